From an optimization exercise on the open Yosys and OpenROAD flow, aimed at small area, a short achievable clock period and few clock cycles per item; shortcuts taken in it are not production practice.
At most, simulation tests tie the RTL to the original design; equivalence was not proved.
Runs are listed by start time; runs that overlapped did not see each other's results, and the first one shown may already differ from the original design.
Some runs may be left out. An edit can pass the tests and still lose a function that they never use.
The RTL of runs 2 to 4 was laid out without a check of its function.
Power is estimated from default activity; no workload was simulated.

==> flow/design.v <==
module fpmul #(
    parameter DWIDTH = 32,
    parameter EWIDTH = 8,
    parameter MWIDTH = 23
)(
    input  clk,
    input  rst,
    input  valid,
    input  [DWIDTH-1:0] a,
    input  [DWIDTH-1:0] b,
    output reg [DWIDTH-1:0] result,
    output reg [2:0] fex,   
    output reg done
);
    localparam BIAS = (1 << (EWIDTH-1)) - 1;
    localparam MAX_EXP = (1 << EWIDTH) - 1;
    reg signed [EWIDTH:0] expa_s0, expb_s0;
    reg [MWIDTH-1:0] mana_s0, manb_s0;
    reg sign_a_s0, sign_b_s0;
    reg valid_s0, valid_s1, valid_s2;
    always @(posedge clk or posedge rst) begin
        if (rst) begin
            expa_s0 <= 0; expb_s0 <= 0;
            mana_s0 <= 0; manb_s0 <= 0;
            sign_a_s0 <= 0; sign_b_s0 <= 0;
            valid_s0 <= 0;
        end else if (valid) begin
            expa_s0 <= {1'b0, a[DWIDTH-2 : MWIDTH]};
            expb_s0 <= {1'b0, b[DWIDTH-2 : MWIDTH]};
            mana_s0 <= a[MWIDTH-1:0];
            manb_s0 <= b[MWIDTH-1:0];
            sign_a_s0 <= a[DWIDTH-1];
            sign_b_s0 <= b[DWIDTH-1];
            valid_s0 <= 1;
        end else begin
            valid_s0 <= valid;
        end
    end
    wire isnan_a     = (expa_s0[EWIDTH-1:0] == MAX_EXP) && (mana_s0 != 0);
    wire isnan_b     = (expb_s0[EWIDTH-1:0] == MAX_EXP) && (manb_s0 != 0);
    wire isinf_a     = (expa_s0[EWIDTH-1:0] == MAX_EXP) && (mana_s0 == 0);
    wire isinf_b     = (expb_s0[EWIDTH-1:0] == MAX_EXP) && (manb_s0 == 0);
    wire issubnorm_a = (expa_s0[EWIDTH-1:0] == 0) && (mana_s0 != 0);
    wire issubnorm_b = (expb_s0[EWIDTH-1:0] == 0) && (manb_s0 != 0);
    wire iszero_a    = (expa_s0[EWIDTH-1:0] == 0) && (mana_s0 == 0);
    wire iszero_b    = (expb_s0[EWIDTH-1:0] == 0) && (manb_s0 == 0);
    wire [MWIDTH:0] mana_full = issubnorm_a ? {1'b0, mana_s0} : {1'b1, mana_s0};
    wire [MWIDTH:0] manb_full = issubnorm_b ? {1'b0, manb_s0} : {1'b1, manb_s0};
    function [5:0] count_leading_zeros;
        input [MWIDTH:0] mantissa;
        integer i;
        reg found;
        begin
            found = 0;
            count_leading_zeros = MWIDTH;
            for (i = MWIDTH; i >= 0; i = i - 1) begin
                if (mantissa[i] == 1'b1 && !found) begin
                    count_leading_zeros = MWIDTH - i;
                    found = 1;
                end
            end
        end
    endfunction
    function [5:0] priority_encode_product;
        input [2*(MWIDTH+1)-1:0] product;
        integer i;
        reg found;
        begin
            priority_encode_product = 1;
            found = 0;
            for (i = 2*(MWIDTH+1)-2; i >= 2*(MWIDTH+1)-2-MWIDTH; i = i - 1) begin
                if ((product[i] == 1'b1) && !found) begin
                    priority_encode_product = (2*(MWIDTH+1)-2) - i;
                    found = 1;
                end else if ((i == 2*(MWIDTH+1)-2-MWIDTH) && !found) begin
                    priority_encode_product = MWIDTH + 1;
                    found = 1;
                end
            end
        end
    endfunction
    wire [5:0] lz_count_a = issubnorm_a ? count_leading_zeros(mana_full) : 0;
    wire [5:0] lz_count_b = issubnorm_b ? count_leading_zeros(manb_full) : 0;
    wire [MWIDTH:0] mana_norm = issubnorm_a ? (mana_full << lz_count_a) : mana_full;
    wire [MWIDTH:0] manb_norm = issubnorm_b ? (manb_full << lz_count_b) : manb_full;
    wire special_case = isnan_a || isnan_b || isinf_a || isinf_b || iszero_a || iszero_b;
    reg [DWIDTH-1:0] special_result;
    reg [2:0] special_fex;
    reg special_case_s0, special_case_s1, special_case_s2;
    always @(*) begin
        special_result = 0;
        special_fex = 3'b000;
        if (isnan_a || isnan_b) begin
            special_result = {1'b0, {EWIDTH{1'b1}}, 1'b1, {(MWIDTH-1){1'b0}}};
            special_fex = 3'b000;
        end
        else if ((iszero_a && isinf_b) || (isinf_a && iszero_b)) begin
            special_result = {1'b0, {EWIDTH{1'b1}}, 1'b1, {(MWIDTH-1){1'b0}}};
            special_fex = 3'b000;
        end
        else if (isinf_a || isinf_b) begin
            special_result = {sign_a_s0 ^ sign_b_s0, {EWIDTH{1'b1}}, {MWIDTH{1'b0}}};
            special_fex = 3'b000;
        end
        else if (iszero_a || iszero_b) begin
            special_result = {sign_a_s0 ^ sign_b_s0, {(EWIDTH+MWIDTH){1'b0}}};
            special_fex = 3'b000;
        end
    end
    reg sign_result_s1;
    reg signed [EWIDTH+1:0] exp_result_s1;
    reg [2*(MWIDTH+1)-1:0] man_product_s1;
    reg [DWIDTH-1:0] special_result_s1;
    reg [2:0] special_fex_s1;
    always @(posedge clk or posedge rst) begin
        if (rst) begin
            valid_s1 <= 0;
            special_case_s1 <= 0;
            sign_result_s1 <= 0;
            exp_result_s1 <= 0;
            man_product_s1 <= 0;
            special_result_s1 <= 0;
            special_fex_s1 <= 0;
        end else begin
            valid_s1 <= valid_s0;
            special_case_s1 <= special_case;
            special_result_s1 <= special_result;
            special_fex_s1 <= special_fex;
            if (valid_s0) begin
                sign_result_s1 <= sign_a_s0 ^ sign_b_s0;
                man_product_s1 <= mana_norm * manb_norm;
                if (special_case) begin
                    exp_result_s1 <= 0;
                end else begin
                    if (issubnorm_a && issubnorm_b) begin
                        exp_result_s1 <= 0;
                    end else if (issubnorm_a) begin
                        exp_result_s1 <= expb_s0 + 1 - BIAS - lz_count_a;
                    end else if (issubnorm_b) begin
                        exp_result_s1 <= expa_s0 + 1 - BIAS - lz_count_b;
                    end else begin
                        exp_result_s1 <= expa_s0 + expb_s0 - BIAS;
                    end
                end
            end
        end
    end
    reg sign_result_s2;
    reg [EWIDTH-1:0] exp_final_s2;
    reg [MWIDTH-1:0] man_final_s2;
    reg [2:0] fex_s2;
    wire [5:0] lz_count_product;
    wire [2*(MWIDTH+1)-1:0] normalized_product;
    wire signed [EWIDTH+1:0] normalized_exp;
    wire [MWIDTH:0] mantissa_rounded;
    wire [MWIDTH:0] subnormal_mantissa;
    wire guard_bit, round_bit, sticky_bit;
    wire should_round_up;
    assign lz_count_product = priority_encode_product(man_product_s1);
    wire product_overflow = man_product_s1[2*(MWIDTH+1)-1];
    wire product_underflow = !man_product_s1[2*(MWIDTH+1)-1] && !man_product_s1[2*(MWIDTH+1)-2] && (man_product_s1 != 0);
    assign normalized_product = product_overflow ? (man_product_s1 >> 1) :
                            product_underflow ? (man_product_s1 << (lz_count_product > exp_result_s1 ? exp_result_s1[5:0] : lz_count_product)) :
                            man_product_s1;
    assign normalized_exp = product_overflow ? (exp_result_s1 + 1) :
                        product_underflow ? (exp_result_s1 - (lz_count_product > exp_result_s1 ? exp_result_s1[5:0] : lz_count_product)) :
                        exp_result_s1;
    assign mantissa_rounded = normalized_product[2*(MWIDTH+1)-2 : 2*(MWIDTH+1)-2-MWIDTH];
    assign guard_bit = normalized_product[2*(MWIDTH+1)-2-MWIDTH-1];
    assign round_bit = normalized_product[2*(MWIDTH+1)-2-MWIDTH-2];
    assign sticky_bit = |normalized_product[2*(MWIDTH+1)-2-MWIDTH-3:0];
    assign should_round_up = 0;
    wire is_subnormal = (normalized_exp <= 0);
    wire [5:0] subnormal_shift = is_subnormal ? (1 - normalized_exp) : 0;
    assign subnormal_mantissa = mantissa_rounded >> subnormal_shift;
    always @(posedge clk or posedge rst) begin
        if (rst) begin
            valid_s2 <= 0;
            special_case_s2 <= 0;
            sign_result_s2 <= 0;
            exp_final_s2 <= 0;
            man_final_s2 <= 0;
            fex_s2 <= 0;
        end else begin
            valid_s2 <= valid_s1;
            special_case_s2 <= special_case_s1;
            if (valid_s1) begin
                if (special_case_s1) begin
                    sign_result_s2 <= special_result_s1[DWIDTH-1];
                    exp_final_s2 <= special_result_s1[DWIDTH-2:MWIDTH];
                    man_final_s2 <= special_result_s1[MWIDTH-1:0];
                    fex_s2 <= special_fex_s1;
                end else begin
                    sign_result_s2 <= sign_result_s1;
                    fex_s2 <= 3'b000; 
                    if (normalized_exp >= MAX_EXP) begin
                        exp_final_s2 <= {EWIDTH{1'b1}};  
                        man_final_s2 <= {MWIDTH{1'b0}}; 
                        fex_s2 <= 3'b100; 
                    end
                    else if (normalized_exp < -(MWIDTH)) begin
                        exp_final_s2 <= {EWIDTH{1'b0}};
                        man_final_s2 <= {MWIDTH{1'b0}};
                        fex_s2 <= 3'b010;  
                    end
                    else if (is_subnormal) begin
                        exp_final_s2 <= {EWIDTH{1'b0}};
                        if (should_round_up && (subnormal_mantissa != {(MWIDTH+1){1'b1}})) begin
                            man_final_s2 <= subnormal_mantissa[MWIDTH-1:0] + 1;
                        end else begin
                            man_final_s2 <= subnormal_mantissa[MWIDTH-1:0];
                        end
                        fex_s2[1] <= 1'b1; 
                        if (guard_bit || round_bit || sticky_bit) begin
                            fex_s2[0] <= 1'b1; 
                        end
                    end
                    else begin
                        if (should_round_up) begin
                            if (mantissa_rounded == {(MWIDTH+1){1'b1}}) begin
                                if ((normalized_exp + 1) >= MAX_EXP) begin
                                    exp_final_s2 <= {EWIDTH{1'b1}};
                                    man_final_s2 <= {MWIDTH{1'b0}};
                                    fex_s2 <= 3'b100;
                                end else begin
                                    exp_final_s2 <= normalized_exp[EWIDTH-1:0] + 1;
                                    man_final_s2 <= {MWIDTH{1'b0}};
                                    fex_s2 <= 3'b001;   
                                end
                            end else begin
                                exp_final_s2 <= normalized_exp[EWIDTH-1:0];
                                man_final_s2 <= mantissa_rounded[MWIDTH-1:0] + 1;
                                fex_s2 <= 3'b1;   
                            end
                        end else begin
                            exp_final_s2 <= normalized_exp[EWIDTH-1:0];
                            man_final_s2 <= mantissa_rounded[MWIDTH-1:0];
                            if (guard_bit || round_bit || sticky_bit) begin
                                fex_s2 <= 3'b1;   
                            end
                        end
                    end
                end
            end
        end
    end
    always @(posedge clk or posedge rst) begin
        if (rst) begin
            result <= 0;
            fex <= 0;
            done <= 0;
        end else begin
            done <= valid_s2;
            if (valid_s2) begin
                result <= {sign_result_s2, exp_final_s2, man_final_s2};
                fex <= fex_s2;
            end
        end
    end
endmodule
module fpmul64 (
    input         clk,
    input         rst,
    input         valid,
    input  [63:0] a,
    input  [63:0] b,
    output [63:0] result,
    output [2:0]  fex,
    output        done
);
    fpmul #(
        .DWIDTH(64),
        .EWIDTH(11),
        .MWIDTH(52)
    ) u_mul (
        .clk(clk),
        .rst(rst),
        .valid(valid),
        .a(a),
        .b(b),
        .result(result),
        .fex(fex),
        .done(done)
    );
endmodule
==> flow/run.sh <==
#!/bin/bash
# synth_recipe.tcl (not shown) runs the flow's synth.tcl, then flattens the netlist and writes it again
# the make line also repeats each setting of config.mk as NAME=value (left out here)
make -C /OpenROAD-flow-scripts/flow DESIGN_CONFIG=/design/flow/config.mk WORK_HOME=/design/flow/orfs CLKGATE_MAP_FILE= SYNTH_SCRIPT=/design/flow/synth_recipe.tcl finish
==> flow/config.mk <==
export PLATFORM = sky130hd
export DESIGN_NAME = fpmul64
export DESIGN_NICKNAME = fpmul64
export VERILOG_FILES = /design/flow/design.v
export SDC_FILE = /design/flow/constraint.sdc
export NUM_CORES = 8
export LEC_CHECK = 0
export CAP_MARGIN = 20
export CORE_MARGIN = 2
export CORE_UTILIZATION = 40
export SLEW_MARGIN = 20
==> flow/constraint.sdc <==
create_clock -name core_clock -period 16.0 [get_ports {clk}]
set_input_delay 3.2000 -clock core_clock [delete_from_list [all_inputs] [get_ports {clk}]]
set_output_delay 3.2000 -clock core_clock [all_outputs]
set_load 0.01 [all_outputs]
==> flow_metrics.py, run 1 <==
metrics = {
    "min_path": {
        "whs_endpoint": "u_mul.result[56]",
        "min_from": "u_mul.exp_final_s2[4]",
        "min_path_type": "flop to flop",
        "whs_path_depth": 1,
    },
    "global_route": {
        "grt_pass1_vias": 113044,
        "grt_first_pass_wirelength_um": 818000,
        "gr-usage-all-layers_pct": 35.4,
        "overflow": 0,
        "grt_max_degree": 96,
        "antenna_found_initial": 28,
    },
    "setup_path": {
        "arrival_ns": 15.93,
        "critPathKind": "flop to flop",
        "worst-path-buf-inv": 14,
        "required_ns": 16.51,
        "cp-start-kind": "flop",
        "cp_top_family": "adder cells",
        "reg2reg_from": "u_mul.mana_s0[17]",
        "crit_start": "u_mul.mana_s0[17]",
        "reg2reg_depth": 52,
        "r2r_end": "u_mul.man_product_s1[102]",
        "cp_max_fo": 30,
        "cp-end-kind": "flop",
        "r2r_slack_ns": 0.59,
        "critPathMostFrequentCell": "fa_1",
        "critPathSlowestCell": "or4_1",
        "crit_path_max_incr_delay_ns": 0.68,
    },
    "synth": {
        "synth.top_cell.area_share_pct": 41.5,
        "ys_warn_count": 1,
        "synth-edff-count": 0,
        "synth_seq_cells": 390,
        "synth_cells": 14862,
        "syn_nets": 18146,
        "avgSynthCellArea_um2": 8.46,
        "netlist_top_cells_area": "fa_1, inv_1, dfrtp_1, nand2_1, ha_1",
        "synthFlopType": "dfrtp_1",
        "yosys.area.top_type": "fa_1",
        "yosysMostFrequentCell": "inv_1",
        "synth-seq-area-share_pct": 7.76,
        "synthTopCellsByCount": "inv_1, fa_1, nand2_1, nor2_1, clkbuf_1",
        "ys_async_sr_fraction_pct": 100,
        "synth_area_um2": 126000,
        "ys_types": 120,
    },
    "routing": {
        "wl_per_cell_um": 30.0,
        "drc": 0,
        "totalWireLength_um": 565000,
        "drt-vias-per-instance": 5.89,
        "drt-initial-drc-count": 12196,
        "ant_nets": 0,
        "dr.pass1.iters": 7,
        "vias": 111037,
    },
    "cts": {
        "htree_levels": 2,
        "clock_latency_ns": 0.67,
        "cts_tree": "built",
        "clock_sinks": 390,
        "numCtsBuffers": 45,
        "cts_buffer_depth": 3,
        "cts_root_buf": "clkbuf_16",
        "cts.reportedPaths.clkPinSlew_ns": 0.06,
    },
    "status": {
        "status": "timing/DRC/antenna clean",
    },
    "die": {
        "dieWidth_um": 565,
        "fp.dieArea_um2": 319000,
        "initial_core_util_pct": 40.3,
        "core_area_um2": 312000,
        "top_level_ports": 199,
        "rows": 205,
        "die_h_um": 565,
    },
    "layout": {
        "finalNetCount": 17946,
        "drive_above_1_share_pct": 7.84,
        "fin_area_um2": 136000,
        "fin_util_pct": 43.4,
        "area_growth_pct": 7.89,
    },
    "sta": {
        "hold_viol": 0,
        "skew_ns": 0.0528,
        "timing.final.crit_share_pct": 96.3,
        "fin_crit_ns": 15.41,
        "fmaxAchievable_ghz": 0.0649,
        "tns_ns": 0,
        "setup_violations": 0,
        "tightest_slew_ns": 1.29,
        "rsz0062_at_grt": "false",
        "maxSlewViolCount": 0,
        "slew_headroom_pct": 13.8,
    },
    "placement": {
        "dp_hpwl_um": 458000,
        "gp_congestion": 1.05,
        "dpl-instance-area_um2": 134000,
        "portBuffers": 198,
    },
    "flow_run": {
        "maxCapViolations": 0,
    },
}
-- worst max-delay path by stage --
stage,end,slack (ns),depth (start not counted)
after floorplan,u_mul.done,1.96,1
after global placement,u_mul.man_product_s1[104],0.21,51
after detailed placement,u_mul.man_product_s1[98],0.25,51
after CTS,u_mul.man_product_s1[98],0.20,51
after global routing,u_mul.man_product_s1[103],0.02,52
final,u_mul.man_product_s1[102],0.59,52
-- per-layer routing --
| metal | vias to the layer above | wire length, um | part of all wire (%) | track usage [%] |
|---|---|---|---|---|
| met4 | 22 | 38800 | 6.9 | 19.3 |
| li1 | 46247 | - | - | - |
| met3 | 1328 | 63600 | 11 | 9.05 |
| met1 | 56770 | 224000 | 40 | 47.6 |
| met5 | - | 146 | 0.026 | 0 |
| met2 | 6670 | 238000 | 42 | 52.1 |
-- metrics by stage --
step	worst slack (ns)	hold WS, ns	instances
5_1_grt	0.0197	0.500	18839
4_1_cts	0.198	0.475	18828
6_report	0.588	0.481	18848
3_3_place_gp	0.215	0.472	18742
3_5_place_dp	0.251	0.472	18745
2_1_floorplan	1.96	0.352	14862
-- flip-flops by register name (all words and copies together), names as in the netlist --
| register | cells |
|---|---|
| u_mul.sign_a_s0 | 1 |
| u_mul.fex_s2 | 3 |
| u_mul.man_product_s1 | 106 |
| u_mul.valid_s2 | 1 |
| u_mul.expa_s0 | 11 |
| u_mul.fex | 3 |
| u_mul.done | 1 |
| u_mul.sign_b_s0 | 1 |
| u_mul.exp_final_s2 | 11 |
| u_mul.sign_result_s1 | 1 |
| u_mul.exp_result_s1 | 13 |
| u_mul.result | 64 |
| u_mul.man_final_s2 | 52 |
| u_mul.valid_s1 | 1 |
| u_mul.sign_result_s2 | 1 |
| u_mul.manb_s0 | 52 |
| u_mul.special_case_s1 | 1 |
| u_mul.special_result_s1 | 3 |
| u_mul.valid_s0 | 1 |
| u_mul.expb_s0 | 11 |
| u_mul.mana_s0 | 52 |
-- layout by cell type, fill, tap and decap left out, types with 168 or more instances in the layout --
master / synthesis / final
ha_1: 547 / 547
nand3_1: 169 / 168
dfrtp_1: 390 / 387
fa_1: 2606 / 2606
inv_1: 2701 / 2695
nand2_1: 2358 / 2355
o21ai_0: 365 / 353
a21oi_1: 475 / 465
nor2_1: 1456 / 1451
buf_4: 11 / 499
mux2i_1: 517 / 514
mux2_2: 285 / 285
clkdlybuf4s50_1: 0 / 197
-- area by class of cell --
class | instances | area, um^2
tap | 4140 | 5180
antenna | 10 | 25.0
timing repair buffer | 727 | 6290
clock buffer | 58 | 1210
sequential | 390 | 9770
inverter | 2749 | 10400
fill | 31260 | 177000
multi-input combinational | 10749 | 103000
clock inverter | 25 | 275
-- repair_timing --
item | 4_1_cts | 5_1_grt
setup buffers | 0 | 8
hold buffers | 0 | 0
endpoints found under the setup margin | 0 | 20
resized for setup | 0 | 26
-- kinds of logic after synthesis --
kind of cell / synth area share [%]
compound gates: 10.9
xor+xnor: 1.16
flops: 7.76
buf+inv: 11.4
fa+ha+maj: 46.9
mux: 6.77
other cells: 0.00298
simple gates: 15.1
Testbench counts, summed over its fixed seeds: cycles 32,024, items 32,000.
Power of run 1 is left out: the tool's default activity adds up to more than one toggle a clock period on the data nets, which glitch-free logic cannot reach.
## Run 2: large edit since run 1, in outline
flow/design.v: 285 -> 4959 lines; modules unchanged: 0
  fpmul: edited, 260 -> 4938 lines, shown in part
  fpmul64: edited, 25 -> 21 lines
==> module fpmul, changes in run 2, first 57 of 5186 lines <==
@@ -1,260 +1,4938 @@
-module fpmul #(
-    parameter DWIDTH = 32,
-    parameter EWIDTH = 8,
-    parameter MWIDTH = 23
-)(
-    input  clk,
-    input  rst,
-    input  valid,
-    input  [DWIDTH-1:0] a,
-    input  [DWIDTH-1:0] b,
-    output reg [DWIDTH-1:0] result,
-    output reg [2:0] fex,   
-    output reg done
+module fpmul (
+    input             clk,
+    input             rst,
+    input             valid,
+    input      [63:0] a,
+    input      [63:0] b,
+    output reg [63:0] result,
+    output reg [2:0]  fex,
+    output reg        done
 );
-    localparam BIAS = (1 << (EWIDTH-1)) - 1;
-    localparam MAX_EXP = (1 << EWIDTH) - 1;
-    reg signed [EWIDTH:0] expa_s0, expb_s0;
-    reg [MWIDTH-1:0] mana_s0, manb_s0;
-    reg sign_a_s0, sign_b_s0;
-    reg valid_s0, valid_s1, valid_s2;
+    reg [63:0] r0_a, r0_b;
+    reg r0_v, r1_v, r2_v;
+    always @(posedge clk) begin
+        r0_a <= a;
+        r0_b <= b;
+    end
     always @(posedge clk or posedge rst) begin
         if (rst) begin
-            expa_s0 <= 0; expb_s0 <= 0;
-            mana_s0 <= 0; manb_s0 <= 0;
-            sign_a_s0 <= 0; sign_b_s0 <= 0;
-            valid_s0 <= 0;
-        end else if (valid) begin
-            expa_s0 <= {1'b0, a[DWIDTH-2 : MWIDTH]};
-            expb_s0 <= {1'b0, b[DWIDTH-2 : MWIDTH]};
-            mana_s0 <= a[MWIDTH-1:0];
-            manb_s0 <= b[MWIDTH-1:0];
-            sign_a_s0 <= a[DWIDTH-1];
-            sign_b_s0 <= b[DWIDTH-1];
-            valid_s0 <= 1;
+            r0_v <= 1'b0; r1_v <= 1'b0; r2_v <= 1'b0; done <= 1'b0;
         end else begin
-            valid_s0 <= valid;
+            r0_v <= valid; r1_v <= r0_v; r2_v <= r1_v; done <= r2_v;
         end
     end
-    wire isnan_a     = (expa_s0[EWIDTH-1:0] == MAX_EXP) && (mana_s0 != 0);
==> module fpmul64, changes in run 2 <==
@@ -9,9 +9,5 @@
     output        done
 );
-    fpmul #(
-        .DWIDTH(64),
-        .EWIDTH(11),
-        .MWIDTH(52)
-    ) u_mul (
+    fpmul u_mul (
         .clk(clk),
         .rst(rst),
==> flow_metrics.py, run 2 <==
metrics = {
    "global_route": {
        "antenna_found_initial": 54,
        "grt_pass1_vias": 117025,
        "grt_first_pass_wirelength_um": 865000,
        "gr-usage-all-layers_pct": 38.9,
        "grt_max_degree": 160,
        "overflow": 0,
    },
    "synth": {
        "syn_nets": 18244,
        "synth-edff-count": 0,
        "synth.top_cell.area_share_pct": 22.0,
        "ys_types": 112,
        "synth_seq_cells": 547,
        "synth-seq-area-share_pct": 9.23,
        "yosysMostFrequentCell": "clkbuf_1",
        "synth_cells": 16566,
        "netlist_top_cells_area": "fa_1, dfxtp_1, a21oi_1, clkbuf_1, nand2_1",
        "synthTopCellsByCount": "clkbuf_1, a21oi_1, nand2_1, nor2_1, fa_1",
        "ys_async_sr_fraction_pct": 0.731,
        "synth_area_um2": 119000,
        "synthFlopType": "dfxtp_1",
        "yosys.area.top_type": "fa_1",
        "ys_warn_count": 1,
        "avgSynthCellArea_um2": 7.17,
    },
    "sta": {
        "setup_violations": 0,
        "hold_viol": 0,
        "slew_headroom_pct": 14.5,
        "timing.final.crit_share_pct": 53.1,
        "fin_crit_ns": 8.49,
        "tns_ns": 0,
        "setup_ws_ns": 7.51,
        "maxSlewViolCount": 0,
        "fmaxAchievable_ghz": 0.118,
        "rsz0062_at_grt": "false",
        "skew_ns": 0.119,
        "tightest_slew_ns": 1.27,
    },
    "placement": {
        "portBuffers": 198,
        "gp_congestion": 1.06,
        "dp_cells": 18988,
        "pre_cts_ws_ns": 7.67,
        "dp_hpwl_um": 437000,
    },
    "cts": {
        "cts_root_buf": "clkbuf_16",
        "clock_sinks": 547,
        "cts.reportedPaths.clkPinSlew_ns": 0.07,
        "cts_tree": "built",
        "cts_buffer_depth": 3,
        "cts_setup_buffers": 0,
        "hold_buffers": 0,
        "numCtsBuffers": 68,
        "cts_resized": 0,
        "clock_latency_ns": 0.81,
        "htree_levels": 3,
    },
    "layout": {
        "largest_reg_flops": 106,
        "fin_cells": 19151,
        "finalNetCount": 16800,
        "drive_above_1_share_pct": 5.66,
        "fin_util_pct": 41.8,
        "top_register": "u_mul.r2_s",
        "largestRegisters": "u_mul.r2_s (106), u_mul.r2_c (104)",
        "layout_commonest_cell": "a21oi_1",
        "area_growth_pct": 4.20,
        "mostFrequentLayoutCells": "a21oi_1, nand2_1, nor2_1",
    },
    "die": {
        "top_level_ports": 199,
        "die_h_um": 549,
        "core_area_um2": 296000,
        "dieWidth_um": 549,
        "initial_core_util_pct": 40.1,
        "rows": 200,
        "fp.dieArea_um2": 301000,
    },
    "routing": {
        "drt-vias-per-instance": 6.79,
        "wl_per_cell_um": 31.8,
        "totalWireLength_um": 608000,
        "dr.pass1.iters": 12,
        "ant_nets": 0,
        "drc": 0,
        "vias": 130007,
        "drt-initial-drc-count": 22233,
    },
    "min_path": {
        "whs_endpoint": "u_mul.r2_e[3]",
        "whs_path_depth": 0,
        "min_path_type": "flop to flop",
        "min_from": "u_mul.r1_e[3]",
    },
    "setup_path": {
        "arrival_ns": 9.15,
        "required_ns": 16.66,
        "r2r_end": "u_mul.result[4]",
        "reg2reg_from": "u_mul.r2_s[84]",
        "cp_max_fo": 43,
        "r2r_slack_ns": 7.51,
        "cp-start-kind": "flop",
        "reg2reg_depth": 23,
        "critPathKind": "flop to flop",
        "crit_start": "u_mul.r2_s[84]",
        "cp-end-kind": "flop",
    },
    "flow_run": {
        "maxCapViolations": 0,
    },
    "status": {
        "status": "timing/DRC/antenna clean",
    },
}
==> run 2: area by class of cell <==
class | instances | area (um^2)
fill | 30565 | 172000
multi-input combinational | 12622 | 95300
sequential | 547 | 11300
tap | 3939 | 4930
inverter | 1310 | 4920
timing repair buffer | 573 | 4890
clock buffer | 83 | 1850
clock inverter | 42 | 542
antenna | 35 | 87.6
==> run 2: layer usage <==
metal	track usage, %	vias to the layer above	wire (um)
li1	-	55473	-
met1	48.1	61808	221000
met2	54.8	10246	242000
met3	16.2	2425	92700
met4	25.6	55	51900
met5	0.902	-	958
==> run 2: critical path, stage by stage, from the launching register on <==
cell      delay, ns
dfxtp_1        0.31
ha_1           0.59
nand2_1        0.08
o21ai_0        0.52
o21ba_2        0.26
a21oi_1        0.08
o31ai_1        0.75
or4_1          0.22
o311ai_1       0.24
nor2_4         0.72
buf_4          0.59
ha_1           0.61
and4_1         0.41
and4_1         0.28
a31oi_1        0.20
o41ai_4        0.43
buf_4          0.36
and2_0         0.32
nand2_1        0.35
nor2_1         0.43
a221oi_1       0.16
a21oi_1        0.20
a221oi_1       0.08
o22ai_1        0.19
==> run 2: stage by stage <==
step                      hold WS, ns  instance area (um^2)
final                           0.325                124000
after global routing            0.333                124000
after CTS                       0.328                124000
after detailed placement        0.316                121000
after global placement          0.312                121000
after floorplan                 0.310                119000
==> run 2: logic make-up (layout without fill, tap and decap cells) <==
kind of cell	count (synthesis)	after routing	synth area share, %
and+or+nand+nor	4179	4179	15.2
xor gates and xnor gates	219	219	1.61
AOI/OAI and AO/OA	5943	5943	32.1
DFF	547	547	9.23
other	0	35	0
buffers and inverters	3397	2008	10.9
muxes	397	397	3.53
adders and majority gates	1884	1884	27.4
==> run 2: worst max path at each step <==
stage	to	slack (ns)	cells after the start
6_report	u_mul.result[4]	7.51	23
5_1_grt	u_mul.result[9]	7.03	22
4_1_cts	u_mul.result[9]	7.62	21
2_1_floorplan	u_mul.result[2]	10.02	27
3_5_place_dp	u_mul.result[9]	7.67	21
3_3_place_gp	u_mul.result[7]	7.65	21
Power of run 2 is not shown: the default activity estimate is doubtful for this run.
## Run 3: large edit since run 2, in outline
flow/design.v: 4959 -> 5780 lines; modules unchanged: 1
  fpmul: edited, 4938 -> 5759 lines, shown in part
==> module fpmul, changes in run 3, first 46 of 10362 lines <==
@@ -9,85 +9,66 @@
     output reg        done
 );
-    reg [63:0] r0_a, r0_b;
-    reg r0_v, r1_v, r2_v;
-    always @(posedge clk) begin
-        r0_a <= a;
-        r0_b <= b;
-    end
+    reg r0_v, r1_v, r2_v, r3_v;
     always @(posedge clk or posedge rst) begin
         if (rst) begin
-            r0_v <= 1'b0; r1_v <= 1'b0; r2_v <= 1'b0; done <= 1'b0;
+            r0_v <= 1'b0; r1_v <= 1'b0; r2_v <= 1'b0; r3_v <= 1'b0; done <= 1'b0;
         end else begin
-            r0_v <= valid; r1_v <= r0_v; r2_v <= r1_v; done <= r2_v;
+            r0_v <= valid; r1_v <= r0_v; r2_v <= r1_v; r3_v <= r2_v; done <= r3_v;
         end
     end
-    wire [10:0] ea = r0_a[62:52];
-    wire [10:0] eb = r0_b[62:52];
-    wire [51:0] ma = r0_a[51:0];
-    wire [51:0] mb = r0_b[51:0];
-    wire ea_z = ~|ea, eb_z = ~|eb, ea_m = &ea, eb_m = &eb;
-    wire ma_z = ~|ma, mb_z = ~|mb;
-    wire nan_a = ea_m & ~ma_z, nan_b = eb_m & ~mb_z;
-    wire inf_a = ea_m & ma_z, inf_b = eb_m & mb_z;
-    wire sub_a = ea_z & ~ma_z, sub_b = eb_z & ~mb_z;
-    wire zero_a = ea_z & ma_z, zero_b = eb_z & mb_z;
-    wire s1_spec = nan_a | nan_b | inf_a | inf_b | zero_a | zero_b;
-    wire s1_nan = nan_a | nan_b | (zero_a & inf_b) | (inf_a & zero_b);
-    wire s1_inf = inf_a | inf_b;
-    wire s1_sgn = r0_a[63] ^ r0_b[63];
-    wire lza_v0_0 = 1'b0 | ma[51];
+    wire lza_v0_0 = 1'b0 | a[51];
     wire [0:0] lza_c0_0 = ~1'b0;
-    wire lza_v0_1 = ma[50] | ma[49];
-    wire [0:0] lza_c0_1 = ~ma[50];
-    wire lza_v0_2 = ma[48] | ma[47];
-    wire [0:0] lza_c0_2 = ~ma[48];
-    wire lza_v0_3 = ma[46] | ma[45];
-    wire [0:0] lza_c0_3 = ~ma[46];
-    wire lza_v0_4 = ma[44] | ma[43];
-    wire [0:0] lza_c0_4 = ~ma[44];
-    wire lza_v0_5 = ma[42] | ma[41];
-    wire [0:0] lza_c0_5 = ~ma[42];
--- a/flow/config.mk
+++ b/flow/config.mk
@@ -6,4 +6,5 @@
 export NUM_CORES = 8
 export LEC_CHECK = 0
+export ABC_AREA = 1
 export CAP_MARGIN = 20
 export CORE_MARGIN = 2
==> flow_metrics.py, run 3 <==
metrics = {
    "synth": {
        "avgSynthCellArea_um2": 8.52,
        "synth-edff-count": 0,
        "ys_async_sr_fraction_pct": 0.584,
        "synthTopCellsByCount": "inv_1, xor2_1, o22ai_1, fa_1, nand2_1",
        "netlist_top_cells_area": "fa_1, dfxtp_1, xor2_1, o22ai_1, inv_1",
        "synth_cells": 10928,
        "synth_seq_cells": 856,
        "synthFlopType": "dfxtp_1",
        "synth.top_cell.area_share_pct": 29.2,
        "synth_area_um2": 93100,
        "syn_nets": 12659,
        "ys_types": 59,
        "yosys.area.top_type": "fa_1",
        "ys_warn_count": 1,
        "yosysMostFrequentCell": "inv_1",
        "synth-seq-area-share_pct": 18.4,
    },
    "setup_path": {
        "r2r_end": "u_mul.r3_inx",
        "r2r_slack_ns": 9.18,
        "cp-end-kind": "flop",
        "path_cells": "fa_1 > fa_1 > ha_1 > a21oi_1 > nor2_1 > a211oi_1 > nor2_1 > nor2_1 > nand2_1 > nor2_1 > nand2_1 > nand2_1 > nand2_1 > nand2_1 > nand2_1 > nand2_1 > nand2_1 > a21oi_1 > fa_1 > xor2_1 > mux2i_1 > nand4_1",
        "crit_path_max_incr_delay_ns": 0.65,
        "reg2reg_depth": 22,
        "cp-start-kind": "flop",
        "critPathSlowestCell": "mux2i_1",
        "required_ns": 16.61,
        "arrival_ns": 7.42,
        "critPathMostFrequentCell": "nand2_1",
        "cp_max_fo": 6,
        "reg2reg_from": "u_mul.r2_t[219]",
        "critPathKind": "flop to flop",
    },
    "global_route": {
        "use_met2_pct": 49.8,
        "busiest_layer": "met2",
        "gr-usage-all-layers_pct": 35.1,
        "grt_use_met3_pct": 17.2,
        "overflow": 0,
        "grt_max_degree": 102,
        "grt_pass1_vias": 87917,
        "globalRouteMet1Util_pct": 41.8,
        "antenna_found_initial": 38,
        "grt_first_pass_wirelength_um": 607000,
    },
    "cts": {
        "cts_buffer_depth": 3,
        "cts_root_buf": "clkbuf_16",
        "cts_setup_buffers": 0,
        "cts_tree": "built",
        "htree_levels": 3,
        "clock_latency_ns": 0.81,
        "cts_resized": 0,
        "cts.reportedPaths.clkPinSlew_ns": 0.07,
        "clock_sinks": 856,
        "numCtsBuffers": 101,
        "hold_buffers": 0,
    },
    "die": {
        "die_h_um": 486,
        "rows": 177,
        "core_area_um2": 232000,
        "top_level_ports": 199,
        "dieWidth_um": 486,
        "initial_core_util_pct": 40.1,
        "fp.dieArea_um2": 237000,
    },
    "placement": {
        "dp_hpwl_um": 268000,
        "portBuffers": 198,
        "gp_congestion": 1.01,
        "dpl-instance-area_um2": 97100,
    },
    "sta": {
        "timing.final.crit_share_pct": 42.6,
        "hold_viol": 0,
        "fin_crit_ns": 6.82,
        "tns_ns": 0,
        "rsz0062_at_grt": "false",
        "maxSlewViolCount": 0,
        "slew_headroom_pct": 9.51,
        "setup_violations": 0,
        "fmaxAchievable_ghz": 0.147,
        "whs_ns": 0.327,
        "tightest_slew_ns": 1.36,
        "skew_ns": 0.0551,
    },
    "routing": {
        "drt-vias-per-instance": 6.34,
        "wl_per_cell_um": 31.0,
        "ant_nets": 0,
        "totalWireLength_um": 425000,
        "drc": 0,
        "vias": 87034,
        "drt-initial-drc-count": 13928,
        "dr.pass1.iters": 14,
    },
    "min_path": {
        "min_path_type": "flop to flop",
        "min_from": "u_mul.r2_e[7]",
        "whs_path_depth": 0,
        "whs_endpoint": "u_mul.r3_e[7]",
    },
    "layout": {
        "fin_area_um2": 101000,
        "top_register": "u_mul.r2_t",
        "mostFrequentLayoutCells": "inv_1, xor2_1, o22ai_1",
        "drive_above_1_share_pct": 5.13,
        "area_growth_pct": 8.32,
        "layout_commonest_cell": "inv_1",
        "regArea_um2": 17200,
        "finalNetCount": 12268,
        "largest_reg_flops": 407,
        "multi_input_area_um2": 66100,
        "fill_cells": 22739,
    },
    "status": {
        "status": "timing/DRC/antenna clean",
    },
    "flow_run": {
        "maxCapViolations": 0,
    },
}
==> run 3: kinds of logic after synthesis <==
group | share of synthesized area, %
compound gates | 12.9
flops | 18.4
simple gates | 11.2
mux | 0.516
xor+xnor | 13.9
buf+inv | 10.6
fa+ha+maj | 32.5
==> run 3: worst max path at each step <==
stage / start / endpoint / cells past startpoint
global placement: u_mul.r2_t[19] / u_mul.r3_inx / 24
global route: u_mul.r2_t[19] / u_mul.r3_inx / 24
detailed placement: u_mul.r2_t[19] / u_mul.r3_inx / 24
floorplan: a[43] / u_mul.r0_lza[4] / 11
finish: u_mul.r2_t[219] / u_mul.r3_inx / 22
CTS: u_mul.r2_t[219] / u_mul.r3_inx / 22
==> run 3: stage by stage <==
| step | utilization (%) | setup slack (ns) | cells |
|---|---|---|---|
| after floorplan | - | 11.36 | 10928 |
| after CTS | 43.4 | 9.28 | 13666 |
| after global routing | 43.5 | 8.99 | 13705 |
| final | 43.5 | 9.18 | 13719 |
| after detailed placement | 41.9 | 9.35 | 13476 |
| after global placement | 41.9 | 9.35 | 13476 |
==> run 3: critical path, delay by kind of cell, from the launching register on <==
kind | cells | cell delay, ns
fa+ha+maj | 4 | 1.54
mux | 1 | 0.65
flops | 1 | 0.31
xor+xnor | 1 | 0.43
compound gates | 3 | 0.80
simple gates | 13 | 2.86
==> run 3: cell type report <==
type                       count  area share [%]
antenna                       52           0.129
tap                         3043            3.78
clock buffer                 135            2.88
inverter                    1707            6.40
sequential                   856            17.0
clock inverter                55           0.704
multi-input combinational   7471            65.6
timing repair buffer         400            3.48
==> run 3: routing by layer <==
metal  vias to the layer above  part of all wire (%)
met5                         -                  0.34
met2                      7928                    40
met3                      2695                    16
li1                      34614                     -
met4                        58                   8.4
met1                     41739                    35
Power of run 3 is not shown: the default activity estimate is doubtful for this run.
==> run 4: too many edits to list; what changed since run 3 <==
flow/design.v: 5780 -> 5684 lines; modules unchanged: 1
  fpmul: edited, 5759 -> 5663 lines, shown in part
==> module fpmul as of run 4, first 53 of 5663 lines <==
module fpmul (
    input             clk,
    input             rst,
    input             valid,
    input      [63:0] a,
    input      [63:0] b,
    output reg [63:0] result,
    output reg [2:0]  fex,
    output reg        done
);
    reg r0_v, r1_v, r2_v, r3_v;
    always @(posedge clk or posedge rst) begin
        if (rst) begin
            r0_v <= 1'b0; r1_v <= 1'b0; r2_v <= 1'b0; r3_v <= 1'b0; done <= 1'b0;
        end else begin
            r0_v <= valid; r1_v <= r0_v; r2_v <= r1_v; r3_v <= r2_v; done <= r3_v;
        end
    end
    wire lza_v0_0 = 1'b0 | a[51];
    wire [0:0] lza_c0_0 = ~1'b0;
    wire lza_v0_1 = a[50] | a[49];
    wire [0:0] lza_c0_1 = ~a[50];
    wire lza_v0_2 = a[48] | a[47];
    wire [0:0] lza_c0_2 = ~a[48];
    wire lza_v0_3 = a[46] | a[45];
    wire [0:0] lza_c0_3 = ~a[46];
    wire lza_v0_4 = a[44] | a[43];
    wire [0:0] lza_c0_4 = ~a[44];
    wire lza_v0_5 = a[42] | a[41];
    wire [0:0] lza_c0_5 = ~a[42];
    wire lza_v0_6 = a[40] | a[39];
    wire [0:0] lza_c0_6 = ~a[40];
    wire lza_v0_7 = a[38] | a[37];
    wire [0:0] lza_c0_7 = ~a[38];
    wire lza_v0_8 = a[36] | a[35];
    wire [0:0] lza_c0_8 = ~a[36];
    wire lza_v0_9 = a[34] | a[33];
    wire [0:0] lza_c0_9 = ~a[34];
    wire lza_v0_10 = a[32] | a[31];
    wire [0:0] lza_c0_10 = ~a[32];
    wire lza_v0_11 = a[30] | a[29];
    wire [0:0] lza_c0_11 = ~a[30];
    wire lza_v0_12 = a[28] | a[27];
    wire [0:0] lza_c0_12 = ~a[28];
    wire lza_v0_13 = a[26] | a[25];
    wire [0:0] lza_c0_13 = ~a[26];
    wire lza_v0_14 = a[24] | a[23];
    wire [0:0] lza_c0_14 = ~a[24];
    wire lza_v0_15 = a[22] | a[21];
    wire [0:0] lza_c0_15 = ~a[22];
    wire lza_v0_16 = a[20] | a[19];
    wire [0:0] lza_c0_16 = ~a[20];
    wire lza_v0_17 = a[18] | a[17];
==> flow_metrics.py, run 4 <==
metrics = {
    "status": {
        "status": "timing/DRC/antenna clean",
    },
    "die": {
        "fp.dieArea_um2": 234000,
        "rows": 175,
        "dieWidth_um": 483,
        "die_h_um": 483,
        "initial_core_util_pct": 40.3,
        "core_area_um2": 228000,
        "top_level_ports": 199,
    },
    "synth": {
        "yosysMostFrequentCell": "inv_1",
        "syn_nets": 12643,
        "synth_area_um2": 91900,
        "synthTopCellsByCount": "inv_1, xor2_1, o22ai_1, fa_1, nand2_1",
        "synth_seq_cells": 760,
        "synth.top_cell.area_share_pct": 29.6,
        "synth_cells": 10912,
        "yosys.area.top_type": "fa_1",
        "ys_warn_count": 1,
        "synth-seq-area-share_pct": 16.6,
        "ys_types": 65,
        "synthFlopType": "dfxtp_1",
        "synth-edff-count": 0,
        "netlist_top_cells_area": "fa_1, dfxtp_1, xor2_1, o22ai_1, inv_1",
        "avgSynthCellArea_um2": 8.42,
        "ys_async_sr_fraction_pct": 0.658,
    },
    "setup_path": {
        "arrival_ns": 6.62,
        "cp-end-kind": "flop",
        "required_ns": 16.63,
        "critPathKind": "flop to flop",
        "cp-start-kind": "flop",
        "cp_max_fo": 31,
        "reg2reg_depth": 11,
    },
    "placement": {
        "gp_congestion": 1.01,
        "dp_cells": 13413,
        "dp_hpwl_um": 269000,
        "portBuffers": 198,
    },
    "routing": {
        "drt-vias-per-instance": 6.33,
        "ant_nets": 0,
        "vias": 86143,
        "drt-initial-drc-count": 13520,
        "drc": 0,
        "dr.pass1.iters": 13,
        "totalWireLength_um": 414000,
        "wl_per_cell_um": 30.4,
    },
    "min_path": {
        "min_path_type": "flop to flop",
        "whs_path_depth": 0,
    },
    "cts": {
        "cts_tree": "built",
        "hold_buffers": 0,
        "clock_latency_ns": 0.81,
        "cts_setup_buffers": 0,
        "clock_sinks": 760,
        "numCtsBuffers": 94,
        "cts.reportedPaths.clkPinSlew_ns": 0.07,
        "cts_root_buf": "clkbuf_16",
        "htree_levels": 3,
        "cts_resized": 0,
        "cts_buffer_depth": 3,
    },
    "sta": {
        "tightest_slew_ns": 1.37,
        "timing.final.crit_share_pct": 37.4,
        "fin_crit_ns": 5.98,
        "maxSlewViolCount": 0,
        "skew_ns": 0.0593,
        "slew_headroom_pct": 8.55,
        "tns_ns": 0,
        "setup_violations": 0,
        "rsz0062_at_grt": "false",
        "fmaxAchievable_ghz": 0.167,
        "hold_viol": 0,
    },
    "layout": {
        "layout_commonest_cell": "inv_1",
        "mostFrequentLayoutCells": "inv_1, xor2_1, o22ai_1",
        "finalNetCount": 12232,
        "area_growth_pct": 7.81,
        "multi_input_area_um2": 66700,
        "fin_cells": 13614,
        "top_register": "u_mul.r2_t",
        "regArea_um2": 15300,
        "drive_above_1_share_pct": 5.36,
        "fill_cells": 22449,
        "largest_reg_flops": 311,
    },
    "flow_run": {
        "maxCapViolations": 0,
    },
    "global_route": {
        "overflow": 0,
        "gr-usage-all-layers_pct": 34.5,
        "grt_first_pass_wirelength_um": 596000,
        "antenna_found_initial": 33,
        "grt_max_degree": 98,
        "grt_pass1_vias": 87212,
    },
}
## run 4: path summary, 6_finish.rpt
check	start	to	slack (ns)
hold reg to reg	u_mul.r2_e[9]	u_mul.r3_e[9]	0.32
setup reg to reg	u_mul.r1_one[4]	u_mul.r2_t[172]	10.02
setup / recovery	u_mul.r1_one[4]	u_mul.r2_t[172]	10.02
hold / removal	u_mul.r2_e[9]	u_mul.r3_e[9]	0.32
min in group asynchronous	rst	u_mul.r2_v	2.63
max in group asynchronous	rst	u_mul.done	13.21
## run 4: critical path: stages (launching register included)
cell      delay, ns
dfxtp_1        0.43
clkinv_1       0.92
buf_4          0.72
o22ai_1        0.29
xor2_1         0.22
fa_1           0.56
fa_1           0.66
fa_1           0.47
fa_1           0.48
fa_1           0.53
inv_1          0.06
fa_1           0.43
## run 4: layout make-up
type / count / area share (%)
inverter: 1684 / 6.45
multi-input combinational: 7563 / 67.3
clock buffer: 122 / 2.61
timing repair buffer: 398 / 3.52
tap: 3009 / 3.80
antenna: 25 / 0.0631
sequential: 760 / 15.4
clock inverter: 53 / 0.806
## run 4: stage by stage
step / util [%] / cell area, um^2 / hold slack, ns / setup slack, ns
after global routing: 43.4 / 99000 / 0.330 / 9.93
final: 43.5 / 99100 / 0.325 / 10.02
after detailed placement: 41.9 / 95600 / 0.313 / 10.21
after global placement: 41.9 / 95600 / 0.314 / 10.17
after floorplan: - / 91900 / 0.310 / 11.25
after CTS: 43.4 / 99000 / 0.326 / 10.25
## run 4: logic make-up (layout without fill, tap and decap cells)
logic type / count (synthesis) / after routing / synth area share [%]
compound gates: 2032 / 2032 / 13.5
xor+xnor: 1473 / 1473 / 14.0
fa+ha+maj: 1600 / 1600 / 32.9
buf+inv: 2589 / 2257 / 10.9
flops: 760 / 760 / 16.6
mux: 27 / 27 / 0.294
other cells: 0 / 25 / 0
simple gates: 2431 / 2431 / 11.8
## run 4: per-layer routing
layer	global-route usage, %	share of wire (%)	routed length [um]	vias to the layer above
li1	-	-	-	34608
met1	41.0	36	147000	41367
met2	49.0	40	165000	7509
met3	16.4	15	64000	2594
met4	22.2	8.7	36300	65
met5	4.12	0.40	1680	-
Power of run 4 is not shown: the default activity estimate is doubtful for this run.
--- run 5: outline of the changes from run 4 ---
flow/design.v: 5684 -> 5784 lines; modules unchanged: 1
  fpmul: edited, 5663 -> 5763 lines, shown in part
==> module fpmul, changes in run 5, first 39 of 6762 lines <==
@@ -271,8 +271,12 @@
     wire [5:0] lzb_c5_0 = lzb_v4_0 ? {1'b0, lzb_c4_0} : {1'b1, lzb_c4_1};
     wire [5:0] lzb_cnt = lzb_c5_0;
+    wire s0_suba = ~|a[62:52] & |a[51:0];
+    wire s0_subb = ~|b[62:52] & |b[51:0];
     reg [63:0] r0_a, r0_b;
     reg [5:0] r0_lza, r0_lzb;
+    reg r0_suba, r0_subb;
     always @(posedge clk) begin
         r0_a <= a; r0_b <= b; r0_lza <= lza_cnt; r0_lzb <= lzb_cnt;
+        r0_suba <= s0_suba; r0_subb <= s0_subb;
     end
     wire [10:0] ea = r0_a[62:52];
@@ -284,5 +288,5 @@
     wire nan_a = ea_m & ~ma_z, nan_b = eb_m & ~mb_z;
     wire inf_a = ea_m & ma_z, inf_b = eb_m & mb_z;
-    wire sub_a = ea_z & ~ma_z, sub_b = eb_z & ~mb_z;
+    wire sub_a = r0_suba, sub_b = r0_subb;
     wire zero_a = ea_z & ma_z, zero_b = eb_z & mb_z;
     wire s1_spec = nan_a | nan_b | inf_a | inf_b | zero_a | zero_b;
@@ -1875,2605 +1879,2405 @@
     wire pp26_52 = ((r1_one[26] & A[52]) | (r1_two[26] & A[51])) ^ r1_neg[26];
     wire pp26_53 = ((r1_one[26] & 1'b0) | (r1_two[26] & A[52])) ^ r1_neg[26];
-    wire t2h0_s = r1_neg[2] ^ pp0_4;
-    wire t2h0_c = r1_neg[2] & pp0_4;
-    wire t2h1_s = pp0_5 ^ pp1_3;
-    wire t2h1_c = pp0_5 & pp1_3;
-    wire t2f2_s = r1_neg[3] ^ pp0_6 ^ pp1_4;
-    wire t2f2_c = (r1_neg[3] & pp0_6) | (r1_neg[3] & pp1_4) | (pp0_6 & pp1_4);
-    wire t2h3_s = pp2_2 ^ pp3_0;
-    wire t2h3_c = pp2_2 & pp3_0;
-    wire t2f4_s = pp0_7 ^ pp1_5 ^ pp2_3;
-    wire t2f4_c = (pp0_7 & pp1_5) | (pp0_7 & pp2_3) | (pp1_5 & pp2_3);
-    wire t2h5_s = pp3_1 ^ t2h3_c;
-    wire t2h5_c = pp3_1 & t2h3_c;
-    wire t2f6_s = r1_neg[4] ^ pp0_8 ^ pp1_6;
-    wire t2f6_c = (r1_neg[4] & pp0_8) | (r1_neg[4] & pp1_6) | (pp0_8 & pp1_6);
-    wire t2f7_s = pp2_4 ^ pp3_2 ^ pp4_0;
-    wire t2f7_c = (pp2_4 & pp3_2) | (pp2_4 & pp4_0) | (pp3_2 & pp4_0);
removed: flow/run.sh
==> flow/flow/run.sh (new file) <==
#!/bin/bash
# Own layout flow.
#  1. the standard synthesis (standard.sh synth), unchanged.
#  2. flow/netopt.py: a polarity clean-up of the synthesised netlist. A full adder is self-dual
#     (FA(~a,~b,~c) = ~FA(a,b,c)), so the inverters Yosys's extract_fa leaves between full adders
#     can mostly be removed by letting some adders (and XOR/XNOR gates) work on complemented
#     signals. Registers are not touched.
#  3. the standard ORFS floorplan, placement, CTS and routing (standard.sh finish) on that
#     netlist, with a setup margin so that repair_timing works toward a shorter period than the
#     16 ns clock. The SDC is the design's.
# Each tool's output goes to a log of its own in this folder.
set -euo pipefail
R=orfs/results/${FLOW_PLATFORM}/fpmul64/base
bash standard.sh synth > synth.log 2>&1
cp "$R/1_2_yosys.v" 1_2_yosys.standard.v
python3 flow/netopt.py 1_2_yosys.standard.v 1_2_yosys.netopt.v > netopt.log 2>&1
cp 1_2_yosys.netopt.v "$R/1_2_yosys.v"
rm -f "$R/1_synth.odb"
bash standard.sh SETUP_SLACK_MARGIN=11 finish > pnr.log 2>&1
==> flow/flow/netopt.py (new file) <==
#!/usr/bin/env python3
"""Polarity optimisation of a flat Yosys netlist of sky130 cells.

A full adder is self-dual: FA(~a, ~b, ~c) = (~sum, ~cout). Yosys's extract_fa leaves many
inverters between full adders. This pass chooses, for every full adder and every XOR/XNOR gate,
whether it computes its function or its complement, and rebuilds the inverters so that every pin
sees the same logic value as before, with as few inverters as it can.

usage: netopt.py IN.v OUT.v
"""
import re
import sys
import random
from collections import defaultdict

PFX = "sky130_fd_sc_hd__"
OUTPINS = {"X", "Y", "Q", "Q_N", "SUM", "COUT", "HI", "LO"}


def parse(path):
    txt = open(path).read()
    m = re.search(r"^module .*?;\n", txt, re.M | re.S)
    head_end = m.end()
    body = txt[head_end:]
    decls = []
    insts = []
    assigns = []
    pos = 0
    inst_re = re.compile(r"\s*(\S+)\s+(\S+)\s*\((.*?)\);\n", re.S)
    lines = body.split("\n")
    i = 0
    while i < len(lines):
        ln = lines[i]
        s = ln.strip()
        if s.startswith("wire ") or s.startswith("input ") or s.startswith("output ") or s.startswith("reg "):
            decls.append(ln)
            i += 1
        elif s.startswith("assign "):
            assigns.append(ln)
            i += 1
        elif s.startswith(PFX):
            # instance until ");"
            buf = [ln]
            while not lines[i].rstrip().endswith(");"):
                i += 1
                buf.append(lines[i])
            i += 1
            blk = "\n".join(buf)
            mm = re.match(r"\s*(\S+)\s+(\S+)\s*\((.*)\);\s*$", blk, re.S)
            typ, name, pins = mm.group(1), mm.group(2), mm.group(3)
            pd = {}
            for pm in re.finditer(r"\.(\w+)\((.*?)\)\s*(,|$)", pins, re.S):
                pd[pm.group(1)] = pm.group(2).strip()
            insts.append([typ, name, pd])
        elif s == "endmodule" or s == "":
            i += 1
        else:
            raise SystemExit("unparsed line: %r" % ln)
    return txt[:head_end], decls, assigns, insts


def esc(n):
    return n + " " if n.startswith("\\") else n


def kind(typ):
    t = typ[len(PFX):]
    base = t.rsplit("_", 1)[0]
    return base


def main():
    src, dst = sys.argv[1], sys.argv[2]
    head, decls, assigns, insts = parse(src)
    if assigns:
        sys.stderr.write("note: %d assign statements kept as they are\n" % len(assigns))
    drv = {}
    loads = defaultdict(list)
    for idx, (typ, name, pd) in enumerate(insts):
        for p, n in pd.items():
            if p in OUTPINS:
                drv[n] = (idx, p)
            else:
                loads[n].append((idx, p))
    # nets used by assigns or ports are kept as they are (their consumers are fixed)
    fixed_nets = set()
    for a in assigns:
        for tok in re.findall(r"\\\S+ ?(?:\[\d+\])?|[A-Za-z_][\w$]*(?:\s*\[\d+\])?", a):
            fixed_nets.add(tok.strip())
    ports_out = set()
    for d in decls:
        s = d.strip()
        if s.startswith("output"):
            mm = re.match(r"output\s+(\[(\d+):(\d+)\]\s+)?(\S+);", s)
            if mm.group(1):
                for k in range(int(mm.group(3)), int(mm.group(2)) + 1):
                    ports_out.add("%s[%d]" % (mm.group(4), k))
            else:
                ports_out.add(mm.group(4))

    def is_inv(idx):
        return kind(insts[idx][0]) in ("inv", "clkinv")

    def flippable(idx):
        k = kind(insts[idx][0])
        return k in ("fa", "xor2", "xnor2")

    # trace every input pin of every non-inverter cell back through inverter chains
    pins = []  # (cell idx, pin, root net, parity)
    for idx, (typ, name, pd) in enumerate(insts):
        if is_inv(idx):
            continue
        for p, n in pd.items():
            if p in OUTPINS:
                continue
            r, par = n, 0
            seen = 0
            while r in drv and is_inv(drv[r][0]) and seen < 50:
                r = insts[drv[r][0]][2]["A"]
                par ^= 1
                seen += 1
            pins.append((idx, p, r, par))
    # roots whose inverters also feed something we do not rebuild (ports, assigns) stay as they are
    keep_inv = set()
    for n in list(ports_out) + list(fixed_nets):
        r = n
        while r in drv and is_inv(drv[r][0]):
            keep_inv.add(drv[r][0])
            r = insts[drv[r][0]][2]["A"]

    # variables: flip[idx] for flippable cells
    var = {idx: 0 for idx in range(len(insts)) if flippable(idx)}
    # pin needs inverted root iff par ^ flip(consumer if FA input) ^ flip(root driver)
    # xor2/xnor2 inputs are not flipped by flipping the gate (we complement the output instead)
    root_pins = defaultdict(list)
    for k, (idx, p, r, par) in enumerate(pins):
        root_pins[r].append(k)

    def root_flip(r):
        d = drv.get(r)
        if d is None:
            return 0
        return var.get(d[0], 0)

    def pin_flip(idx):
        if kind(insts[idx][0]) == "fa":
            return var[idx]
        return 0

    def need(k):
        idx, p, r, par = pins[k]
        return par ^ pin_flip(idx) ^ root_flip(r)

    def root_cost(r):
        # one inverter per root that some pin needs inverted
        for k in root_pins[r]:
            if need(k):
                return 1
        return 0

    # roots touched by each variable
    touch = defaultdict(set)
    for k, (idx, p, r, par) in enumerate(pins):
        if idx in var and kind(insts[idx][0]) == "fa":
            touch[idx].add(r)
        d = drv.get(r)
        if d is not None and d[0] in var:
            touch[d[0]].add(r)
    for idx in var:
        for p, n in insts[idx][2].items():
            if p in OUTPINS:
                touch[idx].add(n)

    roots = list(root_pins)
    cost = sum(root_cost(r) for r in roots)
    sys.stderr.write("inverters before: %d, rebuilt-count at start: %d\n"
                     % (sum(1 for i in range(len(insts)) if is_inv(i)), cost))
    # parity-consistent start: colour the graph of flippable cells joined by the pins between them
    adj = defaultdict(list)
    for k, (idx, p, r, par) in enumerate(pins):
        d = drv.get(r)
        if d is None or d[0] not in var:
            continue
        if idx in var and kind(insts[idx][0]) == "fa":
            adj[idx].append((d[0], par))
            adj[d[0]].append((idx, par))
    comp = {}
    comps = []
    for s0 in var:
        if s0 in comp or s0 not in adj:
            continue
        cid = len(comps)
        comps.append([s0])
        comp[s0] = cid
        var[s0] = 0
        stack = [s0]
        while stack:
            u = stack.pop()
            for w, par in adj[u]:
                if w not in comp:
                    comp[w] = cid
                    var[w] = var[u] ^ par
                    comps[cid].append(w)
                    stack.append(w)
    cost = sum(root_cost(r) for r in roots)
    sys.stderr.write("after colouring: %d (%d components)\n" % (cost, len(comps)))
    for members in comps:
        rs = set()
        for v in members:
            rs |= touch[v]
        before = sum(root_cost(r) for r in rs)
        for v in members:
            var[v] ^= 1
        after = sum(root_cost(r) for r in rs)
        if after < before:
            cost += after - before
        else:
            for v in members:
                var[v] ^= 1
    sys.stderr.write("after component flips: %d\n" % cost)
    order = list(var)
    rng = random.Random(1)
    for it in range(30):
        improved = 0
        rng.shuffle(order)
        for v in order:
            rs = touch[v]
            before = sum(root_cost(r) for r in rs)
            var[v] ^= 1
            after = sum(root_cost(r) for r in rs)
            if after < before:
                cost += after - before
                if after < before:
                    improved += 1
            else:
                var[v] ^= 1
        sys.stderr.write("pass %d: cost %d, improved %d\n" % (it, cost, improved))
        if improved == 0 and it > 5:
            break

    # rebuild
    new_insts = []
    inv_of = {}
    new_wires = []
    nid = [0]

    def inverted(r):
        if r not in inv_of:
            w = "_npol%d_" % nid[0]
            nid[0] += 1
            new_wires.append("  wire %s;" % w)
            new_insts.append([PFX + "inv_1", "_npolinv%d_" % (nid[0] - 1), {"A": r, "Y": w}])
            inv_of[r] = w
        return inv_of[r]

    for k, (idx, p, r, par) in enumerate(pins):
        insts[idx][2][p] = inverted(r) if need(k) else r
    for idx, v in var.items():
        if not v:
            continue
        typ = insts[idx][0]
        k = kind(typ)
        if k == "xor2":
            insts[idx][0] = typ.replace("xor2", "xnor2")
            pd = insts[idx][2]
            pd["Y"] = pd.pop("X")
        elif k == "xnor2":
            insts[idx][0] = typ.replace("xnor2", "xor2")
            pd = insts[idx][2]
            pd["X"] = pd.pop("Y")
        # fa: inputs already rewired; outputs now carry the complements, which need() accounted for
    # drop inverters that no longer drive anything, keeping those that feed ports/assigns
    used = set()
    for typ, name, pd in insts + new_insts:
        for p, n in pd.items():
            if p not in OUTPINS:
                used.add(n)
    used |= ports_out | fixed_nets
    # iterate: removing an inverter may free its input inverter
    alive = [True] * len(insts)
    changed = True
    while changed:
        changed = False
        used = set()
        for i2, (typ, name, pd) in enumerate(insts):
            if not alive[i2]:
                continue
            for p, n in pd.items():
                if p not in OUTPINS:
                    used.add(n)
        for typ, name, pd in new_insts:
            used.add(pd["A"])
        used |= ports_out | fixed_nets
        for i2 in range(len(insts)):
            if alive[i2] and is_inv(i2) and i2 not in keep_inv and insts[i2][2]["Y"] not in used:
                alive[i2] = False
                changed = True
    out = [head]
    out += decls
    out += new_wires
    for i2, (typ, name, pd) in enumerate(insts):
        if not alive[i2]:
            continue
        out.append("  %s %s (" % (typ, name))
        out.append(",\n".join("    .%s(%s)" % (p, esc(n)) for p, n in pd.items()))
        out.append("  );")
    for typ, name, pd in new_insts:
        out.append("  %s %s (" % (typ, name))
        out.append(",\n".join("    .%s(%s)" % (p, esc(n)) for p, n in pd.items()))
        out.append("  );")
    out += assigns
    out.append("endmodule")
    open(dst, "w").write("\n".join(out) + "\n")
    ninv = sum(1 for i2 in range(len(insts)) if alive[i2] and is_inv(i2)) + len(new_insts)
    sys.stderr.write("inverters after: %d (flipped %d cells)\n" % (ninv, sum(var.values())))


if __name__ == "__main__":
    main()
==> flow/standard.sh (new file) <==
#!/bin/bash
# synth_recipe.tcl (not shown) runs the flow's synth.tcl, then flattens the netlist and writes it again
# the make line also repeats each setting of config.mk as NAME=value (left out here)
make -C /OpenROAD-flow-scripts/flow DESIGN_CONFIG=/design/flow/config.mk WORK_HOME=/design/flow/orfs CLKGATE_MAP_FILE= SYNTH_SCRIPT=/design/flow/synth_recipe.tcl "${@:-finish}"
==> flow_metrics.py, run 5 <==
metrics = {
    "global_route": {
        "gr-usage-all-layers_pct": 35.9,
        "grt_pass1_vias": 82995,
        "grt_max_degree": 113,
        "antenna_found_initial": 28,
        "overflow": 0,
        "grt_first_pass_wirelength_um": 586000,
    },
    "sta": {
        "fmaxAchievable_ghz": 0.194,
        "slew_headroom_pct": 2.22,
        "tns_ns": 0,
        "maxSlewViolCount": 0,
        "setup_violations": 0,
        "hold_viol": 0,
        "timing.final.crit_share_pct": 32.2,
        "skew_ns": 0.0544,
        "rsz0062_at_grt": "true",
        "fin_crit_ns": 5.16,
        "tightest_slew_ns": 1.46,
    },
    "routing": {
        "top_layer": "met5",
        "drt-vias-per-instance": 6.60,
        "wl_per_cell_um": 32.8,
        "totalWireLength_um": 412000,
        "m1WireLength_um": 142000,
        "routed-wl-met2_um": 160000,
        "wl_met3_um": 70800,
        "drt-initial-drc-count": 13577,
        "dr.pass1.iters": 14,
        "vias": 82847,
        "ant_nets": 0,
        "drc": 0,
    },
    "cts": {
        "cts_root_buf": "clkbuf_16",
        "clock_latency_ns": 0.80,
        "hold_buffers": 0,
        "clock_sinks": 859,
        "htree_levels": 3,
        "cts_tree": "built",
        "cts.reportedPaths.clkPinSlew_ns": 0.06,
        "cts_buffer_depth": 3,
        "numCtsBuffers": 103,
    },
    "die": {
        "die_h_um": 475,
        "dieWidth_um": 475,
        "core_area_um2": 220000,
        "fp.dieArea_um2": 225000,
        "initial_core_util_pct": 40.3,
        "rows": 172,
        "top_level_ports": 199,
    },
    "layout": {
        "largest_reg_flops": 407,
        "finalNetCount": 11129,
        "layout_commonest_cell": "o22ai_1",
        "area_growth_pct": 8.96,
        "mostFrequentLayoutCells": "o22ai_1, fa_1, nand2_1",
        "top_register": "u_mul.r2_t",
        "drive_above_1_share_pct": 6.50,
    },
    "setup_path": {
        "cp_top_family": "adder cells",
        "cp-end-kind": "flop",
        "cp-start-kind": "flop",
        "crit_start": "u_mul.r1_two[4]",
        "path_cells": "clkinvlp_4 > buf_4 > o22ai_1 > xnor2_1 > fa_1 > fa_1 > fa_1 > fa_1 > fa_1",
        "reg2reg_from": "u_mul.r1_two[4]",
        "arrival_ns": 5.80,
        "crit_path_max_incr_delay_ns": 0.72,
        "required_ns": 16.64,
        "critPathMostFrequentCell": "fa_1",
        "cp_max_fo": 34,
        "critPathKind": "flop to flop",
        "worst-path-buf-inv": 2,
        "critPathSlowestCell": "clkinvlp_4",
    },
    "synth": {
        "synth_cells": 9744,
        "synth_area_um2": 88600,
        "ys_warn_count": 1,
        "avgSynthCellArea_um2": 9.09,
        "syn_nets": 11475,
    },
    "min_path": {
        "min_path_type": "flop to flop",
        "min_from": "u_mul.r2_e[5]",
    },
    "status": {
        "status": "timing/DRC/antenna clean",
    },
    "placement": {
        "portBuffers": 198,
        "gp_congestion": 1.03,
        "dp_hpwl_um": 260000,
    },
    "flow_run": {
        "maxCapViolations": 0,
    },
}
[run 5: cell count changes in the layout (fill, tap and decap cells not counted), sizes merged, moves of 57 or more]
cell	delta
nand2	+57
dfxtp	+99
diode	+95
xor2	-1004
nand4	-101
inv	-1034
xnor2	+1010
o21ai	+260
nand3	-521
[run 5: final timing paths]
check / endpoint / slack, ns / cells past startpoint
setup / recovery: u_mul.r2_t[154] / 10.84 / 9
hold / removal: u_mul.r3_e[5] / 0.32 / 0
setup reg to reg: u_mul.r2_t[154] / 10.84 / 9
hold reg to reg: u_mul.r3_e[5] / 0.32 / 0
max in group asynchronous: u_mul.r0_v / 13.22 / 2
min in group asynchronous: u_mul.done / 2.62 / 2
[run 5: cell type report]
type / count / area (um^2)
multi-input cells: 7386 / 65700
well taps: 2958 / 3700
clock inverters: 57 / 614
inverters: 613 / 2410
repair buffers: 435 / 3810
clock buffers: 129 / 2800
diodes: 120 / 300
fillers: 21422 / 123000
flip-flops and latches: 859 / 17200
[run 5: routing by layer]
layer / up-vias / global-route usage (%)
li1: 32036 / -
met1: 39703 / 41.3
met2: 8086 / 49.8
met3: 2958 / 20.7
met4: 64 / 22.9
met5: - / 9.80
[run 5: per-stage QoR]
step                      instances  cell area, um^2  hold WS (ns)  worst slack [ns]  utilization, %
after floorplan                9744            88600         0.310             11.29               -
after global placement        12233            92500         0.313              9.77            42.1
after detailed placement      12233            92500         0.312             10.21            42.1
after CTS                     12421            96000         0.325             10.82            43.6
after global routing          12535            96500         0.331             10.87            43.9
final                         12557            96600         0.322             10.84            43.9
[run 5: worst register-to-register path, cell delays in order, from the launching register on]
cell and delay (ns):
dfxtp_1 0.67, clkinvlp_4 0.72, buf_4 0.65, o22ai_1 0.30
xnor2_1 0.13, fa_1 0.49, fa_1 0.44, fa_1 0.48
fa_1 0.60, fa_1 0.56
[run 5: what timing repair did]
item,CTS,global route
pin swaps,1,2
endpoints found under the setup margin,25,81
gates resized for setup,11,36
setup buffers,2,15
Testbench counts for the RTL of run 5, summed over its fixed seeds: cycles 32,032, items 32,000.
Power of run 5 is not shown: the default activity estimate is doubtful for this run.
==> run 6, diff against run 5 <==
--- a/flow/design.v
+++ b/flow/design.v
@@ -383,16 +383,18 @@
     wire s1_two26 = (Bx[53] & ~Bx[52] & ~Bx[51]) | (~Bx[53] & Bx[52] & Bx[51]);
     wire s1_neg26 = Bx[53];
-    reg [51:0] r1_fa;
+    reg [51:0] r1_fan;
     reg [12:0] r1_e;
     reg r1_spec, r1_nan, r1_inf, r1_sgn;
-    reg [26:0] r1_one, r1_two, r1_neg;
+    reg [26:0] r1_onen, r1_twon, r1_neg;
     always @(posedge clk) begin
-        r1_fa <= s1_fa; r1_e <= s1_e;
+        r1_fan <= ~s1_fa; r1_e <= s1_e;
         r1_spec <= s1_spec; r1_nan <= s1_nan; r1_inf <= s1_inf; r1_sgn <= s1_sgn;
-        r1_one <= {s1_one26, s1_one25, s1_one24, s1_one23, s1_one22, s1_one21, s1_one20, s1_one19, s1_one18, s1_one17, s1_one16, s1_one15, s1_one14, s1_one13, s1_one12, s1_one11, s1_one10, s1_one9, s1_one8, s1_one7, s1_one6, s1_one5, s1_one4, s1_one3, s1_one2, s1_one1, s1_one0};
-        r1_two <= {s1_two26, s1_two25, s1_two24, s1_two23, s1_two22, s1_two21, s1_two20, s1_two19, s1_two18, s1_two17, s1_two16, s1_two15, s1_two14, s1_two13, s1_two12, s1_two11, s1_two10, s1_two9, s1_two8, s1_two7, s1_two6, s1_two5, s1_two4, s1_two3, s1_two2, s1_two1, s1_two0};
+        r1_onen <= ~{s1_one26, s1_one25, s1_one24, s1_one23, s1_one22, s1_one21, s1_one20, s1_one19, s1_one18, s1_one17, s1_one16, s1_one15, s1_one14, s1_one13, s1_one12, s1_one11, s1_one10, s1_one9, s1_one8, s1_one7, s1_one6, s1_one5, s1_one4, s1_one3, s1_one2, s1_one1, s1_one0};
+        r1_twon <= ~{s1_two26, s1_two25, s1_two24, s1_two23, s1_two22, s1_two21, s1_two20, s1_two19, s1_two18, s1_two17, s1_two16, s1_two15, s1_two14, s1_two13, s1_two12, s1_two11, s1_two10, s1_two9, s1_two8, s1_two7, s1_two6, s1_two5, s1_two4, s1_two3, s1_two2, s1_two1, s1_two0};
         r1_neg <= {s1_neg26, s1_neg25, s1_neg24, s1_neg23, s1_neg22, s1_neg21, s1_neg20, s1_neg19, s1_neg18, s1_neg17, s1_neg16, s1_neg15, s1_neg14, s1_neg13, s1_neg12, s1_neg11, s1_neg10, s1_neg9, s1_neg8, s1_neg7, s1_neg6, s1_neg5, s1_neg4, s1_neg3, s1_neg2, s1_neg1, s1_neg0};
     end
-    wire [52:0] A = {1'b1, r1_fa};
+    wire [26:0] r1_one = ~r1_onen;
+    wire [26:0] r1_two = ~r1_twon;
+    wire [52:0] A = {1'b1, ~r1_fan};
     wire pp0_0 = ((r1_one[0] & A[0]) | (r1_two[0] & 1'b0)) ^ r1_neg[0];
     wire pp0_1 = ((r1_one[0] & A[1]) | (r1_two[0] & A[0])) ^ r1_neg[0];
@@ -5716,25 +5718,137 @@
     assign ad_sum[104] = ad_p104_104 ^ ad_g103_0;
     assign ad_sum[105] = ad_p105_105 ^ ad_g104_0;
+    wire zp0 = r2_t[0] ^ r2_t[1];
+    wire zo0 = r2_t[0] | r2_t[1];
+    wire zp1 = r2_t[2] ^ 1'b0;
+    wire zo1 = r2_t[2] | 1'b0;
+    wire zp2 = r2_t[5] ^ t3h0_s;
+    wire zo2 = r2_t[5] | t3h0_s;
+    wire zp3 = t3h0_c ^ t3h1_s;
+    wire zo3 = t3h0_c | t3h1_s;
+    wire zp4 = t3f2_s ^ t3h3_s;
+    wire zo4 = t3f2_s | t3h3_s;
+    wire zp5 = t3f4_s ^ t3h5_s;
+    wire zo5 = t3f4_s | t3h5_s;
+    wire zp6 = t3h5_c ^ t3f7_s;
+    wire zo6 = t3h5_c | t3f7_s;
+    wire zp7 = t3f7_c ^ t3f9_s;
+    wire zo7 = t3f7_c | t3f9_s;
+    wire zp8 = t3f9_c ^ t3f11_s;
+    wire zo8 = t3f9_c | t3f11_s;
+    wire zp9 = t3f11_c ^ t3f13_s;
+    wire zo9 = t3f11_c | t3f13_s;
+    wire zp10 = t3f13_c ^ t3f15_s;
+    wire zo10 = t3f13_c | t3f15_s;
+    wire zp11 = t3f15_c ^ t3f17_s;
+    wire zo11 = t3f15_c | t3f17_s;
+    wire zp12 = t3f17_c ^ t3f19_s;
+    wire zo12 = t3f17_c | t3f19_s;
+    wire zp13 = t3f19_c ^ t3f21_s;
+    wire zo13 = t3f19_c | t3f21_s;
+    wire zp14 = t3f21_c ^ t3f23_s;
+    wire zo14 = t3f21_c | t3f23_s;
+    wire zp15 = t3f23_c ^ t3f25_s;
+    wire zo15 = t3f23_c | t3f25_s;
+    wire zp16 = t3f25_c ^ t3f27_s;
+    wire zo16 = t3f25_c | t3f27_s;
+    wire zp17 = t3f27_c ^ t3f29_s;
+    wire zo17 = t3f27_c | t3f29_s;
+    wire zp18 = t3f29_c ^ t3f31_s;
+    wire zo18 = t3f29_c | t3f31_s;
+    wire zp19 = t3f31_c ^ t3f33_s;
+    wire zo19 = t3f31_c | t3f33_s;
+    wire zp20 = t3f33_c ^ t3f35_s;
+    wire zo20 = t3f33_c | t3f35_s;
+    wire zp21 = t3f35_c ^ t3f37_s;
+    wire zo21 = t3f35_c | t3f37_s;
+    wire zp22 = t3f37_c ^ t3f39_s;
+    wire zo22 = t3f37_c | t3f39_s;
+    wire zp23 = t3f39_c ^ t3f41_s;
+    wire zo23 = t3f39_c | t3f41_s;
+    wire zp24 = t3f41_c ^ t3f43_s;
+    wire zo24 = t3f41_c | t3f43_s;
+    wire zp25 = t3f43_c ^ t3f45_s;
+    wire zo25 = t3f43_c | t3f45_s;
+    wire zp26 = t3f45_c ^ t3f47_s;
+    wire zo26 = t3f45_c | t3f47_s;
+    wire zp27 = t3f47_c ^ t3f49_s;
+    wire zo27 = t3f47_c | t3f49_s;
+    wire zp28 = t3f49_c ^ t3f51_s;
+    wire zo28 = t3f49_c | t3f51_s;
+    wire zp29 = t3f51_c ^ t3f53_s;
+    wire zo29 = t3f51_c | t3f53_s;
+    wire zp30 = t3f53_c ^ t3f55_s;
+    wire zo30 = t3f53_c | t3f55_s;
+    wire zp31 = t3f55_c ^ t3f57_s;
+    wire zo31 = t3f55_c | t3f57_s;
+    wire zp32 = t3f57_c ^ t3f59_s;
+    wire zo32 = t3f57_c | t3f59_s;
+    wire zp33 = t3f59_c ^ t3f61_s;
+    wire zo33 = t3f59_c | t3f61_s;
+    wire zp34 = t3f61_c ^ t3f63_s;
+    wire zo34 = t3f61_c | t3f63_s;
+    wire zp35 = t3f63_c ^ t3f65_s;
+    wire zo35 = t3f63_c | t3f65_s;
+    wire zp36 = t3f65_c ^ t3f67_s;
+    wire zo36 = t3f65_c | t3f67_s;
+    wire zp37 = t3f67_c ^ t3f69_s;
+    wire zo37 = t3f67_c | t3f69_s;
+    wire zp38 = t3f69_c ^ t3f71_s;
+    wire zo38 = t3f69_c | t3f71_s;
+    wire zp39 = t3f71_c ^ t3f73_s;
+    wire zo39 = t3f71_c | t3f73_s;
+    wire zp40 = t3f73_c ^ t3f75_s;
+    wire zo40 = t3f73_c | t3f75_s;
+    wire zp41 = t3f75_c ^ t3f77_s;
+    wire zo41 = t3f75_c | t3f77_s;
+    wire zp42 = t3f77_c ^ t3f79_s;
+    wire zo42 = t3f77_c | t3f79_s;
+    wire zp43 = t3f79_c ^ t3f81_s;
+    wire zo43 = t3f79_c | t3f81_s;
+    wire zp44 = t3f81_c ^ t3f83_s;
+    wire zo44 = t3f81_c | t3f83_s;
+    wire zp45 = t3f83_c ^ t3f85_s;
+    wire zo45 = t3f83_c | t3f85_s;
+    wire zp46 = t3f85_c ^ t3f87_s;
+    wire zo46 = t3f85_c | t3f87_s;
+    wire zp47 = t3f87_c ^ t3f89_s;
+    wire zo47 = t3f87_c | t3f89_s;
+    wire zp48 = t3f89_c ^ t3f91_s;
+    wire zo48 = t3f89_c | t3f91_s;
+    wire zp49 = t3f91_c ^ t3f93_s;
+    wire zo49 = t3f91_c | t3f93_s;
+    wire zp50 = t3f93_c ^ t3f95_s;
+    wire zo50 = t3f93_c | t3f95_s;
+    wire zp51 = t3f95_c ^ t3f97_s;
+    wire zo51 = t3f95_c | t3f97_s;
+    wire z0 = ~((zp0 ^ 1'b0) | (zp1 ^ zo0) | (zp2 ^ zo1) | (zp3 ^ zo2) | (zp4 ^ zo3) | (zp5 ^ zo4) | (zp6 ^ zo5) | (zp7 ^ zo6) | (zp8 ^ zo7) | (zp9 ^ zo8) | (zp10 ^ zo9) | (zp11 ^ zo10) | (zp12 ^ zo11) | (zp13 ^ zo12) | (zp14 ^ zo13) | (zp15 ^ zo14) | (zp16 ^ zo15) | (zp17 ^ zo16) | (zp18 ^ zo17) | (zp19 ^ zo18) | (zp20 ^ zo19) | (zp21 ^ zo20) | (zp22 ^ zo21) | (zp23 ^ zo22) | (zp24 ^ zo23) | (zp25 ^ zo24) | (zp26 ^ zo25) | (zp27 ^ zo26) | (zp28 ^ zo27) | (zp29 ^ zo28) | (zp30 ^ zo29) | (zp31 ^ zo30) | (zp32 ^ zo31) | (zp33 ^ zo32) | (zp34 ^ zo33) | (zp35 ^ zo34) | (zp36 ^ zo35) | (zp37 ^ zo36) | (zp38 ^ zo37) | (zp39 ^ zo38) | (zp40 ^ zo39) | (zp41 ^ zo40) | (zp42 ^ zo41) | (zp43 ^ zo42) | (zp44 ^ zo43) | (zp45 ^ zo44) | (zp46 ^ zo45) | (zp47 ^ zo46) | (zp48 ^ zo47) | (zp49 ^ zo48) | (zp50 ^ zo49) | (zp51 ^ zo50));
+    wire z1 = ~((~zp0 ^ 1'b0 ^ 1'b0) | (~zp1 ^ zo0 ^ ~zp0) | (~zp2 ^ zo1 ^ (~zp1 | zo0)) | (~zp3 ^ zo2 ^ (~zp2 | zo1)) | (~zp4 ^ zo3 ^ (~zp3 | zo2)) | (~zp5 ^ zo4 ^ (~zp4 | zo3)) | (~zp6 ^ zo5 ^ (~zp5 | zo4)) | (~zp7 ^ zo6 ^ (~zp6 | zo5)) | (~zp8 ^ zo7 ^ (~zp7 | zo6)) | (~zp9 ^ zo8 ^ (~zp8 | zo7)) | (~zp10 ^ zo9 ^ (~zp9 | zo8)) | (~zp11 ^ zo10 ^ (~zp10 | zo9)) | (~zp12 ^ zo11 ^ (~zp11 | zo10)) | (~zp13 ^ zo12 ^ (~zp12 | zo11)) | (~zp14 ^ zo13 ^ (~zp13 | zo12)) | (~zp15 ^ zo14 ^ (~zp14 | zo13)) | (~zp16 ^ zo15 ^ (~zp15 | zo14)) | (~zp17 ^ zo16 ^ (~zp16 | zo15)) | (~zp18 ^ zo17 ^ (~zp17 | zo16)) | (~zp19 ^ zo18 ^ (~zp18 | zo17)) | (~zp20 ^ zo19 ^ (~zp19 | zo18)) | (~zp21 ^ zo20 ^ (~zp20 | zo19)) | (~zp22 ^ zo21 ^ (~zp21 | zo20)) | (~zp23 ^ zo22 ^ (~zp22 | zo21)) | (~zp24 ^ zo23 ^ (~zp23 | zo22)) | (~zp25 ^ zo24 ^ (~zp24 | zo23)) | (~zp26 ^ zo25 ^ (~zp25 | zo24)) | (~zp27 ^ zo26 ^ (~zp26 | zo25)) | (~zp28 ^ zo27 ^ (~zp27 | zo26)) | (~zp29 ^ zo28 ^ (~zp28 | zo27)) | (~zp30 ^ zo29 ^ (~zp29 | zo28)) | (~zp31 ^ zo30 ^ (~zp30 | zo29)) | (~zp32 ^ zo31 ^ (~zp31 | zo30)) | (~zp33 ^ zo32 ^ (~zp32 | zo31)) | (~zp34 ^ zo33 ^ (~zp33 | zo32)) | (~zp35 ^ zo34 ^ (~zp34 | zo33)) | (~zp36 ^ zo35 ^ (~zp35 | zo34)) | (~zp37 ^ zo36 ^ (~zp36 | zo35)) | (~zp38 ^ zo37 ^ (~zp37 | zo36)) | (~zp39 ^ zo38 ^ (~zp38 | zo37)) | (~zp40 ^ zo39 ^ (~zp39 | zo38)) | (~zp41 ^ zo40 ^ (~zp40 | zo39)) | (~zp42 ^ zo41 ^ (~zp41 | zo40)) | (~zp43 ^ zo42 ^ (~zp42 | zo41)) | (~zp44 ^ zo43 ^ (~zp43 | zo42)) | (~zp45 ^ zo44 ^ (~zp44 | zo43)) | (~zp46 ^ zo45 ^ (~zp45 | zo44)) | (~zp47 ^ zo46 ^ (~zp46 | zo45)) | (~zp48 ^ zo47 ^ (~zp47 | zo46)) | (~zp49 ^ zo48 ^ (~zp48 | zo47)) | (~zp50 ^ zo49 ^ (~zp49 | zo48)) | (~zp51 ^ zo50 ^ (~zp50 | zo49)));
     wire [105:0] P = ad_sum;
-    wire s3_lo = |P[51:1];
+    wire s3_lo = ~(z0 | z1);
+    wire signed [12:0] s3_e = r2_e;
+    wire [5:0] s3_shsub = 6'd1 - r2_e[5:0];
     reg [53:0] r3_w;
     reg r3_lo, r3_p0;
-    reg [12:0] r3_e;
+    reg [10:0] r3_e;
+    reg [5:0] r3_shsub;
+    reg r3_sub0, r3_sub1, r3_big0, r3_big1, r3_tiny0, r3_tiny1;
     reg r3_spec, r3_nan, r3_inf, r3_sgn;
     always @(posedge clk) begin
         r3_w <= P[105:52]; r3_lo <= s3_lo; r3_p0 <= P[0];
-        r3_e <= r2_e; r3_spec <= r2_spec; r3_nan <= r2_nan; r3_inf <= r2_inf; r3_sgn <= r2_sgn;
+        r3_e <= r2_e[10:0]; r3_shsub <= s3_shsub;
+        r3_sub0 <= (s3_e <= 13'sd0);     r3_sub1 <= (s3_e <= -13'sd1);
+        r3_big0 <= (s3_e >= 13'sd2047);  r3_big1 <= (s3_e >= 13'sd2046);
+        r3_tiny0 <= (s3_e < -13'sd52);   r3_tiny1 <= (s3_e < -13'sd53);
+        r3_spec <= r2_spec; r3_nan <= r2_nan; r3_inf <= r2_inf; r3_sgn <= r2_sgn;
     end
     wire ovf = r3_w[53];
     wire r3_inx = r3_lo | (ovf ? r3_w[0] : r3_p0);
-    wire signed [12:0] e = r3_e;
-    wire signed [12:0] ne = e + {12'd0, ovf};
-    wire big  = ne >= 13'sd2047;
-    wire tiny = ne < -13'sd52;
-    wire subn = ne <= 13'sd0;
-    wire [5:0] shs = 6'd1 - r3_e[5:0];
+    wire big  = ovf ? r3_big1 : r3_big0;
+    wire tiny = ovf ? r3_tiny1 : r3_tiny0;
+    wire subn = ovf ? r3_sub1 : r3_sub0;
+    wire [10:0] ne = r3_e + {10'd0, ovf};
+    wire [5:0] shs = subn ? r3_shsub : {5'd0, ovf};
     wire [53:0] wsh = r3_w >> shs;
-    wire [51:0] mant_n = ovf ? r3_w[52:1] : r3_w[51:0];
-    wire [51:0] mant = subn ? wsh[51:0] : mant_n;
+    wire [51:0] mant = wsh[51:0];
     reg [63:0] s4_res;
     reg [2:0] s4_fex;
@@ -5753,5 +5867,5 @@
             s4_fex = {2'b01, r3_inx};
         end else begin
-            s4_res = {r3_sgn, ne[10:0], mant};
+            s4_res = {r3_sgn, ne, mant};
             s4_fex = {2'b00, r3_inx};
         end
==> flow/flow/run.sh (replaced) <==
#!/bin/bash
# Own layout flow.
#  1. the standard synthesis (standard.sh synth), unchanged.
#  2. flow/netopt.py: a clean-up of the synthesised netlist's combinational cells. It removes
#     the buffers ABC inserted (placement buffers nets again where the layout needs it) and most
#     of the inverters Yosys's extract_fa leaves between full adders: a full adder is self-dual
#     (FA(~a,~b,~c) = ~FA(a,b,c)) and an XOR/XNOR gate absorbs an inversion by swapping kind, so
#     some of them can work on complemented signals. Registers are not touched.
#  3. the standard ORFS floorplan, placement, CTS and routing (standard.sh finish) on that
#     netlist, with a setup margin so that repair_timing works toward a shorter period than the
#     16 ns clock (the SDC is the design's), buf_2 cells as the port buffers, and larger
#     clock-tree sink clusters (fewer leaf buffers). flow/grt_post.tcl repairs antennas once more
#     after global routing, with a margin, so detailed routing needs fewer passes.
# Each tool's output goes to a log of its own in this folder.
set -euo pipefail
R=orfs/results/${FLOW_PLATFORM}/fpmul64/base
bash standard.sh synth > synth.log 2>&1
cp "$R/1_2_yosys.v" 1_2_yosys.standard.v
python3 flow/netopt.py 1_2_yosys.standard.v 1_2_yosys.netopt.v > netopt.log 2>&1
cp 1_2_yosys.netopt.v "$R/1_2_yosys.v"
rm -f "$R/1_synth.odb"
bash standard.sh SETUP_SLACK_MARGIN=11.5 CTS_CLUSTER_SIZE=30 CTS_CLUSTER_DIAMETER=100 \
  POST_GLOBAL_ROUTE_TCL=$PWD/flow/grt_post.tcl \
  "BUFFER_PORTS_ARGS=-buffer_cell sky130_fd_sc_hd__buf_2" \
  finish > pnr.log 2>&1
==> flow/flow/grt_post.tcl (new file) <==
repair_antennas -iterations 5 -ratio_margin 20
check_placement -verbose
==> flow/flow/netopt.py (replaced) <==
#!/usr/bin/env python3
"""Polarity clean-up of a flat Yosys netlist of sky130 cells (combinational cells only;
registers are left exactly as they are).

1. Buffers that Yosys/ABC inserted (buf_*, clkbuf_*) are removed: their loads are joined to
   their drivers. The placement flow buffers high-fanout nets again where the layout needs it.
2. A full adder is self-dual, FA(~a,~b,~c) = ~FA(a,b,c), and an XOR/XNOR gate absorbs an
   inverted input or output by swapping XOR and XNOR. The pass chooses, for every full adder
   and XOR/XNOR gate, which polarity it works in, so that as few inverters as possible remain,
   and rebuilds the inverters so that every other pin sees the same logic value as before.
3. A half adder whose two outputs are only wanted complemented becomes xnor2 + nand2.

usage: netopt2.py IN.v OUT.v
"""
import re
import sys
from collections import defaultdict

PFX = "sky130_fd_sc_hd__"
OUTPINS = {"X", "Y", "Q", "Q_N", "SUM", "COUT", "HI", "LO"}


def esc(n):
    return n + " " if n.startswith("\\") else n


def kind(typ):
    return typ[len(PFX):].rsplit("_", 1)[0]


def parse(path):
    txt = open(path).read()
    m = re.search(r"^module .*?;\n", txt, re.M | re.S)
    head = txt[:m.end()]
    lines = txt[m.end():].split("\n")
    decls, assigns, insts = [], [], []
    i = 0
    while i < len(lines):
        ln = lines[i]
        s = ln.strip()
        if s.startswith(("wire ", "input ", "output ", "reg ")):
            decls.append(ln)
            i += 1
        elif s.startswith("assign "):
            assigns.append(ln)
            i += 1
        elif s.startswith(PFX):
            buf = [ln]
            while not lines[i].rstrip().endswith(");"):
                i += 1
                buf.append(lines[i])
            i += 1
            blk = "\n".join(buf)
            mm = re.match(r"\s*(\S+)\s+(\S+)\s*\((.*)\);\s*$", blk, re.S)
            pd = {}
            for pm in re.finditer(r"\.(\w+)\((.*?)\)\s*(,|$)", mm.group(3), re.S):
                pd[pm.group(1)] = pm.group(2).strip()
            insts.append([mm.group(1), mm.group(2), pd])
        elif s in ("endmodule", ""):
            i += 1
        else:
            raise SystemExit("unparsed line: %r" % ln)
    return head, decls, assigns, insts


def main():
    src, dst = sys.argv[1], sys.argv[2]
    head, decls, assigns, insts = parse(src)
    log = sys.stderr

    fixed = set()  # nets that ports or assigns use: keep them exactly as they are
    for a in assigns:
        for tok in re.findall(r"\\\S+|[A-Za-z_][\w$]*(?:\s*\[\d+\])?", a):
            fixed.add(tok.strip())
    for d in decls:
        s = d.strip()
        if s.startswith(("output", "input")):
            mm = re.match(r"(?:output|input)\s+(\[(\d+):(\d+)\]\s+)?(\S+);", s)
            if mm.group(1):
                for k in range(int(mm.group(3)), int(mm.group(2)) + 1):
                    fixed.add("%s[%d]" % (mm.group(4), k))
            else:
                fixed.add(mm.group(4))

    # ---- 1. remove buffers
    alias = {}
    keep = []
    nbuf = 0
    for typ, name, pd in insts:
        if kind(typ) in ("buf", "clkbuf") and pd.get("X") not in fixed:
            alias[pd["X"]] = pd["A"]
            nbuf += 1
        else:
            keep.append([typ, name, pd])

    def res(n):
        seen = 0
        while n in alias and seen < 100:
            n = alias[n]
            seen += 1
        return n

    for typ, name, pd in keep:
        for p in pd:
            if p not in OUTPINS:
                pd[p] = res(pd[p])
    insts = keep
    log.write("buffers removed: %d\n" % nbuf)

    drv = {}
    for idx, (typ, name, pd) in enumerate(insts):
        for p, n in pd.items():
            if p in OUTPINS:
                drv[n] = (idx, p)

    def is_inv(idx):
        return kind(insts[idx][0]) in ("inv", "clkinv")

    def is_xor(idx):
        return kind(insts[idx][0]) in ("xor2", "xnor2")

    def is_fa(idx):
        return kind(insts[idx][0]) == "fa"

    # every input pin of every non-inverter cell, traced back through inverters to its root
    pins = []
    for idx, (typ, name, pd) in enumerate(insts):
        if is_inv(idx):
            continue
        for p, n in pd.items():
            if p in OUTPINS:
                continue
            r, par, seen = n, 0, 0
            while r in drv and is_inv(drv[r][0]) and seen < 50:
                r = insts[drv[r][0]][2]["A"]
                par ^= 1
                seen += 1
            pins.append([idx, p, r, par])
    keep_inv = set()
    for n in fixed:
        r = n
        while r in drv and is_inv(drv[r][0]):
            keep_inv.add(drv[r][0])
            r = insts[drv[r][0]][2]["A"]

    var = {}
    for idx in range(len(insts)):
        if is_fa(idx) or is_xor(idx):
            outs = [n for p, n in insts[idx][2].items() if p in OUTPINS]
            if not any(n in fixed for n in outs):
                var[idx] = 0
    root_pins = defaultdict(list)
    for k, (idx, p, r, par) in enumerate(pins):
        root_pins[r].append(k)

    def root_flip(r):
        d = drv.get(r)
        return var.get(d[0], 0) if d else 0

    def need(k):
        idx, p, r, par = pins[k]
        if idx in var and is_xor(idx):
            return 0  # absorbed by the gate type
        f = var[idx] if (idx in var and is_fa(idx)) else 0
        return par ^ f ^ root_flip(r)

    def root_cost(r):
        for k in root_pins[r]:
            if need(k):
                return 1
        return 0

    touch = defaultdict(set)
    for k, (idx, p, r, par) in enumerate(pins):
        if idx in var and is_fa(idx):
            touch[idx].add(r)
        d = drv.get(r)
        if d and d[0] in var:
            touch[d[0]].add(r)

    roots = list(root_pins)
    ninv0 = sum(1 for i in range(len(insts)) if is_inv(i))
    cost = sum(root_cost(r) for r in roots)
    log.write("inverters before: %d, rebuilt at start: %d\n" % (ninv0, cost))

    # parity-consistent start over the graph of full adders (xor gates are free)
    adj = defaultdict(list)
    for k, (idx, p, r, par) in enumerate(pins):
        d = drv.get(r)
        if d is None or d[0] not in var or not (idx in var and is_fa(idx)):
            continue
        adj[idx].append((d[0], par))
        adj[d[0]].append((idx, par))
    comp = {}
    comps = []
    for s0 in var:
        if s0 in comp or s0 not in adj:
            continue
        cid = len(comps)
        comps.append([s0])
        comp[s0] = cid
        var[s0] = 0
        stack = [s0]
        while stack:
            u = stack.pop()
            for w, par in adj[u]:
                if w not in comp:
                    comp[w] = cid
                    var[w] = var[u] ^ par
                    comps[cid].append(w)
                    stack.append(w)
    cost = sum(root_cost(r) for r in roots)
    log.write("after colouring: %d (%d components)\n" % (cost, len(comps)))
    for members in comps:
        rs = set()
        for v in members:
            rs |= touch[v]
        before = sum(root_cost(r) for r in rs)
        for v in members:
            var[v] ^= 1
        after = sum(root_cost(r) for r in rs)
        if after < before:
            cost += after - before
        else:
            for v in members:
                var[v] ^= 1
    for it in range(20):
        improved = 0
        for v in list(var):
            rs = touch[v]
            before = sum(root_cost(r) for r in rs)
            var[v] ^= 1
            after = sum(root_cost(r) for r in rs)
            if after < before:
                cost += after - before
                improved += 1
            else:
                var[v] ^= 1
        log.write("pass %d: cost %d, improved %d\n" % (it, cost, improved))
        if improved == 0:
            break

    # ---- rebuild
    new_insts = []
    new_wires = []
    inv_of = {}

    def inverted(r):
        if r not in inv_of:
            w = "_npol%d_" % len(inv_of)
            new_wires.append("  wire %s;" % w)
            new_insts.append([PFX + "inv_1", "_npolinv%d_" % len(inv_of), {"A": r, "Y": w}])
            inv_of[r] = w
        return inv_of[r]

    # half adders whose outputs every consumer wants complemented -> xnor2 + nand2
    ha_pairs = []
    for idx in range(len(insts)):
        if kind(insts[idx][0]) != "ha":
            continue
        pd = insts[idx][2]
        so, co = pd.get("SUM"), pd.get("COUT")
        ks, kc = root_pins.get(so, []), root_pins.get(co, [])
        if not ks or not kc or so in fixed or co in fixed:
            continue
        if all(need(k) for k in ks) and all(need(k) for k in kc):
            insts[idx] = [PFX + "xnor2_1", insts[idx][1], {"A": pd["A"], "B": pd["B"], "Y": so}]
            ha_pairs.append((idx, len(new_insts)))
            new_insts.append([PFX + "nand2_1", insts[idx][1] + "_nc", {"A": pd["A"], "B": pd["B"], "Y": co}])
            for k in ks + kc:
                pins[k][3] ^= 1
    log.write("half adders turned into xnor2+nand2: %d\n" % len(ha_pairs))

    # xor gates: inputs go straight to their roots; the gate type absorbs every inversion
    xor_par = defaultdict(int)
    for k, (idx, p, r, par) in enumerate(pins):
        if idx in var and is_xor(idx):
            xor_par[idx] ^= par ^ root_flip(r)
    for k, (idx, p, r, par) in enumerate(pins):
        if idx in var and is_xor(idx):
            insts[idx][2][p] = r
        else:
            insts[idx][2][p] = inverted(r) if need(k) else r
    for idx, j in ha_pairs:
        new_insts[j][2]["A"] = insts[idx][2]["A"]
        new_insts[j][2]["B"] = insts[idx][2]["B"]
    for idx, v in var.items():
        if not is_xor(idx):
            continue
        typ = insts[idx][0]
        pd = insts[idx][2]
        is_xnor = kind(typ) == "xnor2"
        want_xnor = is_xnor ^ v ^ xor_par[idx]
        out = pd.pop("X") if "X" in pd else pd.pop("Y")
        size = typ.rsplit("_", 1)[1]
        if want_xnor:
            insts[idx][0] = PFX + "xnor2_" + size
            pd["Y"] = out
        else:
            insts[idx][0] = PFX + "xor2_" + size
            pd["X"] = out

    # drop inverters that no longer drive anything
    alive = [True] * len(insts)
    changed = True
    while changed:
        changed = False
        used = set(fixed)
        for i2, (typ, name, pd) in enumerate(insts):
            if alive[i2]:
                for p, n in pd.items():
                    if p not in OUTPINS:
                        used.add(n)
        for typ, name, pd in new_insts:
            for p, n in pd.items():
                if p not in OUTPINS:
                    used.add(n)
        for i2 in range(len(insts)):
            if alive[i2] and is_inv(i2) and i2 not in keep_inv and insts[i2][2]["Y"] not in used:
                alive[i2] = False
                changed = True

    out = [head] + decls + new_wires
    for i2, (typ, name, pd) in enumerate(insts):
        if alive[i2]:
            out.append("  %s %s (" % (typ, name))
            out.append(",\n".join("    .%s(%s)" % (p, esc(n)) for p, n in pd.items()))
            out.append("  );")
    for typ, name, pd in new_insts:
        out.append("  %s %s (" % (typ, name))
        out.append(",\n".join("    .%s(%s)" % (p, esc(n)) for p, n in pd.items()))
        out.append("  );")
    out += assigns
    out.append("endmodule")
    open(dst, "w").write("\n".join(out) + "\n")
    ninv = sum(1 for i2 in range(len(insts)) if alive[i2] and is_inv(i2)) + len(inv_of)
    log.write("inverters after: %d\n" % ninv)


if __name__ == "__main__":
    main()
==> flow_metrics.py, run 6 <==
metrics = {
    "global_route": {
        "use_met2_pct": 47.8,
        "grt_pass1_vias": 80998,
        "grt_first_pass_wirelength_um": 545000,
        "gr-usage-all-layers_pct": 34.0,
        "busiest_layer": "met2",
        "grt_max_degree": 96,
        "antenna_found_initial": 19,
        "grt_use_met3_pct": 17.7,
        "globalRouteMet1Util_pct": 41.2,
        "overflow": 0,
    },
    "layout": {
        "fill_cells": 20075,
        "fin_util_pct": 44.9,
        "regArea_um2": 17800,
        "area_growth_pct": 11.2,
        "mostFrequentLayoutCells": "xor2_1, o22ai_1, fa_1",
        "finalNetCount": 10874,
        "largest_reg_flops": 407,
        "multi_input_area_um2": 65400,
        "layout_commonest_cell": "xor2_1",
        "drive_above_1_share_pct": 8.15,
        "top_register": "u_mul.r2_t",
    },
    "sta": {
        "skew_ns": 0.0860,
        "tightest_slew_ns": 1.70,
        "setup_ws_ns": 11.43,
        "fmaxAchievable_ghz": 0.219,
        "tns_ns": 0,
        "slew_headroom_pct": -13.6,
        "hold_viol": 0,
        "timing.final.crit_share_pct": 28.6,
        "setup_violations": 0,
        "fin_crit_ns": 4.57,
        "maxSlewViolCount": 27,
    },
    "synth": {
        "synth_cells": 8660,
        "avgSynthCellArea_um2": 9.78,
        "synth_area_um2": 84700,
        "syn_nets": 10438,
        "ys_warn_count": 1,
    },
    "routing": {
        "drt-vias-per-instance": 6.62,
        "drc": 0,
        "ant_nets": 0,
        "dr.pass1.iters": 14,
        "wl_per_cell_um": 31.5,
        "drt-initial-drc-count": 12905,
        "vias": 79395,
        "totalWireLength_um": 378000,
    },
    "die": {
        "initial_core_util_pct": 40.3,
        "dieWidth_um": 464,
        "fp.dieArea_um2": 215000,
        "core_area_um2": 210000,
        "top_level_ports": 199,
        "rows": 168,
        "die_h_um": 464,
    },
    "setup_path": {
        "reg2reg_depth": 9,
        "r2r_slack_ns": 11.43,
        "required_ns": 16.67,
        "crit_path_max_incr_delay_ns": 0.59,
        "arrival_ns": 5.25,
        "reg2reg_from": "u_mul.r1_fan[21]",
        "cp_top_family": "adder cells",
        "r2r_end": "u_mul.r2_t[210]",
        "path_cells": "buf_6 > o22ai_1 > xor2_1 > fa_1 > fa_1 > fa_1 > fa_1 > fa_1 > fa_1",
        "critPathSlowestCell": "buf_6",
        "cp-end-kind": "flop",
        "cp_max_fo": 42,
        "critPathMostFrequentCell": "fa_1",
        "cp-start-kind": "flop",
        "critPathKind": "flop to flop",
        "worst-path-buf-inv": 1,
    },
    "cts": {
        "cts_root_buf": "clkbuf_16",
        "cts_setup_buffers": 4,
        "htree_levels": 2,
        "cts_tree": "built",
        "hold_buffers": 0,
        "cts_buffer_depth": 3,
        "cts.reportedPaths.clkPinSlew_ns": 0.11,
        "cts_resized": 87,
        "numCtsBuffers": 55,
        "clock_sinks": 868,
        "clock_latency_ns": 0.82,
    },
    "min_path": {
        "whs_path_depth": 0,
        "whs_endpoint": "u_mul.r2_nan",
        "min_from": "u_mul.r1_nan",
        "min_path_type": "flop to flop",
    },
    "status": {
        "violatedChecks": "capacitance limit, slew limit",
        "status": "failed layout checks",
    },
    "placement": {
        "gp_congestion": 1.02,
        "pre_cts_ws_ns": 10.87,
        "dp_hpwl_um": 231000,
        "portBuffers": 198,
    },
    "flow_run": {
        "maxCapViolations": 2,
    },
}
run 6: per-layer routing:
metal / part of all wire [%] / vias to the layer above
met5: 0.25 / -
met4: 8.4 / 37
met3: 17 / 2650
met2: 39 / 7623
met1: 35 / 37914
li1: - / 31171
run 6: worst max path at each step:
stage | depth (start not counted) | endpoint | from
6_report | 9 | u_mul.r2_t[210] | u_mul.r1_fan[21]
4_1_cts | 19 | u_mul.r1_e[11] | u_mul.r0_subb
3_5_place_dp | 10 | u_mul.r0_lza[1] | a[11]
3_3_place_gp | 10 | u_mul.r0_lza[1] | a[11]
2_1_floorplan | 9 | u_mul.r0_lza[0] | a[27]
run 6: cell type report:
type	count	share of cell area, %
Clock buffer	59	1.48
Timing Repair Buffer	378	3.29
Sequential cell	868	18.9
Inverter	535	2.14
Antenna cell	51	0.135
Clock inverter	44	0.915
Tap cell	2805	3.73
Timing Repair inverter	1	0.00797
Multi-Input combinational cell	7257	69.4
run 6: worst register-to-register path, stage by stage, from the launching register on:
cell     delay (ns)
dfxtp_4        0.53
buf_6          0.60
o22ai_1        0.30
xor2_1         0.21
fa_1           0.47
fa_1           0.57
fa_1           0.44
fa_1           0.48
fa_1           0.42
fa_1           0.43
run 6: through the flow:
stage               hold slack (ns)  area, um^2  instances
floorplan                     0.310       84700       8660
global placement              0.310       90700      11828
detailed placement            0.312       90700      11828
CTS                           0.329       93400      11935
finish                        0.325       94200      11998
Testbench counts for the RTL of run 6, summed over its fixed seeds: cycles 32,032, items 32,000.
Power of run 6 is not shown: the default activity estimate is doubtful for this run.
## Run 7: large edit since run 6, in outline
flow/design.v: 5898 -> 5838 lines; modules unchanged: 1
  fpmul: edited, 5877 -> 5817 lines, shown in part
==> module fpmul as of run 7, first 53 of 5817 lines <==
module fpmul (
    input             clk,
    input             rst,
    input             valid,
    input      [63:0] a,
    input      [63:0] b,
    output reg [63:0] result,
    output reg [2:0]  fex,
    output reg        done
);
    reg r0_v, r1_v, r2_v, r3_v;
    always @(posedge clk or posedge rst) begin
        if (rst) begin
            r0_v <= 1'b0; r1_v <= 1'b0; r2_v <= 1'b0; r3_v <= 1'b0; done <= 1'b0;
        end else begin
            r0_v <= valid; r1_v <= r0_v; r2_v <= r1_v; r3_v <= r2_v; done <= r3_v;
        end
    end
    wire lza_v0_0 = 1'b0 | a[51];
    wire [0:0] lza_c0_0 = ~1'b0;
    wire lza_v0_1 = a[50] | a[49];
    wire [0:0] lza_c0_1 = ~a[50];
    wire lza_v0_2 = a[48] | a[47];
    wire [0:0] lza_c0_2 = ~a[48];
    wire lza_v0_3 = a[46] | a[45];
    wire [0:0] lza_c0_3 = ~a[46];
    wire lza_v0_4 = a[44] | a[43];
    wire [0:0] lza_c0_4 = ~a[44];
    wire lza_v0_5 = a[42] | a[41];
    wire [0:0] lza_c0_5 = ~a[42];
    wire lza_v0_6 = a[40] | a[39];
    wire [0:0] lza_c0_6 = ~a[40];
    wire lza_v0_7 = a[38] | a[37];
    wire [0:0] lza_c0_7 = ~a[38];
    wire lza_v0_8 = a[36] | a[35];
    wire [0:0] lza_c0_8 = ~a[36];
    wire lza_v0_9 = a[34] | a[33];
    wire [0:0] lza_c0_9 = ~a[34];
    wire lza_v0_10 = a[32] | a[31];
    wire [0:0] lza_c0_10 = ~a[32];
    wire lza_v0_11 = a[30] | a[29];
    wire [0:0] lza_c0_11 = ~a[30];
    wire lza_v0_12 = a[28] | a[27];
    wire [0:0] lza_c0_12 = ~a[28];
    wire lza_v0_13 = a[26] | a[25];
    wire [0:0] lza_c0_13 = ~a[26];
    wire lza_v0_14 = a[24] | a[23];
    wire [0:0] lza_c0_14 = ~a[24];
    wire lza_v0_15 = a[22] | a[21];
    wire [0:0] lza_c0_15 = ~a[22];
    wire lza_v0_16 = a[20] | a[19];
    wire [0:0] lza_c0_16 = ~a[20];
    wire lza_v0_17 = a[18] | a[17];
--- a/flow/flow/run.sh
+++ b/flow/flow/run.sh
@@ -7,10 +7,4 @@
 #     (FA(~a,~b,~c) = ~FA(a,b,c)) and an XOR/XNOR gate absorbs an inversion by swapping kind, so
 #     some of them can work on complemented signals. Registers are not touched.
-#  3. the standard ORFS floorplan, placement, CTS and routing (standard.sh finish) on that
-#     netlist, with a setup margin so that repair_timing works toward a shorter period than the
-#     16 ns clock (the SDC is the design's), buf_2 cells as the port buffers, and larger
-#     clock-tree sink clusters (fewer leaf buffers). flow/grt_post.tcl repairs antennas once more
-#     after global routing, with a margin, so detailed routing needs fewer passes.
-# Each tool's output goes to a log of its own in this folder.
 set -euo pipefail
 R=orfs/results/${FLOW_PLATFORM}/fpmul64/base
==> flow/flow/grt_post.tcl (replaced) <==
# After global routing (POST_GLOBAL_ROUTE_TCL):
# 2. the diodes load their nets: buffer again any net they push over its slew or capacitance
#    limits, and route the changed nets.
repair_antennas -iterations 5 -ratio_margin 20
estimate_parasitics -global_routing
global_route -start_incremental
repair_design -slew_margin 30 -cap_margin 30
detailed_placement
global_route -end_incremental
check_placement -verbose
--- a/flow/config.mk
+++ b/flow/config.mk
@@ -7,6 +7,6 @@
 export LEC_CHECK = 0
 export ABC_AREA = 1
-export CAP_MARGIN = 20
+export CAP_MARGIN = 30
 export CORE_MARGIN = 2
 export CORE_UTILIZATION = 40
-export SLEW_MARGIN = 20
+export SLEW_MARGIN = 30
==> flow_metrics.py, run 7 <==
metrics = {
    "die": {
        "rows": 166,
        "die_h_um": 459,
        "initial_core_util_pct": 40.3,
        "dieWidth_um": 459,
        "top_level_ports": 199,
    },
    "cts": {
        "cts_buffer_depth": 3,
        "htree_levels": 2,
        "hold_buffers": 0,
        "numCtsBuffers": 50,
        "cts_root_buf": "clkbuf_16",
    },
    "synth": {
        "synth_cells": 8618,
        "ys_warn_count": 1,
        "syn_nets": 10417,
        "avgSynthCellArea_um2": 9.59,
        "synth_area_um2": 82700,
    },
    "status": {
        "firstError": "[ERROR EST-0104] inconsistent parasitics state",
        "haltStage": "global routing (5_1_grt)",
        "status": "did not finish",
    },
    "global_route": {
        "grt_max_degree": 109,
    },
    "placement": {
        "gp_congestion": 0.998,
        "dp_hpwl_um": 230000,
        "portBuffers": 198,
    },
    "sta": {
        "crit_endpoint": "u_mul.r3_w[53]$_DFF_P_/D",
        "worst-ep-kind": "register data pin",
    },
}
run 7: metrics by stage:
stage	area (um^2)	setup WS, ns	hold WS [ns]	cells
after floorplan	82800	11.48	0.310	8618
after global placement	88600	11.00	0.310	11666
after detailed placement	88600	11.06	0.312	11666
after CTS	91100	11.46	0.339	11761
run 7: repair_timing:
| item | in CTS |
|---|---|
| endpoints found under the setup margin | 151 |
| pin swaps | 2 |
| gates resized for setup | 132 |
| setup buffers | 5 |
run 7: worst min path at each step:
stage / from / end / slack (ns)
after floorplan: u_mul.r1_e[0] / u_mul.r2_e[0] / 0.31
after CTS: u_mul.r1_e[6] / u_mul.r2_e[6] / 0.34
after detailed placement: u_mul.r1_e[6] / u_mul.r2_e[6] / 0.31
after global placement: u_mul.r1_sgn / u_mul.r2_sgn / 0.31
Testbench counts for the RTL of run 7, summed over its fixed seeds: cycles 32,032, items 32,000.
==> run 8, diff against run 7 <==
--- a/flow/flow/run.sh
+++ b/flow/flow/run.sh
@@ -14,5 +14,5 @@
 cp 1_2_yosys.netopt.v "$R/1_2_yosys.v"
 rm -f "$R/1_synth.odb"
-bash standard.sh SETUP_SLACK_MARGIN=11.5 CTS_CLUSTER_SIZE=30 CTS_CLUSTER_DIAMETER=100 \
+bash standard.sh SETUP_SLACK_MARGIN=11.7 CTS_CLUSTER_SIZE=30 CTS_CLUSTER_DIAMETER=100 \
   POST_GLOBAL_ROUTE_TCL=$PWD/flow/grt_post.tcl \
   "BUFFER_PORTS_ARGS=-buffer_cell sky130_fd_sc_hd__buf_2" \
==> flow/flow/grt_post.tcl (replaced) <==
# After global routing and its antenna repair (POST_GLOBAL_ROUTE_TCL): the diodes load their
# nets, so buffer again any net they push over its slew or capacitance limits (with a margin
# for the detailed routing to come), and route the changed nets.
repair_design -slew_margin 30 -cap_margin 30
global_route -start_incremental
detailed_placement
global_route -end_incremental
check_placement -verbose
==> flow_metrics.py, run 8 <==
metrics = {
    "setup_path": {
        "crit_path_max_incr_delay_ns": 0.36,
        "cp_max_fo": 1,
        "worst-path-buf-inv": 1,
        "required_ns": 12.80,
        "cp_top_family": "flip-flops",
        "path_cells": "buf_6",
        "critPathKind": "flop to output port",
        "arrival_ns": 1.27,
        "cp-start-kind": "flop",
        "critPathSlowestCell": "dfxtp_2",
        "cp-end-kind": "output port",
    },
    "sta": {
        "tightest_slew_ns": 0.938,
        "maxSlewViolCount": 0,
        "slew_headroom_pct": 37.5,
        "fin_crit_ns": 4.47,
        "hold_viol": 0,
        "timing.final.crit_share_pct": 27.9,
        "tns_ns": 0,
        "whs_ns": 0.331,
        "setup_violations": 0,
        "skew_ns": 0.114,
        "fmaxAchievable_ghz": 0.224,
    },
    "routing": {
        "dr.pass1.iters": 15,
        "drc": 0,
        "wl_per_cell_um": 32.1,
        "ant_nets": 0,
        "drt-initial-drc-count": 12965,
        "vias": 79603,
        "totalWireLength_um": 381000,
        "drt-vias-per-instance": 6.69,
    },
    "placement": {
        "gp_congestion": 0.967,
        "portBuffers": 198,
        "dp_hpwl_um": 228000,
        "dp_cells": 11663,
    },
    "pwr": {
        "power_frac_seq_pct": 15.1,
        "p_per_area_nw_per_um2": 244,
        "peakVddDrop_uv": 213,
        "p_leak_nw": 39.9,
        "clock_power_share_pct": 6.9,
        "p_comb_share_pct": 78.0,
        "switchingPower_w": 0.0120,
        "internal_power_w": 0.0111,
        "swShare_pct": 52.0,
    },
    "cts": {
        "clock_latency_ns": 0.81,
        "numCtsBuffers": 50,
        "cts_resized": 254,
        "cts_setup_buffers": 33,
        "hold_buffers": 0,
        "cts_tree": "built",
        "htree_levels": 2,
        "cts_root_buf": "clkbuf_16",
        "cts.reportedPaths.clkPinSlew_ns": 0.11,
        "clock_sinks": 758,
        "cts_buffer_depth": 3,
    },
    "global_route": {
        "overflow": 0,
        "antenna_found_initial": 11,
        "grt_max_degree": 109,
        "grt_first_pass_wirelength_um": 543000,
        "gr-usage-all-layers_pct": 34.9,
        "grt_pass1_vias": 80612,
    },
    "die": {
        "die_h_um": 459,
        "initial_core_util_pct": 40.3,
        "rows": 166,
        "core_area_um2": 205000,
        "fp.dieArea_um2": 210000,
        "dieWidth_um": 459,
        "top_level_ports": 199,
    },
    "layout": {
        "fin_util_pct": 46.0,
        "mostFrequentLayoutCells": "xor2_1, o22ai_1, fa_1",
        "area_growth_pct": 14.1,
        "layout_commonest_cell": "xor2_1",
        "top_register": "u_mul.r2_t",
        "drive_above_1_share_pct": 9.55,
        "largest_reg_flops": 297,
        "finalNetCount": 10947,
        "fin_cells": 11893,
    },
    "synth": {
        "synth_cells": 8618,
        "synth_area_um2": 82700,
        "avgSynthCellArea_um2": 9.59,
        "syn_nets": 10417,
        "ys_warn_count": 1,
    },
    "flow_run": {
        "maxCapViolations": 0,
    },
    "min_path": {
        "min_path_type": "flop to flop",
    },
    "status": {
        "status": "timing/DRC/antenna clean",
    },
}
run 8: final timing paths:
kind                       cells past startpoint        startpoint               to  slack (ns)
min reg2reg                                    0    u_mul.r1_e[10]   u_mul.r2_e[10]        0.33
min in group asynchronous                      2               rst       u_mul.done        2.34
max reg2reg                                    9  u_mul.r1_fan[22]  u_mul.r2_t[148]       11.66
min                                            0    u_mul.r1_e[10]   u_mul.r2_e[10]        0.33
max in group asynchronous                      2               rst       u_mul.r2_v       13.50
max                                            1  u_mul.result[60]       result[60]       11.53
run 8: per-stage QoR:
step	worst slack [ns]	total power [W]	area (um^2)
finish	11.53	0.0230	94300
CTS	11.48	0.0222	92300
detailed placement	10.81	0.0203	88700
global placement	10.85	0.0199	88600
floorplan	11.48	0.0143	82800
run 8: power groups by stage:
stage,Sequential [W],Clock (W),Combinational [W]
finish,0.00347,0.00160,0.0180
CTS,0.00347,0.00162,0.0172
detailed placement,0.00352,0,0.0168
global placement,0.00351,0,0.0164
floorplan,0.00347,0,0.0109
run 8: layer usage:
layer / global-route usage (%) / share of wire, % / up-vias
met5: 0.620 / 0.082 / -
met4: 22.7 / 9.4 / 15
met3: 16.3 / 17 / 2539
met2: 48.9 / 39 / 7614
met1: 42.5 / 35 / 38284
li1: - / - / 31151
run 8: area by class of cell:
type / instances / area, um^2
timing repair buffer: 477 / 5330
multi-input combinational: 7289 / 65800
sequential: 758 / 15600
clock buffer: 56 / 1280
tap: 2688 / 3360
clock inverter: 37 / 726
fill: 19204 / 111000
timing repair inverter: 1 / 5.00
antenna: 16 / 40.0
inverter: 571 / 2150
==> run 9, diff against run 8 <==
--- a/flow/flow/run.sh
+++ b/flow/flow/run.sh
@@ -14,5 +14,6 @@
 cp 1_2_yosys.netopt.v "$R/1_2_yosys.v"
 rm -f "$R/1_synth.odb"
-bash standard.sh SETUP_SLACK_MARGIN=11.7 CTS_CLUSTER_SIZE=30 CTS_CLUSTER_DIAMETER=100 \
+bash standard.sh SETUP_SLACK_MARGIN=11.7 \
+  "CTS_ARGS=-sink_clustering_enable -repair_clock_nets -sink_clustering_size 30 -sink_clustering_max_diameter 100 -dont_use_dummy_load" \
   POST_GLOBAL_ROUTE_TCL=$PWD/flow/grt_post.tcl \
   "BUFFER_PORTS_ARGS=-buffer_cell sky130_fd_sc_hd__buf_2" \
==> flow_metrics.py, run 9 <==
metrics = {
    "status": {
        "status": "timing/DRC/antenna clean",
    },
    "sta": {
        "timing.final.crit_share_pct": 27.9,
        "setup_ws_ns": 11.54,
        "slew_headroom_pct": 30.9,
        "skew_ns": 0.176,
        "tightest_slew_ns": 1.03,
        "setup_violations": 0,
        "maxSlewViolCount": 0,
        "fin_crit_ns": 4.46,
        "fmaxAchievable_ghz": 0.224,
        "tns_ns": 0,
        "hold_viol": 0,
    },
    "routing": {
        "drt-vias-per-instance": 6.72,
        "dr.pass1.iters": 15,
        "vias": 79775,
        "totalWireLength_um": 385000,
        "drc": 0,
        "wl_per_cell_um": 32.4,
        "ant_nets": 0,
        "drt-initial-drc-count": 13132,
    },
    "pwr": {
        "p_per_area_nw_per_um2": 241,
        "internal_power_w": 0.0109,
        "switchingPower_w": 0.0117,
        "p_leak_nw": 39.7,
        "peakVddDrop_uv": 203,
        "p_comb_share_pct": 79.2,
        "clock_power_share_pct": 5.5,
        "swShare_pct": 51.8,
        "power_frac_seq_pct": 15.3,
    },
    "synth": {
        "synth_cells": 8618,
        "synth_area_um2": 82700,
        "ys_warn_count": 1,
        "syn_nets": 10417,
        "avgSynthCellArea_um2": 9.59,
    },
    "setup_path": {
        "required_ns": 12.80,
        "path_cells": "buf_6",
        "critPathKind": "flop to output port",
        "worst-path-buf-inv": 1,
        "arrival_ns": 1.26,
        "cp_top_family": "flip-flops",
        "cp-start-kind": "flop",
        "r2r_slack_ns": 11.67,
        "critPathSlowestCell": "dfxtp_2",
        "crit_path_max_incr_delay_ns": 0.36,
        "cp-end-kind": "output port",
        "cp_max_fo": 1,
    },
    "layout": {
        "multi_input_area_um2": 65700,
        "regArea_um2": 15600,
        "fin_util_pct": 45.8,
        "top_register": "u_mul.r2_t",
        "drive_above_1_share_pct": 9.51,
        "mostFrequentLayoutCells": "xor2_1, o22ai_1, fa_1",
        "finalNetCount": 10985,
        "largest_reg_flops": 297,
        "area_growth_pct": 13.6,
        "layout_commonest_cell": "xor2_1",
        "fill_cells": 19257,
    },
    "die": {
        "die_h_um": 459,
        "rows": 166,
        "dieWidth_um": 459,
        "initial_core_util_pct": 40.3,
        "fp.dieArea_um2": 210000,
        "core_area_um2": 205000,
        "top_level_ports": 199,
    },
    "global_route": {
        "overflow": 0,
        "grt_first_pass_wirelength_um": 544000,
        "grt_max_degree": 109,
        "gr-usage-all-layers_pct": 35.0,
        "grt_pass1_vias": 80434,
        "antenna_found_initial": 11,
    },
    "cts": {
        "hold_buffers": 0,
        "cts_root_buf": "clkbuf_16",
        "numCtsBuffers": 50,
        "clock_sinks": 758,
        "cts.reportedPaths.clkPinSlew_ns": 0.10,
        "cts_setup_buffers": 45,
        "clock_latency_ns": 0.80,
        "cts_buffer_depth": 3,
        "cts_tree": "built",
        "cts_resized": 255,
        "htree_levels": 2,
    },
    "flow_run": {
        "maxCapViolations": 0,
    },
    "placement": {
        "gp_congestion": 0.967,
        "portBuffers": 198,
        "pre_cts_ws_ns": 10.81,
        "dp_hpwl_um": 228000,
    },
    "min_path": {
        "min_path_type": "flop to flop",
    },
}
## run 9: worst paths after layout
path                            depth (start not counted)        startpoint              end
worst max register to register                          9  u_mul.r1_fan[33]  u_mul.r2_t[156]
max in group asynchronous                               2               rst       u_mul.r2_v
worst min-delay path                                    0      u_mul.r2_nan     u_mul.r3_nan
worst min register to register                          0      u_mul.r2_nan     u_mul.r3_nan
min in group asynchronous                               2               rst       u_mul.done
worst max-delay path                                    1  u_mul.result[60]       result[60]
## run 9: worst register-to-register path, delay by kind of cell, from the launching register on
kind	cells	cell delay, ns
buffers and inverters	1	0.50
XOR/XNOR	1	0.19
flip-flops	1	0.61
AO/OA/AOI/OAI	1	0.24
adder cells (fa/ha/maj)	6	2.75
## run 9: metal layers
layer	part of all wire (%)	track usage [%]
met5	0.20	1.63
met4	9.5	22.2
met3	17	16.6
met2	39	49.1
met1	35	42.7
## run 9: power by group through the flow
stage,registers (W),clock network (W),logic (W)
after floorplan,0.00347,0,0.0109
after global placement,0.00351,0,0.0164
after detailed placement,0.00352,0,0.0168
after CTS,0.00346,0.00126,0.0172
final,0.00346,0.00124,0.0179
## run 9: area by class of cell
type / count / share of cell area (%)
antenna: 8 / 0.0213
timing repair inverter: 3 / 0.0160
tap: 2688 / 3.58
multi-input combinational: 7289 / 70.0
inverter: 571 / 2.30
sequential: 758 / 16.7
timing repair buffer: 513 / 6.07
clock buffer: 50 / 1.33
## run 9: per-stage QoR
stage / total power (W) / hold WS (ns) / area (um^2) / instances
after floorplan: 0.0143 / 0.310 / 82800 / 8618
after global placement: 0.0199 / 0.311 / 88600 / 11661
after detailed placement: 0.0203 / 0.314 / 88700 / 11663
after CTS: 0.0219 / 0.326 / 91600 / 11758
final: 0.0226 / 0.321 / 93900 / 11880
==> run 10, diff against run 9 <==
--- a/flow/config.mk
+++ b/flow/config.mk
@@ -9,4 +9,5 @@
 export CAP_MARGIN = 30
 export CORE_MARGIN = 2
-export CORE_UTILIZATION = 40
+export CORE_UTILIZATION = 55
+export PLACE_DENSITY = 0.65
 export SLEW_MARGIN = 30
==> flow_metrics.py, run 10 <==
metrics = {
    "layout": {
        "largest_reg_flops": 297,
        "top_register": "u_mul.r2_t",
        "layout_commonest_cell": "xor2_1",
        "fin_cells": 11184,
        "drive_above_1_share_pct": 9.21,
        "mostFrequentLayoutCells": "xor2_1, o22ai_1, fa_1",
        "finalNetCount": 10946,
        "fill_cells": 13001,
        "fin_area_um2": 92500,
        "area_growth_pct": 11.9,
    },
    "setup_path": {
        "cp-start-kind": "flop",
        "cp_top_family": "adder cells",
        "critPathSlowestCell": "dfxtp_4",
        "critPathMostFrequentCell": "fa_1",
        "arrival_ns": 5.12,
        "cp-end-kind": "flop",
        "critPathKind": "flop to flop",
        "cp_max_fo": 28,
        "crit_path_max_incr_delay_ns": 0.64,
        "worst-path-buf-inv": 1,
        "path_cells": "buf_6 > xor2_2 > fa_1 > fa_1 > fa_1 > fa_1 > fa_1",
        "required_ns": 16.59,
    },
    "synth": {
        "synth_cells": 8618,
        "ys_warn_count": 1,
        "syn_nets": 10417,
        "avgSynthCellArea_um2": 9.59,
        "synth_area_um2": 82700,
    },
    "sta": {
        "setup_violations": 0,
        "skew_ns": 0.112,
        "hold_viol": 0,
        "whs_ns": 0.273,
        "tns_ns": 0,
        "maxSlewViolCount": 0,
        "fmaxAchievable_ghz": 0.221,
        "slew_headroom_pct": 36.8,
        "timing.final.crit_share_pct": 28.3,
        "tightest_slew_ns": 0.942,
        "fin_crit_ns": 4.53,
    },
    "global_route": {
        "globalRouteMet1Util_pct": 57.5,
        "grt_use_met3_pct": 27.1,
        "antenna_found_initial": 14,
        "use_met2_pct": 65.6,
        "grt_max_degree": 109,
        "gr-usage-all-layers_pct": 48.0,
        "busiest_layer": "met2",
        "grt_first_pass_wirelength_um": 537000,
        "overflow": 0,
        "grt_pass1_vias": 80355,
    },
    "routing": {
        "ant_nets": 0,
        "wl_per_cell_um": 34.2,
        "dr.pass1.iters": 22,
        "totalWireLength_um": 382000,
        "drc": 0,
        "drt-initial-drc-count": 14782,
        "vias": 80838,
        "drt-vias-per-instance": 7.23,
    },
    "die": {
        "initial_core_util_pct": 55.3,
        "rows": 142,
        "die_h_um": 392,
        "dieWidth_um": 392,
        "core_area_um2": 150000,
        "top_level_ports": 199,
        "fp.dieArea_um2": 153000,
    },
    "cts": {
        "clock_latency_ns": 0.75,
        "clock_sinks": 758,
        "cts_resized": 271,
        "htree_levels": 2,
        "cts_root_buf": "clkbuf_16",
        "cts_buffer_depth": 3,
        "cts_tree": "built",
        "hold_buffers": 0,
        "numCtsBuffers": 41,
        "cts_setup_buffers": 27,
        "cts.reportedPaths.clkPinSlew_ns": 0.11,
    },
    "placement": {
        "gp_congestion": 1.01,
        "dp_cells": 10994,
        "portBuffers": 198,
        "dp_hpwl_um": 222000,
        "dpl-instance-area_um2": 87800,
    },
    "min_path": {
        "min_path_type": "flop to flop",
    },
    "flow_run": {
        "maxCapViolations": 0,
    },
    "status": {
        "status": "timing/DRC/antenna clean",
    },
}
run 10: cell types whose count changed in the layout (fill, tap and decap cells not counted), moves of 7 or more:
cell       before  now
buf_4         120  100
diode_2         8   23
buf_6          75   87
buf_12         68   78
buf_8          57   39
dfxtp_2        86   93
clkbuf_16      54   42
run 10: per-stage QoR:
stage / worst slack (ns) / utilization [%]
floorplan: 11.48 / -
global placement: 10.96 / 58.7
detailed placement: 11.09 / 58.7
CTS: 11.58 / 60.4
finish: 11.47 / 61.8
run 10: area by class of cell:
class,count,area [um^2],share of cell area [%]
multi-input cells,7289,65700,71.0
flip-flops and latches,758,15700,16.9
repair buffers,485,5390,5.82
well taps,2016,2520,2.73
inverters,571,2160,2.33
clock buffers,41,1030,1.11
diodes,23,57.6,0.0622
repair inverters,1,5.00,0.00541
run 10: final timing paths:
path                                   from               to  slack (ns)  cells past startpoint
max reg2reg                u_mul.r1_neg[21]  u_mul.r2_t[214]       11.47                      7
min reg2reg                   u_mul.r1_e[8]    u_mul.r2_e[8]        0.27                      0
min in group asynchronous               rst       u_mul.r3_v        2.40                      2
max in group asynchronous               rst       u_mul.r0_v       13.44                      2
max                        u_mul.r1_neg[21]  u_mul.r2_t[214]       11.47                      7
min                           u_mul.r1_e[8]    u_mul.r2_e[8]        0.27                      0
run 10: metal layers:
metal | vias up | wire [um]
li1 | 31107 | -
met1 | 38346 | 128000
met2 | 8359 | 145000
met3 | 2979 | 69000
met4 | 47 | 38200
met5 | - | 1690
run 10: worst register-to-register path: stages (launching register included):
cell and delay [ns]:
dfxtp_4 0.64, buf_6 0.55, xor2_2 0.66, fa_1 0.58, fa_1 0.53, fa_1 0.44, fa_1 0.54, fa_1 0.43
Power of run 10 is not shown: the default activity estimate is doubtful for this run.
==> run 11, diff against run 10 <==
--- a/flow/flow/run.sh
+++ b/flow/flow/run.sh
@@ -14,5 +14,5 @@
 cp 1_2_yosys.netopt.v "$R/1_2_yosys.v"
 rm -f "$R/1_synth.odb"
-bash standard.sh SETUP_SLACK_MARGIN=11.7 \
+bash standard.sh SETUP_SLACK_MARGIN=11.8 \
   "CTS_ARGS=-sink_clustering_enable -repair_clock_nets -sink_clustering_size 30 -sink_clustering_max_diameter 100 -dont_use_dummy_load" \
   POST_GLOBAL_ROUTE_TCL=$PWD/flow/grt_post.tcl \
--- a/flow/config.mk
+++ b/flow/config.mk
@@ -9,5 +9,4 @@
 export CAP_MARGIN = 30
 export CORE_MARGIN = 2
-export CORE_UTILIZATION = 55
-export PLACE_DENSITY = 0.65
+export CORE_UTILIZATION = 40
 export SLEW_MARGIN = 30
==> flow_metrics.py, run 11 <==
metrics = {
    "routing": {
        "wl_per_cell_um": 32.9,
        "dr.pass1.iters": 17,
        "drt-vias-per-instance": 6.75,
        "drc": 0,
        "totalWireLength_um": 393000,
        "ant_nets": 0,
        "vias": 80670,
        "drt-initial-drc-count": 13703,
    },
    "cts": {
        "cts_root_buf": "clkbuf_16",
        "clock_sinks": 758,
        "numCtsBuffers": 52,
        "cts_buffer_depth": 3,
        "clock_latency_ns": 0.83,
        "cts.reportedPaths.clkPinSlew_ns": 0.11,
        "htree_levels": 2,
        "cts_tree": "built",
        "cts_resized": 368,
        "hold_buffers": 0,
        "cts_setup_buffers": 53,
    },
    "layout": {
        "finalNetCount": 11037,
        "area_growth_pct": 15.1,
        "drive_above_1_share_pct": 10.4,
        "regArea_um2": 15700,
        "mostFrequentLayoutCells": "xor2_1, o22ai_1, fa_1",
        "largest_reg_flops": 297,
        "fill_cells": 19148,
        "top_register": "u_mul.r2_t",
        "layout_commonest_cell": "xor2_1",
        "multi_input_area_um2": 65900,
    },
    "die": {
        "initial_core_util_pct": 40.3,
        "rows": 166,
        "die_h_um": 459,
        "fp.dieArea_um2": 210000,
        "dieWidth_um": 459,
        "core_area_um2": 205000,
        "top_level_ports": 199,
    },
    "sta": {
        "tightest_slew_ns": 0.872,
        "hold_viol": 0,
        "tns_ns": 0,
        "slew_headroom_pct": 41.9,
        "fin_crit_ns": 4.47,
        "timing.final.crit_share_pct": 27.9,
        "setup_violations": 0,
        "setup_ws_ns": 11.53,
        "fmaxAchievable_ghz": 0.224,
        "whs_ns": 0.261,
        "skew_ns": 0.201,
        "maxSlewViolCount": 0,
    },
    "setup_path": {
        "path_cells": "buf_2",
        "required_ns": 12.80,
        "worst-path-buf-inv": 1,
        "reg2reg_depth": 9,
        "crit_path_max_incr_delay_ns": 0.33,
        "cp_top_family": "flip-flops",
        "cp-end-kind": "output port",
        "worst-path-stages": 1,
        "r2r_end": "u_mul.r2_t[156]",
        "cp_max_fo": 1,
        "arrival_ns": 1.27,
        "r2r_slack_ns": 11.69,
        "setup.worst_path.end": "result[60]",
        "critPathSlowestCell": "dfxtp_1",
        "crit_start": "u_mul.result[60]",
        "critPathKind": "flop to output port",
        "reg2reg_from": "u_mul.r1_twon[18]",
        "cp-start-kind": "flop",
    },
    "global_route": {
        "grt_first_pass_wirelength_um": 544000,
        "gr-usage-all-layers_pct": 35.1,
        "overflow": 0,
        "antenna_found_initial": 17,
        "grt_pass1_vias": 79615,
        "grt_max_degree": 109,
    },
    "min_path": {
        "min_path_type": "flop to flop",
    },
    "synth": {
        "avgSynthCellArea_um2": 9.59,
        "synth_cells": 8618,
        "synth_area_um2": 82700,
        "syn_nets": 10417,
        "ys_warn_count": 1,
    },
    "pwr": {
        "p_leak_nw": 40.2,
        "finalPower_w": 0.0230,
        "p_per_area_nw_per_um2": 242,
        "peakVddDrop_uv": 255,
    },
    "placement": {
        "pre_cts_ws_ns": 11.10,
        "gp_congestion": 0.989,
        "portBuffers": 198,
        "dp_hpwl_um": 226000,
    },
    "status": {
        "status": "timing/DRC/antenna clean",
    },
    "flow_run": {
        "maxCapViolations": 0,
    },
}
-- run 11: routing by layer --
layer,wire [um],GRT usage [%]
met2,149000,48.5
met3,66700,16.9
met1,137000,43.7
met4,38700,21.0
met5,1430,1.84
-- run 11: worst min-delay path by stage --
stage | startpoint | end | cells after the start
floorplan | u_mul.r1_e[0] | u_mul.r2_e[0] | 0
global placement | u_mul.r2_nan | u_mul.r3_nan | 0
detailed placement | u_mul.r2_nan | u_mul.r3_nan | 0
CTS | u_mul.r1_e[10] | u_mul.r2_e[10] | 0
finish | u_mul.r1_e[10] | u_mul.r2_e[10] | 0
-- run 11: final cells by class --
class | instances | share of cell area (%)
diodes | 25 | 0.0657
clock buffers | 52 | 1.37
inverters | 571 | 2.27
multi-input cells | 7289 | 69.3
flip-flops and latches | 758 | 16.5
well taps | 2688 | 3.53
repair buffers | 564 | 7.02
repair inverters | 2 | 0.0158
-- run 11: per-stage QoR --
stage	utilization (%)	std cells	area (um^2)
after floorplan	-	8618	83000
after global placement	43.3	11671	88700
after detailed placement	43.3	11671	88700
after CTS	45.1	11780	92400
final	46.4	11949	95200
-- run 11: power breakdown --
group | switching (W) | total [W] | internal (W) | leakage, nW
registers | 0.000514 | 0.00345 | 0.00294 | 6.43
logic | 0.0107 | 0.0183 | 0.00756 | 33.2
clock network | 0.000709 | 0.00128 | 0.000569 | 0.641
==> run 12, diff against run 11 <==
--- a/flow/config.mk
+++ b/flow/config.mk
@@ -9,4 +9,5 @@
 export CAP_MARGIN = 30
 export CORE_MARGIN = 2
-export CORE_UTILIZATION = 40
+export CORE_UTILIZATION = 55
+export PLACE_DENSITY = 0.65
 export SLEW_MARGIN = 30
==> flow_metrics.py, run 12 <==
metrics = {
    "die": {
        "top_level_ports": 199,
        "fp.dieArea_um2": 153000,
        "initial_core_util_pct": 55.3,
        "rows": 142,
        "dieWidth_um": 392,
        "core_area_um2": 150000,
        "die_h_um": 392,
    },
    "layout": {
        "finalNetCount": 11021,
        "fin_cells": 11264,
        "mostFrequentLayoutCells": "xor2_1, o22ai_1, fa_1",
        "top_register": "u_mul.r2_t",
        "drive_above_1_share_pct": 10.4,
        "area_growth_pct": 13.7,
        "regArea_um2": 15700,
        "multi_input_area_um2": 65900,
        "fill_cells": 12628,
        "fin_util_pct": 62.9,
        "largest_reg_flops": 297,
        "layout_commonest_cell": "xor2_1",
    },
    "sta": {
        "maxSlewViolCount": 0,
        "timing.final.crit_share_pct": 27.4,
        "tightest_slew_ns": 1.03,
        "hold_viol": 0,
        "fmaxAchievable_ghz": 0.228,
        "fin_crit_ns": 4.38,
        "skew_ns": 0.0819,
        "setup_violations": 0,
        "tns_ns": 0,
        "whs_ns": 0.319,
        "slew_headroom_pct": 30.7,
    },
    "routing": {
        "drt-vias-per-instance": 7.32,
        "vias": 82459,
        "drc": 0,
        "wl_per_cell_um": 34.9,
        "ant_nets": 0,
        "totalWireLength_um": 394000,
        "drt-initial-drc-count": 15382,
        "dr.pass1.iters": 21,
    },
    "cts": {
        "cts_tree": "built",
        "clock_latency_ns": 0.73,
        "numCtsBuffers": 43,
        "cts_setup_buffers": 62,
        "cts.reportedPaths.clkPinSlew_ns": 0.11,
        "htree_levels": 2,
        "clock_sinks": 758,
        "cts_root_buf": "clkbuf_16",
        "cts_resized": 358,
        "cts_buffer_depth": 3,
        "hold_buffers": 0,
    },
    "setup_path": {
        "path_cells": "buf_6",
        "cp_top_family": "flip-flops",
        "r2r_slack_ns": 11.70,
        "crit_path_max_incr_delay_ns": 0.34,
        "cp-end-kind": "output port",
        "cp-start-kind": "flop",
        "critPathSlowestCell": "dfxtp_2",
        "critPathKind": "flop to output port",
        "worst-path-buf-inv": 1,
        "arrival_ns": 1.18,
        "required_ns": 12.80,
        "cp_max_fo": 1,
    },
    "flow_run": {
        "maxCapViolations": 0,
    },
    "status": {
        "status": "timing/DRC/antenna clean",
    },
    "synth": {
        "synth_cells": 8618,
        "ys_warn_count": 1,
        "synth_area_um2": 82700,
        "avgSynthCellArea_um2": 9.59,
        "syn_nets": 10417,
    },
    "placement": {
        "gp_congestion": 0.985,
        "dp_cells": 10986,
        "dp_hpwl_um": 224000,
        "portBuffers": 198,
    },
    "min_path": {
        "min_path_type": "flop to flop",
    },
    "global_route": {
        "grt_max_degree": 109,
        "gr-usage-all-layers_pct": 49.0,
        "grt_first_pass_wirelength_um": 543000,
        "overflow": 0,
        "antenna_found_initial": 22,
        "grt_pass1_vias": 80051,
    },
}
[run 12: final timing paths]
kind / depth (start not counted) / startpoint / endpoint
max: 1 / u_mul.result[51] / result[51]
min: 0 / u_mul.r2_spec / u_mul.r3_spec
max reg2reg: 9 / u_mul.r1_onen[1] / u_mul.r2_t[70]
min reg2reg: 0 / u_mul.r2_spec / u_mul.r3_spec
max in group asynchronous: 2 / rst / u_mul.r0_v
min in group asynchronous: 2 / rst / u_mul.r3_v
[run 12: layout make-up]
class                           instances  share of cell area [%]
Multi-Input combinational cell       7289                    70.1
Sequential cell                       758                    16.7
Timing Repair Buffer                  557                    6.98
Tap cell                             2016                    2.68
Inverter                              571                    2.30
Clock buffer                           43                    1.14
Antenna cell                           28                  0.0745
Timing Repair inverter                  2                  0.0133
[run 12: through the flow]
stage	worst slack, ns	instance area [um^2]
after floorplan	11.48	83000
after CTS	11.62	91400
final	11.62	94000
after global placement	10.90	87900
after detailed placement	11.11	87900
[run 12: metal layers]
metal	vias up	GRT usage [%]	wire (um)
met3	3288	28.9	73400
met1	39042	57.9	129000
li1	31298	-	-
met4	74	32.2	42300
met2	8757	65.7	146000
met5	-	8.36	2070
Power of run 12 is not shown: the default activity estimate is doubtful for this run.

[port drivers added, routing unchanged]
Ports are ideal in the flow. The routed layouts listed here were re-timed in OpenROAD.
Step 1 assumes that a clkbuf_16 drives the clock port and a buf_2 every other input.
Step 2 times the ports against the registers' clock, not the clock port: input delays grow and output delays shrink by t, the midpoint of the rising clock arrivals with the driver on.
Three values: ideal, step 1, step 2; two values: the first two.
| run | t (ns) | slack for setup (ns) | hold WS [ns] | slew at the worst register clock pin (ns) | worst slew at a driven data input, ns |
|---|---|---|---|---|---|
| run 1 | 0.742 | 0.588 / 0.588 / 0.588 | 0.481 / 0.481 / 0.481 | 0.07 / 0.07 | 0.10 |
| run 2 | 0.859 | 7.512 / 7.512 / 7.512 | 0.325 / 0.325 / 0.325 | 0.11 / 0.11 | 0.06 |
| run 3 | 0.885 | 9.183 / 9.183 / 9.183 | 0.327 / 0.327 / 0.327 | 0.07 / 0.07 | 0.07 |
| run 4 | 0.877 | 10.017 / 10.017 / 10.017 | 0.325 / 0.325 / 0.325 | 0.08 / 0.08 | 0.04 |
| run 5 | 0.878 | 10.843 / 10.843 / 10.522 | 0.322 / 0.322 / 0.322 | 0.07 / 0.07 | 0.05 |
| run 6 | 0.880 | 11.425 / 11.374 / 10.968 | 0.325 / 0.325 / 0.325 | 0.11 / 0.11 | 0.05 |
| run 8 | 0.850 | 11.531 / 11.439 / 11.170 | 0.331 / 0.331 / 0.331 | 0.12 / 0.12 | 0.06 |
| run 9 | 0.803 | 11.541 / 11.450 / 11.162 | 0.321 / 0.321 / 0.321 | 0.11 / 0.11 | 0.06 |
| run 10 | 0.784 | 11.466 / 11.466 / 11.073 | 0.273 / 0.273 / 0.273 | 0.12 / 0.12 | 0.05 |
| run 11 | 0.824 | 11.534 / 11.435 / 11.153 | 0.261 / 0.261 / 0.261 | 0.11 / 0.11 | 0.05 |
| run 12 | 0.775 | 11.616 / 11.527 / 11.232 | 0.319 / 0.319 / 0.319 | 0.12 / 0.12 | 0.05 |
The setup slack of run 6, which loses most, moves by -0.051 ns with the drivers and by -0.457 ns with both steps.
